From an optimization exercise on the open Yosys and OpenROAD flow, aimed at small area; shortcuts taken in it are not production practice.
Function was checked by simulation only, so behaviour that the tests miss may differ from the original.
Order is by start time. A run may have started before the one above it ended, and the first run may already hold edits.
Some runs may be left out. An edit can pass the tests and still lose a function that they never use.
In runs 2 to 9 the design's own scripts or RTL, not TritonCTS, make the clock network.
The clock port is modelled as an ideal driver, which makes a skipped or thinned clock tree look cheaper than it is; a real chip needs a root buffer or a tree.
Power figures rest on the tool's default switching activity, not on a simulated workload.

--- run.sh ---
#!/bin/bash
# synth_recipe.tcl (not shown) runs the flow's synth.tcl, then flattens the netlist and writes it again
# the make line also repeats each setting of config.mk as NAME=value (left out here)
make -C /OpenROAD-flow-scripts/flow DESIGN_CONFIG=/design/flow/config.mk WORK_HOME=/design/flow/orfs CLKGATE_MAP_FILE= SYNTH_SCRIPT=/design/flow/synth_recipe.tcl finish
--- config.mk ---
export PLATFORM = sky130hd
export DESIGN_NAME = a_buf
export DESIGN_NICKNAME = a_buf
export VERILOG_FILES = /design/flow/design.v
export SDC_FILE = /design/flow/constraint.sdc
export NUM_CORES = 4
export LEC_CHECK = 0
export CAP_MARGIN = 20
export CORE_MARGIN = 2
export CORE_UTILIZATION = 30
export PLACE_DENSITY = 0.45
export SLEW_MARGIN = 20
--- constraint.sdc ---
create_clock -name core_clock -period 7.0 [get_ports {clk}]
set_input_delay 1.4000 -clock core_clock [delete_from_list [all_inputs] [get_ports {clk}]]
set_output_delay 1.4000 -clock core_clock [all_outputs]
set_load 0.01 [all_outputs]
--- design.v ---
module a_buf_shift_reg(
	input 								clk,
	input 								rst_n,
	input  [3-1:0]		shift_mode_i,
	input  [0:0]						right_input_data_valid_i,
	input  [31:0]  						right_input_data_i,
	output [0:0]  						left_output_data_valid_o,
	output [31:0] 						left_output_data_o,
	input  [0:0]   						down_input_data_valid_i,
	input  [31:0]  						down_input_data_i,
	output [0:0]  						up_output_data_valid_o,
	output [31:0] 						up_output_data_o
);
	reg [31:0] buf_data;
	wire shift_byte_mode;
	wire shift_2byte_mode;
	wire shift_4byte_mode;
	wire shift_out_mode;
	assign shift_byte_mode  = shift_mode_i[0]  & right_input_data_valid_i;
	assign shift_2byte_mode = shift_mode_i[1] & right_input_data_valid_i;
	assign shift_4byte_mode = shift_mode_i[2] & right_input_data_valid_i;
	assign shift_out_mode = down_input_data_valid_i;
	always @(posedge clk) begin
		if(shift_byte_mode) begin
			buf_data[7:0]   <= right_input_data_i[7:0];
			buf_data[15:8]  <= buf_data[7:0];
			buf_data[23:16] <= buf_data[15:8];
			buf_data[31:24] <= buf_data[23:16];
		end
		else if(shift_2byte_mode) begin
			buf_data[15:0]  <= right_input_data_i[15:0];
			buf_data[31:16] <= buf_data[15:0];
		end
		else if(shift_4byte_mode) begin
			buf_data[31:0] <= right_input_data_i[31:0];
		end
		else if(shift_out_mode) begin
			buf_data[31:0] <= down_input_data_i;
		end
	end
	assign left_output_data_valid_o = right_input_data_valid_i;
	assign left_output_data_o = {32{shift_byte_mode}} & {24'b0, buf_data[31:24]} |
								{32{shift_2byte_mode}} & {16'b0, buf_data[31:15]} |
								{32{shift_4byte_mode}} & buf_data[31:0];
	assign up_output_data_valid_o = shift_out_mode;
	assign up_output_data_o = buf_data[31:0];
endmodule
module a_buf(
	input  							clk,
	input  							rst_n,
	input  [0:0] 					wr_a_buf_valid_i,
	input  [0:0] 					wr_a_buf_id_i,
	input  [3-1:0] wr_a_buf_data_width_i,
	input  [128-1:0] wr_a_buf_data_i,
	input  [0:0] 					rd_a_buf_valid_i,
	input  [0:0] 					rd_a_buf_id_i,
	output [0:0] 					rd_a_buf_ret_valid_o,
	output [128-1:0] rd_a_buf_ret_data_o
);
	wire wr_1b;
	wire wr_2b;
	wire wr_4b;
	wire [31:0] wr_a_buf_data_rearrenged[4];
	reg [0:0] rd_a_buf_id_r;
	wire [2:0]		reg_i_shift_mode[2][4][4];
	wire [0:0]		reg_i_right_input_data_valid[2][4][4];
	wire [31:0]  	reg_i_right_input_data[2][4][4];
	wire [0:0]  	reg_o_left_output_data_valid[2][4][4];
	wire [31:0] 	reg_o_left_output_data[2][4][4];
	wire [0:0]   	reg_i_down_input_data_valid[2][4][4];
	wire [31:0]  	reg_i_down_input_data[2][4][4];
	wire [0:0]  	reg_o_up_output_data_valid[2][4][4];
	wire [31:0] 	reg_o_up_output_data[2][4][4];
	assign wr_1b = wr_a_buf_data_width_i[0];
	assign wr_2b = wr_a_buf_data_width_i[1];
	assign wr_4b = wr_a_buf_data_width_i[2];
genvar id;
genvar i;
genvar j;
generate
for(i=0; i<4; i=i+1) begin
	assign wr_a_buf_data_rearrenged[i] = wr_1b ? wr_a_buf_data_i[i*8+:8]   : 
										 wr_2b ? wr_a_buf_data_i[i*16+:16] :
												 wr_a_buf_data_i[i*32+:32];
end
endgenerate
generate
for(id=0; id<2; id=id+1) begin
for(i=0; i<4; i=i+1) begin
for(j=0; j<4; j=j+1) begin
	a_buf_shift_reg u_a_buf_shift_reg(
		.clk						(clk),
		.rst_n						(rst_n),
		.shift_mode_i				(reg_i_shift_mode[id][i][j]),
		.right_input_data_valid_i	(reg_i_right_input_data_valid[id][i][j]),
		.right_input_data_i			(reg_i_right_input_data[id][i][j]),
		.left_output_data_valid_o	(reg_o_left_output_data_valid[id][i][j]),
		.left_output_data_o			(reg_o_left_output_data[id][i][j]),
		.down_input_data_valid_i	(reg_i_down_input_data_valid[id][i][j]),
		.down_input_data_i			(reg_i_down_input_data[id][i][j]),
		.up_output_data_valid_o		(reg_o_up_output_data_valid[id][i][j]),
		.up_output_data_o			(reg_o_up_output_data[id][i][j])
	);
	assign reg_i_shift_mode[id][i][j] = wr_a_buf_data_width_i;
if(j==4-1) begin
	assign reg_i_right_input_data_valid[id][i][j] = wr_a_buf_valid_i && id==wr_a_buf_id_i;
	assign reg_i_right_input_data[id][i][j] = wr_a_buf_data_rearrenged[i];
end
else begin
	assign reg_i_right_input_data_valid[id][i][j] = reg_o_left_output_data_valid[id][i][j+1];
	assign reg_i_right_input_data[id][i][j] = reg_o_left_output_data[id][i][j+1];
end
if(i==4-1) begin
	assign reg_i_down_input_data_valid[id][i][j] = rd_a_buf_valid_i && id==rd_a_buf_id_i;
	assign reg_i_down_input_data[id][i][j] = 'b0;
end
else begin
	assign reg_i_down_input_data_valid[id][i][j] = reg_o_up_output_data_valid[id][i+1][j];
	assign reg_i_down_input_data[id][i][j] = reg_o_up_output_data[id][i+1][j];
end
end
end
end
endgenerate
always @(posedge clk or negedge rst_n) begin
	if(!rst_n) begin
		rd_a_buf_id_r <= 'b0;
	end
	else begin
		rd_a_buf_id_r <= rd_a_buf_id_i;
	end
end
generate
for(j=0; j<4; j=j+1) begin
	assign rd_a_buf_ret_data_o[j*32+:32] = reg_o_up_output_data[rd_a_buf_id_r][0][j];
end
endgenerate
	assign rd_a_buf_ret_valid_o = reg_o_up_output_data_valid[rd_a_buf_id_r][0][0];
endmodule
==> run summary, run 1 <==
Remaining antenna violation count after routing -> 0
IO buf count -> 265
Top cell type's share of synthesized area -> 50.5%
Seq pwr share -> 47.8%
Starting Density -> 30.2%
Mapped Cells -> 6211
Final Cycle Share -> 65.8%
Max Cap Viol -> 0
Post-CTS Resized -> 0
H-Tree Depth -> 4
Drt drc -> 0
Core area -> 202000 um^2
Initial antenna violation count -> 7
Switching Share -> 31.2%
I/O Pins -> 266
Grt ovf -> 0
Clock root buffer master -> clkbuf_16
Register Area -> 30800 um^2
Compound-Gate Fraction of Synth Area -> 26.8%
Netlist cell types -> 44
Finish-stage setup viols -> 0
Clock buffer count from CTS -> 134
WL final -> 287 mm
Final worst slack -> 2400 ps
Worst slew margin -> 24.6%
Die height -> 455 um
RePlAce Congestion -> 0.934
Peak VDD IR -> 0.274 mV
Vias in the first global route -> 50300
Largest net degree at the start of global routing -> 230
WP data required -> 5600 ps
Worst-skew pair later-pin latency -> 780 ps
Largest family of logic cells by synthesized area -> compound AO/OA/AOI/OAI gates
Iteration-0 DRC Markers -> 8293
Hold Vio Cnt, Final -> 0
Setup CP Type -> reg2out
Synth Area per Inst -> 9.80 um^2
Max Slew Vio Count -> 0
Clock transition at the registers of the reported paths -> 60 ps
Layout cell share with drive strength beyond 1 -> 6.77%
Syn. warnings -> 2
Nets -> 6154
DR pass1 iterations -> 7
Pre-CTS WS -> 2330 ps
Clk_skew -> 32.8 ps
Adder-cell area share of the yosys netlist -> 0%
Cts hold-fix bufs -> 0
Register area share after synthesis -> 50.5%
# fillers -> 20600
Layout area overhead -> 13.6%
First-pass GRT wire length -> 402 mm
Cell Pwr Density -> 261 nW/um^2
Min cycle time layout -> 4600 ps
P_leak -> 24.0 nW
Overall power -> 0.0181 W
Die width -> 455 um
WP data arrival -> 3200 ps
Internal power -> 0.0124 W
Synthesized area -> 60900 um^2
Peak Freq -> 217 MHz
Leading area contributor after synthesis -> edfxtp_1
DP Wirelength -> 191 mm
Mux contribution to synthesized area -> 3.53%
Min-Delay Path Class -> reg2reg
Clk pwr share -> 36.6%
Worst Tran Pin Value -> 1130 ps
Crit path max fanout -> 53
XOR/XNOR share of the synthesized area -> 0.0144%
Post-CTS Setup Inserts -> 0
CP Launch Type -> flip-flop
DR vias/cell -> 6.14
Post-Syn Nets -> 6348
Area of the multi-input gates -> 26900 um^2
Clk sinks -> 1025
#FFs+latches synth -> 1025
Simple logic cell fraction of the synthesized area -> 13.6%
Drt wl/cell -> 32.6 um
Global Route Usage Sum -> 26.8%
Clk buf depth -> 3
RSZ-0062 raised after global routing -> false
Combinational fraction of design power -> 15.6%
Sw power -> 0.00564 W
Die area -> 207000 um^2
Vias post-DR -> 54000
Critical Path Sink Type -> output pin
Area contributors post-synth -> edfxtp_1 50%, o21ai_0 5.5%, nand2_1 5.3%, a221o_1 4.2%, nor2_1 3.1%
Rows -> 165
TritonCTS clock tree -> built
Status -> complete, no violations
cell usage in the layout (no fill, tap or decap), drive strengths merged, types with 37 or more instances in the layout:
cell type      count
nor2             499
a22o              76
a311oi            51
buf               94
and3             184
mux2             127
nor2b             97
o21ai            781
mux2i             72
a2bb2oi           37
clkbuf           184
a221o            254
nand2            853
edfxtp          1024
inv               94
a221oi           189
clkdlybuf4s50    262
o31ai             50
nand2b           189
clkinv            42
o22ai            256
a222oi           144
a21oi            230
a22oi            198
worst max-delay path, stage by stage (launching register included):
cell,delay (ps)
dfrtp_4,750
buf_4,640
mux2_2,490
clkdlybuf4s50_1,500
worst paths after layout:
| path | startpoint | end | slack, ps | cells after the start |
|---|---|---|---|---|
| min | flip-flop | flip-flop | 550 | 2 |
| max in group asynchronous | rst_n | rd_a_buf_id_r | 6120 | 1 |
| min in group asynchronous | rst_n | rd_a_buf_id_r | 770 | 1 |
| min reg2reg | flip-flop | flip-flop | 550 | 2 |
| max | rd_a_buf_id_r | rd_a_buf_ret_data_o[67] | 2400 | 3 |
| max reg2reg | flip-flop | flip-flop | 5310 | 4 |
state kept, by name, summed over array words and instances (netlist names):
register,count
genblk2.genblk1.genblk1.u_a_buf_shift_reg.buf_data,1024
rd_a_buf_id_r,1
metal layers:
| metal | track usage (%) | part of all wire [%] |
|---|---|---|
| met5 | 0 | 0.0045 |
| met4 | 12.6 | 5.3 |
| met3 | 3.55 | 8.0 |
| met2 | 39.8 | 43 |
| met1 | 38.5 | 43 |
cell type report:
cell class                 count  area share, %
sequential                  1025           44.5
multi-input combinational   4413           38.9
timing repair buffer         356           5.50
clock buffer                 184           5.24
tap                         2672           4.83
clock inverter                53          0.561
inverter                      87          0.476
antenna                        8         0.0289
power groups by stage:
stage | sequential, W | combinational (W) | clock, W
after global placement | 0.00873 | 0.00276 | 0
after floorplan | 0.00812 | 0.00181 | 0
after detailed placement | 0.00873 | 0.00279 | 0
after CTS | 0.00860 | 0.00279 | 0.00670
after global routing | 0.00865 | 0.00304 | 0.00692
final | 0.00863 | 0.00282 | 0.00662
kinds of logic after synthesis:
kind of cell / after synthesis
and+or+nand+nor: 1869
buffers and inverters: 773
AOI/OAI and AO/OA: 2344
DFF: 1025
xor gates and xnor gates: 1
muxes: 199
stage by stage:
stage | util (%) | setup TNS (ps) | instances | hold WS (ps) | instance area [um^2]
floorplan | - | -1627530 | 6211 | 512 | 60900
global placement | 32.3 | 0 | 8552 | 523 | 65100
detailed placement | 32.3 | 0 | 8553 | 547 | 65200
CTS | 34.3 | 0 | 8790 | 560 | 69200
global route | 34.3 | 0 | 8791 | 568 | 69200
finish | 34.3 | 0 | 8798 | 552 | 69200
Yosys cell counts, drive strengths merged:
cell type and n:
nor3 19, a221o 254, a311oi 51, o31ai 50
nor2b 97, dfrtp 1, inv 87, nand3 8
buf 315, or2b 2, a21oi 230, a221oi 189
a2bb2oi 37, a31oi 23, nand2b 189, o22ai 256
o21ai 781, a22o 76, o221ai 21, mux2i 72
mux2 127, and2 6, a22oi 198, clkbuf 371
xor2 1, o211ai 1, and3 184, a32oi 32
nand2 853, edfxtp 1024, a211o 1, nor2 499
a222oi 144, nor4 12
==> inputs of run 2 (changes only) <==
==> design.v (replaced) <==
module a_buf_sop #(
	parameter N = 5
)(
	input  [N-1:0] s,
	input  [N-1:0] d,
	output         y
);
	assign y = |(s & d);
endmodule
module a_buf(
	input  							clk,
	input  							rst_n,
	input  [0:0] 					wr_a_buf_valid_i,
	input  [0:0] 					wr_a_buf_id_i,
	input  [3-1:0] wr_a_buf_data_width_i,
	input  [128-1:0] wr_a_buf_data_i,
	input  [0:0] 					rd_a_buf_valid_i,
	input  [0:0] 					rd_a_buf_id_i,
	output [0:0] 					rd_a_buf_ret_valid_o,
	output [128-1:0] rd_a_buf_ret_data_o
);
	localparam H  = 4;
	localparam NC = 2 * H * H;
	wire d_by = wr_a_buf_data_width_i[0];
	wire d_hf = wr_a_buf_data_width_i[1];
	wire d_wd = wr_a_buf_data_width_i[2];
	reg  [0:0]      rd_a_buf_id_r;
	reg  [32*NC-1:0] c;
	wire [31:0] din [0:H-1];
genvar b, i, j, k;
generate
for (i = 0; i < H; i = i + 1) begin : g_din
	assign din[i][7:0]   = d_by ? wr_a_buf_data_i[i*8+:8] :
	                       d_hf ? wr_a_buf_data_i[i*16+:8] : wr_a_buf_data_i[i*32+:8];
	assign din[i][15:8]  = d_hf ? wr_a_buf_data_i[i*16+8+:8] : wr_a_buf_data_i[i*32+8+:8];
	assign din[i][31:16] = wr_a_buf_data_i[i*32+16+:16];
end
for (b = 0; b < 2; b = b + 1) begin : g_b
	wire w      = wr_a_buf_valid_i & (wr_a_buf_id_i == b);
	wire by     = w & d_by;
	wire hf     = w & d_hf;
	wire wd     = w & d_wd;
	wire any    = by | hf | wd;
	wire rd     = rd_a_buf_valid_i & (rd_a_buf_id_i == b) & ~any;
	wire hd     = ~any & ~rd;
	wire hf_nb  = hf & ~by;
	wire wd_nb  = wd & ~by;
	wire hw_nb  = (hf | wd) & ~by;
	wire wd_nbh = wd & ~by & ~hf;
	for (i = 0; i < H; i = i + 1) begin : g_i
	for (j = 0; j < H; j = j + 1) begin : g_j
		wire [31:0] cur = c[32*((b*H+i)*H+j)+:32];
		wire [31:0] dn;
		wire [31:0] n;
		wire [31:0] nxt;
		if (i == H-1) begin : g_dn0
			assign dn = 32'b0;
		end else begin : g_dn
			assign dn = c[32*((b*H+i+1)*H+j)+:32];
		end
		if (j == H-1) begin : g_n0
			assign n = din[i];
		end else begin : g_n
			assign n = c[32*((b*H+i)*H+j+1)+:32];
		end
		for (k = 0; k < 32; k = k + 1) begin : g_k
			wire [2:0] ws;
			wire [2:0] wv;
			if (j == H-1) begin : g_e
				if (k < 8) begin : g_lo
					assign ws = {any, 1'b0, 1'b0};
					assign wv = {n[k], 1'b0, 1'b0};
				end else if (k < 16) begin : g_mid
					assign ws = {by, hw_nb, 1'b0};
					assign wv = {cur[k-8], n[k], 1'b0};
				end else begin : g_hi
					assign ws = {by, hf_nb, wd_nbh};
					assign wv = {cur[k-8], cur[k-16], n[k]};
				end
			end else begin : g_m
				if (k < 8) begin : g_lo
					assign ws = {by, hf, wd};
					assign wv = {n[24+k], n[15+k], n[k]};
				end else if (k < 16) begin : g_mid
					assign ws = {by, hf_nb, wd_nb};
					assign wv = {cur[k-8], n[15+k], n[k]};
				end else begin : g_hi
					assign ws = {by, hf_nb, wd_nbh};
					assign wv = {cur[k-8], cur[k-16], n[k]};
				end
			end
			localparam NW = (j == H-1) ? ((k < 8) ? 1 : (k < 16) ? 2 : 3) : 3;
			localparam NR = (i == H-1) ? 0 : 1;
			wire [NW+NR:0] s;
			wire [NW+NR:0] v;
			if (NR == 1) begin : g_r
				assign s = {ws[2:3-NW], rd, hd};
				assign v = {wv[2:3-NW], dn[k], cur[k]};
			end else begin : g_nr
				assign s = {ws[2:3-NW], hd};
				assign v = {wv[2:3-NW], cur[k]};
			end
			a_buf_sop #(.N(NW+NR+1)) u_sop (.s(s), .d(v), .y(nxt[k]));
		end
		always @(posedge clk)
			c[32*((b*H+i)*H+j)+:32] <= nxt;
	end
	end
end
for (j = 0; j < H; j = j + 1) begin : g_out
	for (k = 0; k < 32; k = k + 1) begin : g_k
		a_buf_sop #(.N(2)) u_sop (
			.s({rd_a_buf_id_r, ~rd_a_buf_id_r}),
			.d({c[32*(H*H+j)+k], c[32*j+k]}),
			.y(rd_a_buf_ret_data_o[j*32+k])
		);
	end
end
endgenerate
always @(posedge clk or negedge rst_n) begin
	if (!rst_n)
		rd_a_buf_id_r <= 1'b0;
	else
		rd_a_buf_id_r <= rd_a_buf_id_i;
end
	assign rd_a_buf_ret_valid_o = rd_a_buf_valid_i & (rd_a_buf_id_i == rd_a_buf_id_r);
endmodule
==> flow/run.sh (new file) <==
#!/bin/bash
# Layout flow: the standard ORFS flow (standard.sh) run on a private copy
# of the ORFS scripts that differs in two places:
#  - abc_area.script: ABC maps for area only (strash; dc2; dch; amap),
#  - cts.tcl: the clock tree is built by flow/clock_tree.tcl (small inverters
#    over compact groups of flip-flops) instead of TritonCTS.
# Ports get the smallest buffer. Each tool's output goes to the logs in orfs/logs;
# the make output of each part goes to synth.log and layout.log here.
set -euo pipefail
W=$(pwd)
rm -rf "$W/scripts"
cp -r "$FLOW_HOME/scripts" "$W/scripts"
cp "$W/flow/abc_area.script" "$W/scripts/abc_area.script"
grep -q 'log_cmd clock_tree_synthesis {\*}$cts_args' "$W/scripts/cts.tcl"
sed -i 's#log_cmd clock_tree_synthesis {\*}$cts_args#source $::env(MYCTS_TCL)#' "$W/scripts/cts.tcl"

export MYCTS_TCL="$W/flow/clock_tree.tcl"
export MYCTS_LEVELS="inv_4:10 inv_8:8 clkbuf_16:99"
export BUFFER_PORTS_ARGS="-buffer_cell sky130_fd_sc_hd__buf_1"

bash standard.sh SCRIPTS_DIR="$W/scripts" ABC_AREA=1 synth > "$W/synth.log" 2>&1
bash standard.sh SCRIPTS_DIR="$W/scripts" BUFFER_PORTS_ARGS="$BUFFER_PORTS_ARGS" finish > "$W/layout.log" 2>&1
==> flow/abc_area.script (new file) <==
strash
dc2
dch
amap
==> flow/clock_tree.tcl (new file) <==
# Clock tree built by recursive bisection of the sinks: each level groups the
# pins below it into compact groups of at most n, each driven by one cell at
# the group centroid; the clock port drives the top level.
set block [ord::get_db_block]
set db [ord::get_db]
set clk_port_net [$block findNet [expr {[info exists ::env(MYCTS_CLK)] ? $::env(MYCTS_CLK) : "clk"}]]
# MYCTS_LEVELS: from the flip-flops up, "cell:group_size ..."; the port drives the last level
set levels $::env(MYCTS_LEVELS)

# sinks: every instance pin on the clock net except the port
set sinks {}
foreach it [$clk_port_net getITerms] {
  set inst [$it getInst]
  set bb [$inst getBBox]
  set x [expr {([$bb xMin] + [$bb xMax]) / 2}]
  set y [expr {([$bb yMin] + [$bb yMax]) / 2}]
  lappend sinks [list $x $y $it]
}
puts "MYCTS sinks [llength $sinks]"

# split points into groups of at most n by recursive bisection along the wider side
proc bisect {pts n} {
  set cnt [llength $pts]
  set g [expr {($cnt + $n - 1) / $n}]
  set xs [lsort -integer [lmap p $pts {lindex $p 0}]]
  set ys [lsort -integer [lmap p $pts {lindex $p 1}]]
  set w [expr {[lindex $xs end] - [lindex $xs 0]}]
  set h [expr {[lindex $ys end] - [lindex $ys 0]}]
  # a group wider or taller than maxspan (dbu) is split even when small enough
  if {$g <= 1 && ($cnt <= 1 || max($w, $h) <= $::maxspan)} { return [list $pts] }
  if {$g <= 1} { set g 2 }
  set idx [expr {$w >= $h ? 0 : 1}]
  set sorted [lsort -integer -index $idx $pts]
  set g1 [expr {$g / 2}]
  set c1 [expr {($cnt * $g1 + $g / 2) / $g}]
  set a [lrange $sorted 0 [expr {$c1 - 1}]]
  set b [lrange $sorted $c1 end]
  return [concat [bisect $a $n] [bisect $b $n]]
}

proc centroid {pts} {
  set sx 0; set sy 0
  foreach p $pts { incr sx [lindex $p 0]; incr sy [lindex $p 1] }
  set c [llength $pts]
  return [list [expr {$sx / $c}] [expr {$sy / $c}]]
}

set core [$block getCoreArea]
proc place_at {inst xy} {
  global core
  set m [$inst getMaster]
  set x [expr {[lindex $xy 0] - [$m getWidth] / 2}]
  set y [expr {[lindex $xy 1] - [$m getHeight] / 2}]
  set x [expr {max([$core xMin], min($x, [$core xMax] - [$m getWidth]))}]
  set y [expr {max([$core yMin], min($y, [$core yMax] - [$m getHeight]))}]
  $inst setLocation $x $y
  $inst setPlacementStatus PLACED
}

set nb 0
proc new_buf {master name xy} {
  global block
  set inst [odb::dbInst_create $block $master $name]
  place_at $inst $xy
  set out [odb::dbNet_create $block "${name}_o"]
  $out setSigType CLOCK
  set o [$inst findITerm X]
  if {$o eq "NULL"} { set o [$inst findITerm Y] }
  $o connect $out
  return [list $inst $out]
}

set pins $sinks
set lv 0
foreach spec $levels {
  lassign [split $spec :] cell n span
  set ::maxspan [expr {$span eq "" ? 1e12 : int($span * 1000)}]
  set m [$db findMaster sky130_fd_sc_hd__$cell]
  set next {}
  set gi 0
  foreach grp [bisect $pins $n] {
    set xy [centroid $grp]
    lassign [new_buf $m "clktree_${lv}_$gi" $xy] inst out
    foreach p $grp {
      set it [lindex $p 2]
      if {[$it getNet] ne "NULL"} { $it disconnect }
      $it connect $out
    }
    lappend next [list {*}$xy [$inst findITerm A]]
    incr gi
  }
  puts "MYCTS level $lv $cell groups $gi"
  set pins $next
  incr lv
}
foreach p $pins { [lindex $p 2] connect $clk_port_net }
$clk_port_net setSigType CLOCK
set_propagated_clock [all_clocks]
==> standard.sh (new file) <==
#!/bin/bash
# synth_recipe.tcl (not shown) runs the flow's synth.tcl, then flattens the netlist and writes it again
# the make line also repeats each setting of config.mk as NAME=value (left out here)
make -C /OpenROAD-flow-scripts/flow DESIGN_CONFIG=/design/flow/config.mk WORK_HOME=/design/flow/orfs CLKGATE_MAP_FILE= SYNTH_SCRIPT=/design/flow/synth_recipe.tcl "${@:-finish}"
--- a/config.mk
+++ b/config.mk
@@ -7,6 +7,8 @@
 export LEC_CHECK = 0
 export CAP_MARGIN = 20
 export CORE_MARGIN = 2
-export CORE_UTILIZATION = 30
-export PLACE_DENSITY = 0.45
+export CORE_UTILIZATION = 50
+export PLACE_DENSITY = 0.6
 export SLEW_MARGIN = 20
+export SYNTH_HIERARCHICAL = 1
+export SYNTH_MINIMUM_KEEP_SIZE = 0
removed: run.sh
==> run summary, run 2 <==
I/O Pins -> 266
Die area -> 88000 um^2
Post-Syn Nets -> 4396
Overall power -> 0.0127 W
Synthesized area -> 42800 um^2
DR vias/cell -> 7.68
Finish-stage setup viols -> 0
Die width -> 297 um
Top cell type's share of synthesized area -> 47.9%
Crit path cell chain -> inv_6 -> buf_4 -> a22o_1 -> buf_1
Synth top cells by count -> 1240 x a22oi_1, 1024 x dfxtp_1, 948 x nand2_1
Clk_skew -> 34.0 ps
Final worst slack -> 2480 ps
Initial antenna violation count -> 2
RR Startpoint -> c[697]
Worst Tran Pin Value -> 1330 ps
Worst slew margin -> 11.2%
Top FF cell, synth -> dfxtp_1
Seq pwr share -> 63.0%
Combinational fraction of design power -> 15.2%
Vias post-DR -> 45100
Mapped Cells -> 4259
Final Cycle Share -> 64.6%
Worst r2r path cells -> 2
Register area share after synthesis -> 47.9%
Iteration-0 DRC Markers -> 9377
WP data required -> 5600 ps
Core area -> 85000 um^2
Reg2reg setup slack -> 5650 ps
R2R Path End -> c[650]
Leading area contributor after synthesis -> dfxtp_1
Min cycle time layout -> 4520 ps
CP Launch Type -> flip-flop
IO buf count -> 265
Post-CTS Resized -> 0
WL final -> 183 mm
Finished Core Util -> 55.5%
P_leak -> 18.8 nW
First-pass GRT wire length -> 271 mm
Worst-skew pair later-pin latency -> 700 ps
Clk pwr share -> 21.9%
EDFF count, synth -> 0
Hold Vio Cnt, Final -> 0
Most frequent cells in the layout -> 1240 x a22oi_1, 1024 x dfxtp_1, 947 x nand2_1, 736 x a222oi_1, 264 x buf_1
Synth Area per Inst -> 10.1 um^2
WP data arrival -> 3120 ps
Starting Density -> 50.4%
Rows -> 107
Pre-CTS WS -> 1940 ps
Nets -> 4864
Internal power -> 0.00771 W
Asr flop ratio synth -> 0.0976%
Netlist cell types -> 15
Min-Delay Path Class -> in2async
Post-CTS Setup Inserts -> 0
Reg with most FFs -> c
Layout cell share with drive strength beyond 1 -> 4.83%
Setup CP Type -> reg2out
RePlAce Congestion -> 0.890
Commonest non-fill, non-tap cell in the layout -> a22oi_1
#FFs+latches synth -> 1025
Largest net degree at the start of global routing -> 242
Cts hold-fix bufs -> 0
Max Slew Vio Count -> 0
Max Cap Viol -> 0
RSZ-0062 raised after global routing -> false
Peak Freq -> 221 MHz
DP Wirelength -> 116 mm
DR pass1 iterations -> 14
Peak VDD IR -> 0.362 mV
Clock transition at the registers of the reported paths -> 110 ps
Global Route Usage Sum -> 39.5%
Grt ovf -> 0
Setup TNS -> 0 ps
Drt drc -> 0
Status -> complete, no violations
Crit path max fanout -> 84
Area contributors post-synth -> dfxtp_1 48%, a22oi_1 22%, a222oi_1 17%, nand2_1 8.3%, a22o_1 2.9%
Layout area overhead -> 10.2%
Drt wl/cell -> 31.3 um
Most frequent cell after synthesis -> a22oi_1
Max incr delay on CP -> 610 ps
Critical Path Sink Type -> output pin
Remaining antenna violation count after routing -> 0
Cell Pwr Density -> 270 nW/um^2
Switching Share -> 39.5%
Number of flip-flops in the largest register -> 1024
CP max-delay cell -> dfrtp_4
Vias in the first global route -> 40900
Sw power -> 0.00503 W
Syn. warnings -> 7
Die height -> 297 um
Top flop regs -> c x1024, rd_a_buf_id_r x1
[run 2: cells by family (layout without fill, tap and decap cells)]
kind of cell	count (synthesis)	in the layout	share of synthesized area, %
flip-flops	1025	1025	47.9
other	0	1	0
AO/OA/AOI/OAI	2172	2172	42.7
buffers and inverters	71	537	0.623
AND/OR/NAND/NOR	991	991	8.71
[run 2: cell type report]
type,instances,area [um^2]
tap,1144,1430
fill,8064,37800
timing repair buffer,349,1920
antenna,1,2.50
inverter,187,1080
multi-input combinational,3163,22200
sequential,1025,20500
buffer,1,25.0
[run 2: through the flow]
step / hold WS (ps) / area [um^2] / instances
floorplan: 436 / 42900 / 4259
global placement: 452 / 46400 / 5752
detailed placement: 452 / 46400 / 5752
CTS: 431 / 47200 / 5869
global route: 444 / 47200 / 5869
finish: 447 / 47200 / 5870
[run 2: worst max path at each step]
| stage | start | endpoint | slack, ps | cells after the start |
|---|---|---|---|---|
| floorplan | wr_a_buf_id_i[0] | c[0] | -13990 | 7 |
| global placement | wr_a_buf_id_i[0] | c[158] | 1910 | 9 |
| detailed placement | wr_a_buf_id_i[0] | c[158] | 1940 | 9 |
| CTS | rd_a_buf_id_r | rd_a_buf_ret_data_o[37] | 2560 | 4 |
| global route | wr_a_buf_id_i[0] | c[158] | 2410 | 9 |
| finish | rd_a_buf_id_r | rd_a_buf_ret_data_o[37] | 2480 | 4 |
[run 2: per-layer routing]
layer | vias up | share of wire (%) | track usage, %
met3 | 375 | 12 | 6.13
li1 | 19700 | - | -
met1 | 21900 | 40 | 57.4
met5 | - | 0.0060 | 0
met4 | 2 | 4.0 | 15.3
met2 | 3106 | 44 | 58.6
[run 2: power by group through the flow]
stage	sequential (W)	clock (W)	combinational, W
3_3_place_gp	0.00808	0	0.00186
5_1_grt	0.00807	0.00300	0.00211
2_1_floorplan	0.00739	0	0.00140
4_1_cts	0.00795	0.00279	0.00189
3_5_place_dp	0.00809	0	0.00189
6_report	0.00802	0.00279	0.00193
[run 2: worst max-delay path: cells and delay by family, from the launching register on]
kind / cells / cell delay, ps
AOI/OAI and AO/OA: 1 / 270
buffers and inverters: 3 / 1380
DFF: 1 / 610
==> inputs of run 3 (changes only) <==
==> config.mk (replaced) <==
export PLATFORM = sky130hd
export DESIGN_NAME = a_buf
export DESIGN_NICKNAME = a_buf
export VERILOG_FILES = /design/flow/design.v
export SDC_FILE = /design/flow/constraint.sdc
export NUM_CORES = 4
export LEC_CHECK = 0
export CAP_MARGIN = 5
export CORE_MARGIN = 2
export CORE_UTILIZATION = 60
export PLACE_DENSITY = 0.7
export SLEW_MARGIN = 5
export SYNTH_HIERARCHICAL = 1
export SYNTH_MINIMUM_KEEP_SIZE = 0
==> run summary, run 3 <==
Register area share after synthesis -> 47.9%
Area contributors post-synth -> dfxtp_1 48%, a22oi_1 22%, a222oi_1 17%, nand2_1 8.3%, a22o_1 2.9%
Setup CP Type -> reg2out
R2R Path End -> c[34]
Status -> complete, no violations
WL final -> 172 mm
Drt wl/cell -> 30.4 um
Overall power -> 0.0126 W
Syn. warnings -> 7
Top FF cell, synth -> dfxtp_1
CP top delay family -> buffers and inverters
Final Cycle Share -> 67.6%
CP max-delay cell -> buf_4
Synthesized area -> 42800 um^2
Mapped Cells -> 4259
Top cell type's share of synthesized area -> 47.9%
Finish-stage setup viols -> 0
Post-Syn Nets -> 4396
RePlAce Congestion -> 0.942
Global Route Usage Sum -> 43.9%
# fillers -> 6152
RSZ-0062 raised after global routing -> false
Asr flop ratio synth -> 0.0976%
Initial antenna violation count -> 5
Peak VDD IR -> 0.216 mV
Hold Vio Cnt, Final -> 0
Clk_skew -> 27.6 ps
#FFs+latches synth -> 1025
Vias post-DR -> 45800
DR pass1 iterations -> 14
Cell Pwr Density -> 270 nW/um^2
Pre-CTS WS -> 2310 ps
I/O Pins -> 266
Leading area contributor after synthesis -> dfxtp_1
Min-Delay Path Class -> in2async
WP data required -> 5600 ps
Crit path max fanout -> 62
Die height -> 271 um
Min cycle time layout -> 4730 ps
Starting Density -> 60.8%
Final worst slack -> 2270 ps
Area of the multi-input gates -> 22200 um^2
First-pass GRT wire length -> 258 mm
Die width -> 271 um
Layout cell share with drive strength beyond 1 -> 4.50%
Max incr delay on CP -> 780 ps
DP Wirelength -> 108 mm
Netlist cell types -> 15
Vias in the first global route -> 41100
Critical Path Sink Type -> output pin
Post-CTS Resized -> 0
Max Slew Vio Count -> 0
Worst Tran Pin Value -> 1230 ps
WP data arrival -> 3330 ps
IO buf count -> 265
Iteration-0 DRC Markers -> 12000
Remaining antenna violation count after routing -> 0
Grt ovf -> 0
Critical path's most frequent cell -> buf_4
Rows -> 97
Cts hold-fix bufs -> 0
Crit path cell chain -> buf_4 -> buf_4 -> a22o_1 -> buf_1
Most frequent cell after synthesis -> a22oi_1
Peak Freq -> 211 MHz
Post-CTS Setup Inserts -> 0
Commonest non-fill, non-tap cell in the layout -> a22oi_1
Reg with most FFs -> c
Reg2reg setup slack -> 5540 ps
Die area -> 73500 um^2
Nets -> 4848
CP Buf/Inv Count -> 3
Max Cap Viol -> 0
Most frequent cells in the layout -> 1240 x a22oi_1, 1024 x dfxtp_1, 947 x nand2_1, 736 x a222oi_1, 264 x buf_1
Number of flip-flops in the largest register -> 1024
Worst-skew pair later-pin latency -> 690 ps
EDFF count, synth -> 0
Worst r2r path cells -> 2
Layout area overhead -> 9.29%
Drt drc -> 0
P_leak -> 18.7 nW
Top flop regs -> c x1024, rd_a_buf_id_r x1
Synth Area per Inst -> 10.1 um^2
CP Launch Type -> flip-flop
Worst slew margin -> 18.3%
Core area -> 70400 um^2
Largest net degree at the start of global routing -> 214
RR Startpoint -> c[81]
DR vias/cell -> 8.10
Register Area -> 20500 um^2
Synth top cells by count -> 1240 x a22oi_1, 1024 x dfxtp_1, 948 x nand2_1
Clock transition at the registers of the reported paths -> 100 ps
## run 3: how the worst max path moves through the flow
stage | slack, ps | from | endpoint | cells after the start
2_1_floorplan | -13990 | wr_a_buf_id_i[0] | c[0] | 7
3_3_place_gp | 2340 | wr_a_buf_data_width_i[0] | c[612] | 8
3_5_place_dp | 2310 | wr_a_buf_data_width_i[0] | c[612] | 8
4_1_cts | 2390 | rd_a_buf_id_r | rd_a_buf_ret_data_o[101] | 4
5_1_grt | 2270 | rd_a_buf_id_r | rd_a_buf_ret_data_o[101] | 4
6_report | 2270 | rd_a_buf_id_r | rd_a_buf_ret_data_o[101] | 4
## run 3: power by group
part           internal (W)  switching [W]  leakage, nW
combinational      0.000763        0.00115         9.76
sequential          0.00659        0.00139         8.37
clock              0.000340        0.00239        0.551
total               0.00769        0.00493         18.7
## run 3: area by class of cell
class                   instances  area share, %
multi-input cells            3163           47.4
flip-flops and latches       1025           43.9
repair buffers                333           3.81
well taps                     940           2.51
inverters                     187           2.31
plain buffers                   1         0.0535
diodes                          1        0.00535
## run 3: through the flow
step | instances | setup TNS [ps] | util (%) | hold slack [ps] | instance area (um^2)
after floorplan | 4259 | -8024590 | - | 436 | 42900
after global placement | 5532 | 0 | 65.3 | 452 | 46000
after detailed placement | 5532 | 0 | 65.3 | 454 | 46000
after CTS | 5649 | 0 | 66.5 | 443 | 46800
after global routing | 5649 | 0 | 66.5 | 447 | 46800
final | 5650 | 0 | 66.5 | 449 | 46800
## run 3: cells by family (layout without fill, tap and decap cells)
group                  count (synthesis)  after routing  synth area share (%)
AO/OA/AOI/OAI                       2172           2172                  42.7
flip-flops                          1025           1025                  47.9
buffers and inverters                 71            521                 0.623
other                                  0              1                     0
AND/OR/NAND/NOR                      991            991                  8.71
## run 3: layer usage
layer / wire [um] / up-vias / GRT usage, % / part of all wire (%)
li1: - / 19700 / - / -
met1: 63700 / 21700 / 62.2 / 37
met2: 73500 / 3881 / 63.8 / 43
met3: 26200 / 520 / 10.4 / 15
met4: 8550 / 8 / 19.0 / 5.0
met5: 69 / - / 0 / 0.040
==> inputs of run 4 (changes only) <==
--- a/flow/run.sh
+++ b/flow/run.sh
@@ -15,7 +15,7 @@
 sed -i 's#log_cmd clock_tree_synthesis {\*}$cts_args#source $::env(MYCTS_TCL)#' "$W/scripts/cts.tcl"
 
 export MYCTS_TCL="$W/flow/clock_tree.tcl"
-export MYCTS_LEVELS="inv_4:10 inv_8:8 clkbuf_16:99"
+export MYCTS_LEVELS="inv_4:10 inv_16:26"
 export BUFFER_PORTS_ARGS="-buffer_cell sky130_fd_sc_hd__buf_1"
 
 bash standard.sh SCRIPTS_DIR="$W/scripts" ABC_AREA=1 synth > "$W/synth.log" 2>&1
--- a/config.mk
+++ b/config.mk
@@ -5,10 +5,10 @@
 export SDC_FILE = /design/flow/constraint.sdc
 export NUM_CORES = 4
 export LEC_CHECK = 0
-export CAP_MARGIN = 5
+export CAP_MARGIN = 2
 export CORE_MARGIN = 2
 export CORE_UTILIZATION = 60
 export PLACE_DENSITY = 0.7
-export SLEW_MARGIN = 5
+export SLEW_MARGIN = 2
 export SYNTH_HIERARCHICAL = 1
 export SYNTH_MINIMUM_KEEP_SIZE = 0
==> run summary, run 4 <==
Syn. warnings -> 7
Worst setup path start -> wr_a_buf_data_width_i[0]
Core area -> 70400 um^2
Finished Core Util -> 66.3%
Worst slew margin -> 23.4%
Cts hold-fix bufs -> 0
Drt wl/cell -> 30.4 um
Area of the multi-input gates -> 22200 um^2
Post-Syn Nets -> 4396
Status -> complete, no violations
RR Startpoint -> c[81]
Worst-skew pair later-pin latency -> 260 ps
Final worst slack -> 2440 ps
Netlist cell types -> 15
Reg with most FFs -> c
# fillers -> 6158
Grt ovf -> 0
Largest net degree at the start of global routing -> 214
DP Wirelength -> 108 mm
Worst Tran Pin Value -> 1150 ps
Worst hold slack -> 481 ps
Rows -> 97
Drt drc -> 0
WP data arrival -> 4700 ps
Layout area overhead -> 9.08%
Min cycle time layout -> 4560 ps
IO buf count -> 265
RePlAce Congestion -> 0.942
First-pass GRT wire length -> 257 mm
Mapped Cells -> 4259
Nets -> 4838
Starting Density -> 60.8%
Die area -> 73500 um^2
Clk_skew -> 23.4 ps
Setup CP Type -> in2reg
Area contributors post-synth -> dfxtp_1 48%, a22oi_1 22%, a222oi_1 17%, nand2_1 8.3%, a22o_1 2.9%
WP data required -> 7140 ps
Hold Path Origin -> c[415]
Top flop regs -> c x1024, rd_a_buf_id_r x1
Vias post-DR -> 45600
Max Slew Vio Count -> 0
Asr flop ratio synth -> 0.0976%
I/O Pins -> 266
Number of stages on the worst hold path -> 2
Peak Freq -> 219 MHz
Crit path max fanout -> 57
Global Route Usage Sum -> 43.7%
Die width -> 271 um
P_leak -> 18.6 nW
WL final -> 171 mm
Synthesized area -> 42800 um^2
Register Area -> 20500 um^2
Critical Path Sink Type -> flip-flop
CP Launch Type -> input port
Min-Delay Path Class -> reg2reg
Cell Pwr Density -> 265 nW/um^2
Worst r2r path cells -> 2
Post-CTS Resized -> 0
Leading area contributor after synthesis -> dfxtp_1
Vias in the first global route -> 41100
RSZ-0062 raised after global routing -> false
Commonest non-fill, non-tap cell in the layout -> a22oi_1
Top cell type's share of synthesized area -> 47.9%
Register area share after synthesis -> 47.9%
Hold Crit Endpoint -> c[415]
Synth Area per Inst -> 10.1 um^2
R2R Path End -> c[34]
Peak VDD IR -> 0.314 mV
Remaining antenna violation count after routing -> 0
Initial antenna violation count -> 4
Max Cap Viol -> 0
Hold Vio Cnt, Final -> 0
#FFs+latches synth -> 1025
DR vias/cell -> 8.09
Most frequent cells in the layout -> 1240 x a22oi_1, 1024 x dfxtp_1, 947 x nand2_1, 736 x a222oi_1, 264 x buf_1
Top FF cell, synth -> dfxtp_1
Post-CTS Setup Inserts -> 0
Layout cell share with drive strength beyond 1 -> 4.30%
Die height -> 271 um
Synth top cells by count -> 1240 x a22oi_1, 1024 x dfxtp_1, 948 x nand2_1
Most frequent cell after synthesis -> a22oi_1
Number of flip-flops in the largest register -> 1024
Iteration-0 DRC Markers -> 12200
Finish-stage setup viols -> 0
Pre-CTS WS -> 2310 ps
EDFF count, synth -> 0
Final Cycle Share -> 65.1%
Clock transition at the registers of the reported paths -> 100 ps
DR pass1 iterations -> 15
Reg2reg setup slack -> 5560 ps
## run 4: cell counts after synthesis
Identical to the previous run, type by type.
## run 4: cells by family (layout without fill, tap and decap cells)
family | Yosys count | count (layout) | share of synthesized area [%]
simple gates | 991 | 991 | 8.71
flops | 1025 | 1025 | 47.9
compound gates | 2172 | 2172 | 42.7
other cells | 0 | 1 | 0
buf+inv | 71 | 511 | 0.623
## run 4: routing by layer
| metal | wire (um) | global-route usage, % | vias to the layer above |
|---|---|---|---|
| li1 | - | - | 19600 |
| met1 | 63400 | 62.0 | 21600 |
| met2 | 73200 | 63.9 | 3861 |
| met3 | 26300 | 9.98 | 519 |
| met4 | 8500 | 18.5 | 6 |
| met5 | 78 | 0 | - |
## run 4: how the worst max path moves through the flow
stage	end	slack, ps	cells after the start
after floorplan	c[0]	-13990	7
after global placement	c[612]	2340	8
after detailed placement	c[612]	2310	8
after CTS	c[612]	2590	8
after global routing	c[612]	2330	8
final	c[264]	2440	8
## run 4: layout make-up
cell class | count | share of cell area [%]
inverter | 178 | 2.17
tap | 940 | 2.52
timing repair buffer | 333 | 3.82
multi-input combinational | 3163 | 47.5
sequential | 1025 | 44.0
antenna | 1 | 0.00536
## run 4: worst max-delay path: stages
cell	delay (ps)
buf_1	400
clkinv_2	720
buf_4	520
nand2_1	240
inv_4	340
buf_4	480
a222oi_1	460
nand2_1	90
## run 4: power breakdown
part | switching, W | leakage, nW | total [W] | internal, W
sequential | 0.00139 | 8.37 | 0.00798 | 0.00659
combinational | 0.00115 | 9.76 | 0.00191 | 0.000763
clock | 0.00220 | 0.499 | 0.00250 | 0.000295
## run 4: through the flow
stage	cell area, um^2	power (W)	cells	setup TNS [ps]
6_report	46700	0.0124	5640	0
5_1_grt	46700	0.0128	5639	0
4_1_cts	46700	0.0122	5639	0
3_5_place_dp	46000	0.00987	5532	0
3_3_place_gp	46000	0.00982	5532	0
2_1_floorplan	42900	0.00879	4259	-8024590
==> inputs of run 5 (changes only) <==
--- a/design.v
+++ b/design.v
@@ -6,6 +6,13 @@
 	output         y
 );
 	assign y = |(s & d);
+endmodule
+module a_buf_pos4(
+	input  [3:0] sn,
+	input  [3:0] d,
+	output       y
+);
+	assign y = &(sn | d);
 endmodule
 module a_buf(
 	input  							clk,
@@ -47,6 +54,7 @@
 	wire wd_nb  = wd & ~by;
 	wire hw_nb  = (hf | wd) & ~by;
 	wire wd_nbh = wd & ~by & ~hf;
+	wire [3:0] sn_e = ~{by, hw_nb, rd, hd};
 	for (i = 0; i < H; i = i + 1) begin : g_i
 	for (j = 0; j < H; j = j + 1) begin : g_j
 		wire [31:0] cur = c[32*((b*H+i)*H+j)+:32];
@@ -100,7 +108,11 @@
 				assign s = {ws[2:3-NW], hd};
 				assign v = {wv[2:3-NW], cur[k]};
 			end
-			a_buf_sop #(.N(NW+NR+1)) u_sop (.s(s), .d(v), .y(nxt[k]));
+			if (j == H-1 && k >= 8 && k < 16 && NR == 1) begin : g_pos
+				a_buf_pos4 u_pos (.sn(sn_e), .d(v), .y(nxt[k]));
+			end else begin : g_sop
+				a_buf_sop #(.N(NW+NR+1)) u_sop (.s(s), .d(v), .y(nxt[k]));
+			end
 		end
 		always @(posedge clk)
 			c[32*((b*H+i)*H+j)+:32] <= nxt;
--- a/flow/run.sh
+++ b/flow/run.sh
@@ -1,7 +1,8 @@
 #!/bin/bash
 # Layout flow: the standard ORFS flow (standard.sh) run on a private copy
-# of the ORFS scripts that differs in two places:
+# of the ORFS scripts that differs in three places:
 #  - abc_area.script: ABC maps for area only (strash; dc2; dch; amap),
+#  - synth.tcl: module a_buf_pos4 is mapped by ABC with flow/abc_pos.script,
 #  - cts.tcl: the clock tree is built by flow/clock_tree.tcl (small inverters
 #    over compact groups of flip-flops) instead of TritonCTS.
 # Ports get the smallest buffer. Each tool's output goes to the logs in orfs/logs;
@@ -11,6 +12,9 @@
 rm -rf "$W/scripts"
 cp -r "$FLOW_HOME/scripts" "$W/scripts"
 cp "$W/flow/abc_area.script" "$W/scripts/abc_area.script"
+grep -q '  log_cmd abc {\*}$abc_args' "$W/scripts/synth.tcl"
+sed -i 's#^  log_cmd abc {\*}$abc_args#  log_cmd abc -script $::env(POS_ABC_SCRIPT) {*}[lrange $abc_args 2 end] a_buf_pos4\n&#' "$W/scripts/synth.tcl"
+export POS_ABC_SCRIPT="$W/flow/abc_pos.script"
 grep -q 'log_cmd clock_tree_synthesis {\*}$cts_args' "$W/scripts/cts.tcl"
 sed -i 's#log_cmd clock_tree_synthesis {\*}$cts_args#source $::env(MYCTS_TCL)#' "$W/scripts/cts.tcl"
 
==> flow/abc_pos.script (new file) <==
strash
dch
map -a
==> run summary, run 5 <==
Setup CP Type -> in2reg
Die area -> 73300 um^2
EDFF count, synth -> 0
Mapped Cells -> 4266
Critical Path Sink Type -> flip-flop
Compound-Gate Fraction of Synth Area -> 42.5%
XOR/XNOR share of the synthesized area -> 0%
# fillers -> 6133
Vias post-DR -> 46300
Setup TNS -> 0 ps
Register area share after synthesis -> 48.1%
Internal power -> 0.00780 W
Worst-skew pair later-pin latency -> 260 ps
Clk pwr share -> 19.7%
Global Route Usage Sum -> 45.2%
Synthesized area -> 42700 um^2
I/O Pins -> 266
Initial antenna violation count -> 4
Top cell type's share of synthesized area -> 48.0%
Layout cell share with drive strength beyond 1 -> 4.13%
Largest net degree at the start of global routing -> 233
Die height -> 271 um
Peak VDD IR -> 0.312 mV
DR vias/cell -> 8.21
Netlist cell types -> 14
Simple logic cell fraction of the synthesized area -> 8.72%
Area contributors post-synth -> dfxtp_1 48%, a22oi_1 20%, a222oi_1 17%, nand2_1 7.9%, a22o_1 3.0%
Post-CTS Setup Inserts -> 0
Peak Freq -> 204 MHz
Remaining antenna violation count after routing -> 0
Top FF cell, synth -> dfxtp_1
Sw power -> 0.00499 W
Reg with most FFs -> c
Hold Crit Endpoint -> c[410]
Final Cycle Share -> 70.1%
Overall power -> 0.0128 W
WL final -> 177 mm
Worst slew margin -> 11.8%
IO buf count -> 265
First-pass GRT wire length -> 263 mm
Commonest non-fill, non-tap cell in the layout -> a22oi_1
Largest family of logic cells by synthesized area -> compound AO/OA/AOI/OAI gates
Finished Core Util -> 66.2%
Synth Area per Inst -> 10.0 um^2
Status -> complete, no violations
Min cycle time layout -> 4910 ps
Drt wl/cell -> 31.4 um
Max Slew Vio Count -> 0
Synth top cells by count -> 1144 x a22oi_1, 1024 x dfxtp_1, 901 x nand2_1
DR pass1 iterations -> 22
Syn. warnings -> 7
Post-Syn Nets -> 4403
#FFs+latches synth -> 1025
Min-Delay Path Class -> reg2reg
Rows -> 97
Vias in the first global route -> 41600
WP data arrival -> 5100 ps
Most frequent cell after synthesis -> a22oi_1
Clock transition at the registers of the reported paths -> 100 ps
Grt ovf -> 0
RePlAce Congestion -> 0.924
Seq pwr share -> 64.3%
Max Cap Viol -> 0
Drt drc -> 0
Number of stages on the worst hold path -> 2
P_leak -> 18.4 nW
Most frequent cells in the layout -> 1144 x a22oi_1, 1024 x dfxtp_1, 898 x nand2_1, 736 x a222oi_1, 264 x buf_1
Leading area contributor after synthesis -> dfxtp_1
Hold Vio Cnt, Final -> 0
Finish-stage setup viols -> 0
RSZ-0062 raised after global routing -> false
Crit path max fanout -> 195
Mux contribution to synthesized area -> 0%
Nets -> 4837
Combinational fraction of design power -> 16.1%
Layout area overhead -> 8.86%
Cts hold-fix bufs -> 0
CP Launch Type -> input port
RR Startpoint -> c[698]
Starting Density -> 60.8%
Switching Share -> 39.0%
DP Wirelength -> 109 mm
Adder-cell area share of the yosys netlist -> 0%
Core area -> 70300 um^2
Top flop regs -> c x1024, rd_a_buf_id_r x1
Iteration-0 DRC Markers -> 12400
Worst Tran Pin Value -> 1320 ps
Cell Pwr Density -> 275 nW/um^2
Reg2reg setup slack -> 5700 ps
Post-CTS Resized -> 0
Worst r2r path cells -> 2
Hold Path Origin -> c[410]
WP data required -> 7190 ps
Asr flop ratio synth -> 0.0976%
Die width -> 271 um
R2R Path End -> c[651]
Clk_skew -> 17.1 ps
Number of flip-flops in the largest register -> 1024
[run 5: changes by cell type in the layout (fill, tap and decap cells not counted), moves of 2 or more]
cell	delta
buf_4	-3
nor3_4	+2
nor2_1	+49
a22oi_1	-96
buf_12	-5
nor2_4	-6
o22ai_1	+95
nor2_2	+2
diode_2	+2
o21ai_4	-2
clkinv_1	+9
nand2_1	-49
[run 5: power groups by stage]
stage / logic, W / registers, W / clock network [W]
after floorplan: 0.00147 / 0.00752 / 0
after global placement: 0.00195 / 0.00824 / 0
after detailed placement: 0.00199 / 0.00824 / 0
after CTS: 0.00200 / 0.00810 / 0.00248
after global routing: 0.00222 / 0.00826 / 0.00269
final: 0.00205 / 0.00822 / 0.00251
[run 5: per-module statistics from Yosys, one instance, submodules excluded, excerpt]
module      cells inside  area [um^2]  flops+latches
a_buf               1162        21300           1025
a_buf_pos4             3         16.3              0
[run 5: worst max-delay path: stages]
cell      delay (ps)
buf_2            110
inv_2            270
nor2_4            70
nor2_1           360
nand2_8          370
nor3_4           360
buf_12           760
buf_4            880
a222oi_1         190
nand2_1          110
[run 5: layer usage]
| layer | wire length [um] | track usage [%] | share of wire (%) | vias to the layer above |
|---|---|---|---|---|
| met2 | 75700 | 66.1 | 43 | 4228 |
| li1 | - | - | - | 19600 |
| met1 | 63600 | 63.0 | 36 | 21800 |
| met4 | 10400 | 22.9 | 5.9 | 4 |
| met5 | 29 | 0 | 0.016 | - |
| met3 | 27200 | 9.45 | 15 | 617 |
[run 5: cell type report]
class / count / area, um^2 / area share [%]
Antenna cell: 3 / 7.51 / 0.0161
Timing Repair Buffer: 325 / 1660 / 3.57
Multi-Input combinational cell: 3161 / 22100 / 47.5
Tap cell: 940 / 1180 / 2.53
Inverter: 187 / 1060 / 2.28
Sequential cell: 1025 / 20500 / 44.1
[run 5: how the worst max path moves through the flow]
stage	start	to	cells after the start
6_report	wr_a_buf_data_width_i[1]	c[526]	10
5_1_grt	wr_a_buf_data_width_i[1]	c[244]	10
4_1_cts	wr_a_buf_data_width_i[1]	c[131]	10
3_5_place_dp	wr_a_buf_data_width_i[1]	c[83]	10
3_3_place_gp	wr_a_buf_data_width_i[1]	c[60]	10
2_1_floorplan	wr_a_buf_id_i[0]	c[104]	8
[run 5: metrics by stage]
step	instance area, um^2	setup slack (ps)	std cells	hold slack, ps
final	46500	2090	5641	484
after CTS	46500	2180	5638	484
after global routing	46500	1910	5640	513
after detailed placement	45800	1940	5531	456
after floorplan	42900	-6310	4266	439
after global placement	45800	1980	5531	452
[run 5: kinds of logic after synthesis]
group	Yosys count
compound gates	2171
buf+inv	80
simple gates	990
flops	1025
==> inputs of run 6 (changes only) <==
--- a/flow/run.sh
+++ b/flow/run.sh
@@ -19,7 +19,7 @@
 sed -i 's#log_cmd clock_tree_synthesis {\*}$cts_args#source $::env(MYCTS_TCL)#' "$W/scripts/cts.tcl"
 
 export MYCTS_TCL="$W/flow/clock_tree.tcl"
-export MYCTS_LEVELS="inv_4:10 inv_16:26"
+export MYCTS_LEVELS="inv_8:20 inv_16:13"
 export BUFFER_PORTS_ARGS="-buffer_cell sky130_fd_sc_hd__buf_1"
 
 bash standard.sh SCRIPTS_DIR="$W/scripts" ABC_AREA=1 synth > "$W/synth.log" 2>&1
==> run summary, run 6 <==
Status -> complete, no violations
Netlist cell types -> 14
Rows -> 97
Top FF cell, synth -> dfxtp_1
IO buf count -> 265
CP max-delay cell -> buf_4
Post-CTS Resized -> 0
#FFs+latches synth -> 1025
Crit path max fanout -> 195
WL final -> 176 mm
Mapped Cells -> 4266
Post-Syn Nets -> 4403
Vias in the first global route -> 41200
Hold Vio Cnt, Final -> 0
Worst-skew pair later-pin latency -> 250 ps
Min cycle time layout -> 4920 ps
Pre-CTS WS -> 1940 ps
Number of flip-flops in the largest register -> 1024
WP data arrival -> 5110 ps
Global Route Usage Sum -> 45.0%
Min-Delay Path Class -> reg2reg
Syn. warnings -> 7
Synthesized area -> 42700 um^2
DP Wirelength -> 109 mm
CP Launch Type -> input port
Max Slew Vio Count -> 0
RePlAce Congestion -> 0.924
Leading area contributor after synthesis -> dfxtp_1
XOR/XNOR share of the synthesized area -> 0%
Largest net degree at the start of global routing -> 233
Largest family of logic cells by synthesized area -> compound AO/OA/AOI/OAI gates
DR vias/cell -> 8.24
CP Buf/Inv Count -> 4
Register Area -> 20500 um^2
Crit path cell chain -> buf_2 -> inv_2 -> nor2_4 -> nor2_1 -> nand2_8 -> nor3_4 -> buf_12 -> buf_4 -> a222oi_1 -> nand2_1
WP data required -> 7190 ps
Drt wl/cell -> 31.4 um
Final Cycle Share -> 70.3%
CP top delay family -> buffers and inverters
Area contributors post-synth -> dfxtp_1 48%, a22oi_1 20%, a222oi_1 17%, nand2_1 7.9%, a22o_1 3.0%
Peak VDD IR -> 0.273 mV
Worst Tran Pin Value -> 1310 ps
Die area -> 73300 um^2
Compound-Gate Fraction of Synth Area -> 42.5%
Layout area overhead -> 8.71%
Cts hold-fix bufs -> 0
Grt ovf -> 0
First-pass GRT wire length -> 262 mm
Cell Pwr Density -> 274 nW/um^2
Core area -> 70300 um^2
I/O Pins -> 266
Setup CP Type -> in2reg
RSZ-0062 raised after global routing -> false
Clk_skew -> 20.0 ps
Worst hold slack -> 481 ps
Simple logic cell fraction of the synthesized area -> 8.72%
EDFF count, synth -> 0
Reg with most FFs -> c
Max Cap Viol -> 0
Die width -> 271 um
Layout cell share with drive strength beyond 1 -> 3.08%
Drt drc -> 0
Starting Density -> 60.8%
Top cell type's share of synthesized area -> 48.0%
Register area share after synthesis -> 48.1%
DP Cell Count -> 5531
Die height -> 271 um
# fillers -> 6164
Clock transition at the registers of the reported paths -> 100 ps
Synth top cells by count -> 1144 x a22oi_1, 1024 x dfxtp_1, 901 x nand2_1
Vias post-DR -> 46000
Nets -> 4786
Final worst slack -> 2080 ps
Adder-cell area share of the yosys netlist -> 0%
Critical Path Sink Type -> flip-flop
Most frequent cell after synthesis -> a22oi_1
Area of the multi-input gates -> 22100 um^2
Overall power -> 0.0127 W
Initial antenna violation count -> 2
Most frequent cells in the layout -> 1144 x a22oi_1, 1024 x dfxtp_1, 898 x nand2_1, 736 x a222oi_1, 264 x buf_1
P_leak -> 18.3 nW
Mux contribution to synthesized area -> 0%
Post-CTS Setup Inserts -> 0
Iteration-0 DRC Markers -> 12600
Commonest non-fill, non-tap cell in the layout -> a22oi_1
Top flop regs -> c x1024, rd_a_buf_id_r x1
Finish-stage setup viols -> 0
Synth Area per Inst -> 10.0 um^2
Peak Freq -> 203 MHz
Worst slew margin -> 12.8%
Final std cells w/o fill -> 5588
Remaining antenna violation count after routing -> 0
DR pass1 iterations -> 15
Asr flop ratio synth -> 0.0976%
Max incr delay on CP -> 870 ps
[run 6: cell families (layout without fill, tap and decap cells)]
kind of cell / Yosys count / after routing
flip-flops: 1025 / 1025
AND/OR/NAND/NOR: 990 / 990
AO/OA/AOI/OAI: 2171 / 2171
buffers and inverters: 80 / 461
other: 0 / 1
[run 6: path summary, 6_finish.rpt]
kind                                  to                     start  slack, ps  depth (start not counted)
min in group asynchronous  rd_a_buf_id_r                     rst_n        890                          1
setup / recovery                  c[694]  wr_a_buf_data_width_i[1]       2080                         10
max in group asynchronous  rd_a_buf_id_r                     rst_n       6000                          1
hold / removal                    c[925]                    c[925]        480                          2
setup reg to reg                  c[651]                    c[698]       5740                          2
hold reg to reg                   c[925]                    c[925]        480                          2
[run 6: cell type report]
type | count | share of cell area (%)
well taps | 940 | 2.53
multi-input cells | 3161 | 47.5
inverters | 136 | 2.15
repair buffers | 325 | 3.57
flip-flops and latches | 1025 | 44.2
diodes | 1 | 0.00539
[run 6: through the flow]
| stage | util (%) | TNS, ps | area [um^2] |
|---|---|---|---|
| detailed placement | 65.1 | 0 | 45800 |
| global route | 66.1 | 0 | 46400 |
| global placement | 65.1 | 0 | 45800 |
| finish | 66.1 | 0 | 46400 |
| CTS | 66.1 | 0 | 46400 |
| floorplan | - | -5211150 | 42900 |
[run 6: modules after synthesis, one instance, submodules excluded, excerpt]
module | flip-flops and latches | times used | cell area [um^2]
a_buf | 1025 | 1 | 21300
a_buf_pos4 | 0 | 48 | 16.3
[run 6: worst register-to-register path, delay by kind of cell (launching register included)]
family	cells	cell delay (ps)
flip-flops	1	460
AO/OA/AOI/OAI	1	590
AND/OR/NAND/NOR	1	100
[run 6: layer usage]
metal	part of all wire, %	GRT usage [%]	vias up	routed length, um
li1	-	-	19500	-
met1	37	63.4	21900	64300
met2	43	65.7	4082	75100
met3	15	8.80	598	26000
met4	5.8	22.1	4	10200
met5	0.070	1.18	-	123
[run 6: power breakdown]
group / total, W / switching, W / leakage (nW) / internal, W
clock network: 0.00243 / 0.00213 / 0.354 / 0.000300
logic: 0.00205 / 0.00121 / 9.54 / 0.000839
registers: 0.00822 / 0.00156 / 8.40 / 0.00666
==> inputs of run 7 (changes only) <==
--- a/flow/run.sh
+++ b/flow/run.sh
@@ -19,7 +19,7 @@
 sed -i 's#log_cmd clock_tree_synthesis {\*}$cts_args#source $::env(MYCTS_TCL)#' "$W/scripts/cts.tcl"
 
 export MYCTS_TCL="$W/flow/clock_tree.tcl"
-export MYCTS_LEVELS="inv_8:20 inv_16:13"
+export MYCTS_LEVELS="inv_8:22 inv_16:12"
 export BUFFER_PORTS_ARGS="-buffer_cell sky130_fd_sc_hd__buf_1"
 
 bash standard.sh SCRIPTS_DIR="$W/scripts" ABC_AREA=1 synth > "$W/synth.log" 2>&1
==> run summary, run 7 <==
Clock transition at the registers of the reported paths -> 110 ps
Die width -> 271 um
Setup CP Type -> in2reg
Finish-stage setup viols -> 0
#FFs+latches synth -> 1025
Mapped Cells -> 4266
Clk_skew -> 17.1 ps
Vias post-DR -> 45900
Min cycle time layout -> 4980 ps
Synth Area per Inst -> 10.0 um^2
Register area share after synthesis -> 48.1%
Worst Tran Pin Value -> 1280 ps
Synth top cells by count -> 1144 x a22oi_1, 1024 x dfxtp_1, 901 x nand2_1
Syn. warnings -> 7
Setup TNS -> 0 ps
Grt ovf -> 0
DR pass1 iterations -> 17
Crit path cell chain -> buf_2 -> inv_2 -> nor2_4 -> nor2_1 -> nand2_8 -> a21oi_4 -> buf_12 -> buf_4 -> a22oi_1 -> nand2_1
Asr flop ratio synth -> 0.0976%
WL final -> 176 mm
DR vias/cell -> 8.22
Iteration-0 DRC Markers -> 12300
Rows -> 97
RePlAce Congestion -> 0.924
Die area -> 73300 um^2
Worst setup path start -> wr_a_buf_data_width_i[1]
Most frequent cell after synthesis -> a22oi_1
WP data required -> 7190 ps
Layout cell share with drive strength beyond 1 -> 2.97%
Status -> complete, no violations
Initial antenna violation count -> 3
Final Cycle Share -> 71.1%
DP Wirelength -> 109 mm
Cell Pwr Density -> 273 nW/um^2
Max Slew Vio Count -> 0
Worst slew margin -> 14.6%
Critical Path Sink Type -> flip-flop
EDFF count, synth -> 0
Global Route Usage Sum -> 45.0%
Drt wl/cell -> 31.5 um
Cts hold-fix bufs -> 0
Crit path max fanout -> 232
CP Buf/Inv Count -> 4
Hold Vio Cnt, Final -> 0
Post-DP Area -> 45800 um^2
Layout area overhead -> 8.59%
Finished Core Util -> 66.0%
Vias in the first global route -> 41100
P_leak -> 18.3 nW
# fillers -> 6145
Reg with most FFs -> c
CP max-delay cell -> buf_4
I/O Pins -> 266
Core area -> 70300 um^2
Post-Syn Nets -> 4403
Leading area contributor after synthesis -> dfxtp_1
Netlist cell types -> 14
Peak Freq -> 201 MHz
Reg2reg setup slack -> 5720 ps
Hold Path Origin -> c[410]
Most frequent cells in the layout -> 1144 x a22oi_1, 1024 x dfxtp_1, 898 x nand2_1, 736 x a222oi_1, 264 x buf_1
Remaining antenna violation count after routing -> 0
Post-CTS Resized -> 0
Synthesized area -> 42700 um^2
Area contributors post-synth -> dfxtp_1 48%, a22oi_1 20%, a222oi_1 17%, nand2_1 7.9%, a22o_1 3.0%
CP top delay family -> buffers and inverters
Max Cap Viol -> 0
Number of flip-flops in the largest register -> 1024
First-pass GRT wire length -> 262 mm
Commonest non-fill, non-tap cell in the layout -> a22oi_1
Register Area -> 20500 um^2
RSZ-0062 raised after global routing -> false
Die height -> 271 um
CP Launch Type -> input port
IO buf count -> 265
Worst-skew pair later-pin latency -> 250 ps
Post-CTS Setup Inserts -> 0
Nets -> 4781
Peak VDD IR -> 0.266 mV
Top FF cell, synth -> dfxtp_1
WP data arrival -> 5160 ps
Largest net degree at the start of global routing -> 233
Min-Delay Path Class -> reg2reg
Max incr delay on CP -> 970 ps
Top flop regs -> c x1024, rd_a_buf_id_r x1
Drt drc -> 0
RR Startpoint -> c[302]
Post-route cell area -> 46400 um^2
Area of the multi-input gates -> 22100 um^2
Top cell type's share of synthesized area -> 48.0%
Starting Density -> 60.8%
==> run 7: cell types whose count changed in the layout (fill, tap and decap cells not counted) <==
| cell | change |
|---|---|
| diode_2 | +1 |
| inv_8 | -5 |
==> run 7: path summary, 6_finish.rpt <==
| path | cells after the start | endpoint |
|---|---|---|
| max | 10 | c[83] |
| min | 2 | c[410] |
| max reg2reg | 2 | c[270] |
| min reg2reg | 2 | c[410] |
| max in group asynchronous | 1 | rd_a_buf_id_r |
| min in group asynchronous | 1 | rd_a_buf_id_r |
==> run 7: modules after synthesis, one instance, submodules excluded, a selection <==
module	cell area (um^2)	flip-flops and latches
a_buf_pos4	16.3	0
a_buf	21300	1025
==> run 7: cells by family after synthesis <==
family | share of synthesized area (%)
AND/OR/NAND/NOR | 8.72
AO/OA/AOI/OAI | 42.5
buffers and inverters | 0.703
flip-flops | 48.1
==> run 7: cell type report <==
type	instances	share of cell area (%)
inverters	131	2.03
diodes	2	0.0108
well taps	940	2.54
repair buffers	325	3.58
multi-input cells	3161	47.6
flip-flops and latches	1025	44.3
==> run 7: worst reg2reg max path: cells and delay by family, from the launching register on <==
kind / cells / cell delay, ps
AO/OA/AOI/OAI: 1 / 590
flip-flops: 1 / 430
AND/OR/NAND/NOR: 1 / 120
==> run 7: routing by layer <==
layer  GRT usage (%)  routed length [um]
met4            22.4               10200
met5            1.18                 127
met3            8.86               26100
met1            63.1               64000
met2            65.9               75600
==> run 7: metrics by stage <==
| stage | hold slack (ps) | setup WS, ps | cells | power [W] |
|---|---|---|---|---|
| 2_1_floorplan | 439 | -6310 | 4266 | 0.00899 |
| 3_5_place_dp | 456 | 1940 | 5531 | 0.0102 |
| 4_1_cts | 487 | 2180 | 5582 | 0.0125 |
| 5_1_grt | 517 | 1880 | 5584 | 0.0130 |
| 6_report | 490 | 2020 | 5584 | 0.0127 |
| 3_3_place_gp | 452 | 1980 | 5531 | 0.0102 |
==> run 7: power breakdown <==
part           internal [W]  switching [W]
Clock              0.000280        0.00210
Combinational      0.000839        0.00121
Sequential          0.00666        0.00156
Total               0.00778        0.00487
==> inputs of run 8 (changes only) <==
--- a/config.mk
+++ b/config.mk
@@ -5,10 +5,10 @@
 export SDC_FILE = /design/flow/constraint.sdc
 export NUM_CORES = 4
 export LEC_CHECK = 0
-export CAP_MARGIN = 2
+export CAP_MARGIN = 0
 export CORE_MARGIN = 2
 export CORE_UTILIZATION = 60
 export PLACE_DENSITY = 0.7
-export SLEW_MARGIN = 2
+export SLEW_MARGIN = 0
 export SYNTH_HIERARCHICAL = 1
 export SYNTH_MINIMUM_KEEP_SIZE = 0
==> run summary, run 8 <==
Status -> complete, no violations
Top FF cell, synth -> dfxtp_1
WL final -> 176 mm
P_leak -> 18.3 nW
R2R Path End -> c[270]
Rows -> 97
Leading area contributor after synthesis -> dfxtp_1
Number of flip-flops in the largest register -> 1024
Switching Share -> 38.5%
Simple logic cell fraction of the synthesized area -> 8.72%
Largest family of logic cells by synthesized area -> compound AO/OA/AOI/OAI gates
Finish-stage setup viols -> 0
Max incr delay on CP -> 970 ps
Layout area overhead -> 8.59%
Register Area -> 20500 um^2
IO buf count -> 265
Worst Tran Pin Value -> 1280 ps
Post-route cell area -> 46400 um^2
Synth top cells by count -> 1144 x a22oi_1, 1024 x dfxtp_1, 901 x nand2_1
DR pass1 iterations -> 17
Die height -> 271 um
Register area share after synthesis -> 48.1%
#FFs+latches synth -> 1025
Top flop regs -> c x1024, rd_a_buf_id_r x1
Sw power -> 0.00487 W
Post-DP Area -> 45800 um^2
Combinational fraction of design power -> 16.2%
Most frequent cells in the layout -> 1144 x a22oi_1, 1024 x dfxtp_1, 898 x nand2_1, 736 x a222oi_1, 264 x buf_1
Setup TNS -> 0 ps
Cts hold-fix bufs -> 0
Nets -> 4781
Final Cycle Share -> 71.1%
Reg2reg setup slack -> 5720 ps
Finished Core Util -> 66.0%
# fillers -> 6145
Most frequent cell after synthesis -> a22oi_1
Top cell type's share of synthesized area -> 48.0%
Synthesized area -> 42700 um^2
Setup CP Type -> in2reg
Peak Freq -> 201 MHz
Clock transition at the registers of the reported paths -> 110 ps
Number of stages on the worst hold path -> 2
Area contributors post-synth -> dfxtp_1 48%, a22oi_1 20%, a222oi_1 17%, nand2_1 7.9%, a22o_1 3.0%
DP Wirelength -> 109 mm
XOR/XNOR share of the synthesized area -> 0%
Min-Delay Path Class -> reg2reg
Hold Path Origin -> c[410]
Global Route Usage Sum -> 45.0%
CP Launch Type -> input port
Crit path cell chain -> buf_2 -> inv_2 -> nor2_4 -> nor2_1 -> nand2_8 -> a21oi_4 -> buf_12 -> buf_4 -> a22oi_1 -> nand2_1
Vias in the first global route -> 41100
Layout cell share with drive strength beyond 1 -> 2.97%
Netlist cell types -> 14
Largest net degree at the start of global routing -> 233
Clk_skew -> 17.1 ps
RR Startpoint -> c[302]
Hold Crit Endpoint -> c[410]
Mux contribution to synthesized area -> 0%
Initial antenna violation count -> 3
Drt drc -> 0
Post-Syn Nets -> 4403
Core area -> 70300 um^2
Adder-cell area share of the yosys netlist -> 0%
WP data arrival -> 5160 ps
RePlAce Congestion -> 0.924
Remaining antenna violation count after routing -> 0
Max Cap Viol -> 0
Crit path max fanout -> 232
Worst slew margin -> 14.6%
Cell Pwr Density -> 273 nW/um^2
Die width -> 271 um
Drt wl/cell -> 31.5 um
Post-CTS Resized -> 0
Worst r2r path cells -> 2
Asr flop ratio synth -> 0.0976%
CP Buf/Inv Count -> 4
CP top delay family -> buffers and inverters
Commonest non-fill, non-tap cell in the layout -> a22oi_1
Grt ovf -> 0
Syn. warnings -> 7
WP data required -> 7190 ps
First-pass GRT wire length -> 262 mm
Area of the multi-input gates -> 22100 um^2
Reg with most FFs -> c
Max Slew Vio Count -> 0
Seq pwr share -> 65.0%
Vias post-DR -> 45900
Worst hold slack -> 490 ps
Worst-skew pair later-pin latency -> 250 ps
I/O Pins -> 266
Min cycle time layout -> 4980 ps
Iteration-0 DRC Markers -> 12300
Clk pwr share -> 18.8%
Hold Vio Cnt, Final -> 0
CP max-delay cell -> buf_4
Die area -> 73300 um^2
Synth Area per Inst -> 10.0 um^2
Critical Path Sink Type -> flip-flop
DR vias/cell -> 8.22
Post-CTS Setup Inserts -> 0
Mapped Cells -> 4266
Compound-Gate Fraction of Synth Area -> 42.5%
Peak VDD IR -> 0.266 mV
EDFF count, synth -> 0
Starting Density -> 60.8%
Internal power -> 0.00778 W
RSZ-0062 raised after global routing -> false
## run 8: cell counts in the layout (fill, tap and decap cells not counted)
No cell type changed its count.
## run 8: area by class of cell
cell class,instances,share of cell area [%]
inverters,131,2.03
well taps,940,2.54
repair buffers,325,3.58
multi-input cells,3161,47.6
flip-flops and latches,1025,44.3
diodes,2,0.0108
## run 8: modules after synthesis (local to each module, per instance), excerpt
module | flops+latches | cells inside
a_buf | 1025 | 1162
a_buf_pos4 | 0 | 3
## run 8: power groups by stage
stage | Sequential (W) | Combinational [W] | Clock (W)
2_1_floorplan | 0.00752 | 0.00147 | 0
3_3_place_gp | 0.00824 | 0.00195 | 0
3_5_place_dp | 0.00824 | 0.00199 | 0
4_1_cts | 0.00810 | 0.00200 | 0.00235
5_1_grt | 0.00826 | 0.00222 | 0.00256
6_report | 0.00822 | 0.00205 | 0.00238
## run 8: how the worst max path moves through the flow
stage,cells after the start,end,from
after floorplan,8,c[104],wr_a_buf_id_i[0]
after detailed placement,10,c[83],wr_a_buf_data_width_i[1]
after CTS,10,c[83],wr_a_buf_data_width_i[1]
after global routing,10,c[156],wr_a_buf_data_width_i[1]
after global placement,10,c[60],wr_a_buf_data_width_i[1]
final,10,c[83],wr_a_buf_data_width_i[1]
## run 8: logic make-up (layout without fill, tap and decap cells)
logic type	after synthesis	after routing
compound gates	2171	2171
flops	1025	1025
simple gates	990	990
buf+inv	80	456
other cells	0	2
## run 8: through the flow
step	std cells	worst slack (ps)	total power (W)
floorplan	4266	-6310	0.00899
global placement	5531	1980	0.0102
detailed placement	5531	1940	0.0102
CTS	5582	2180	0.0125
global route	5584	1880	0.0130
finish	5584	2020	0.0127
## run 8: worst register-to-register path, stage by stage (launching register included)
cell	delay [ps]
dfxtp_1	430
a222oi_1	590
nand2_1	120
## run 8: metal layers
layer / vias up / routed length [um] / track usage (%)
met5: - / 127 / 1.18
met4: 4 / 10200 / 22.4
met3: 580 / 26100 / 8.86
met2: 4100 / 75600 / 65.9
met1: 21800 / 64000 / 63.1
li1: 19500 / - / -
==> inputs of run 9 (changes only) <==
--- a/flow/run.sh
+++ b/flow/run.sh
@@ -19,7 +19,7 @@
 sed -i 's#log_cmd clock_tree_synthesis {\*}$cts_args#source $::env(MYCTS_TCL)#' "$W/scripts/cts.tcl"
 
 export MYCTS_TCL="$W/flow/clock_tree.tcl"
-export MYCTS_LEVELS="inv_8:22 inv_16:12"
+export MYCTS_LEVELS="inv_8:20 inv_16:13"
 export BUFFER_PORTS_ARGS="-buffer_cell sky130_fd_sc_hd__buf_1"
 
 bash standard.sh SCRIPTS_DIR="$W/scripts" ABC_AREA=1 synth > "$W/synth.log" 2>&1
==> run summary, run 9 <==
Min-Delay Path Class -> reg2reg
Iteration-0 DRC Markers -> 12600
Reg2reg setup slack -> 5740 ps
Clk_skew -> 20.0 ps
Post-Syn Nets -> 4403
Die width -> 271 um
Asr flop ratio synth -> 0.0976%
Hold Crit Endpoint -> c[925]
Synth top cells by count -> 1144 x a22oi_1, 1024 x dfxtp_1, 901 x nand2_1
Nets -> 4786
Netlist cell types -> 14
DR vias/cell -> 8.24
Cts hold-fix bufs -> 0
Finish-stage setup viols -> 0
Starting Density -> 60.8%
Clock transition at the registers of the reported paths -> 100 ps
Layout area overhead -> 8.71%
Register area share after synthesis -> 48.1%
Leading area contributor after synthesis -> dfxtp_1
Area contributors post-synth -> dfxtp_1 48%, a22oi_1 20%, a222oi_1 17%, nand2_1 7.9%, a22o_1 3.0%
Status -> complete, no violations
Peak VDD IR -> 0.273 mV
Switching Share -> 38.6%
Drt wl/cell -> 31.4 um
R2R Path End -> c[651]
RR Startpoint -> c[698]
Worst setup path start -> wr_a_buf_data_width_i[1]
Cell Pwr Density -> 274 nW/um^2
Largest net degree at the start of global routing -> 233
Worst Tran Pin Value -> 1310 ps
RePlAce Congestion -> 0.924
Synth Area per Inst -> 10.0 um^2
Top cell type's share of synthesized area -> 48.0%
Vias in the first global route -> 41200
CP max-delay cell -> buf_4
Initial antenna violation count -> 2
Vias post-DR -> 46000
EDFF count, synth -> 0
Max incr delay on CP -> 870 ps
Max Cap Viol -> 0
Most frequent cell after synthesis -> a22oi_1
Peak Freq -> 203 MHz
Critical Path Sink Type -> flip-flop
DR pass1 iterations -> 15
Remaining antenna violation count after routing -> 0
Crit path max fanout -> 195
Most frequent cells in the layout -> 1144 x a22oi_1, 1024 x dfxtp_1, 898 x nand2_1, 736 x a222oi_1, 264 x buf_1
Top FF cell, synth -> dfxtp_1
CP Launch Type -> input port
Crit path cell chain -> buf_2 -> inv_2 -> nor2_4 -> nor2_1 -> nand2_8 -> nor3_4 -> buf_12 -> buf_4 -> a222oi_1 -> nand2_1
Layout cell share with drive strength beyond 1 -> 3.08%
#FFs+latches synth -> 1025
Reg with most FFs -> c
Number of flip-flops in the largest register -> 1024
Final Cycle Share -> 70.3%
WP data arrival -> 5110 ps
Min cycle time layout -> 4920 ps
Worst slew margin -> 12.8%
Post-DP Area -> 45800 um^2
Global Route Usage Sum -> 45.0%
Die area -> 73300 um^2
Hold Vio Cnt, Final -> 0
Max Slew Vio Count -> 0
WP data required -> 7190 ps
Drt drc -> 0
WL final -> 176 mm
RSZ-0062 raised after global routing -> false
IO buf count -> 265
DP Wirelength -> 109 mm
I/O Pins -> 266
DP Cell Count -> 5531
Clk pwr share -> 19.1%
Hold Path Origin -> c[925]
Core area -> 70300 um^2
Final std cells w/o fill -> 5588
Setup CP Type -> in2reg
Post-route cell area -> 46400 um^2
Worst-skew pair later-pin latency -> 250 ps
Internal power -> 0.00780 W
Die height -> 271 um
Post-CTS Setup Inserts -> 0
Number of stages on the worst hold path -> 2
Mapped Cells -> 4266
Overall power -> 0.0127 W
Worst r2r path cells -> 2
P_leak -> 18.3 nW
Grt ovf -> 0
Setup TNS -> 0 ps
Seq pwr share -> 64.7%
Commonest non-fill, non-tap cell in the layout -> a22oi_1
First-pass GRT wire length -> 262 mm
Sw power -> 0.00490 W
Syn. warnings -> 7
Combinational fraction of design power -> 16.2%
Top flop regs -> c x1024, rd_a_buf_id_r x1
Post-CTS Resized -> 0
Synthesized area -> 42700 um^2
Rows -> 97
run 9: cell families (layout without fill, tap and decap cells):
group | after synthesis | after routing | share of synthesized area, %
compound gates | 2171 | 2171 | 42.5
flops | 1025 | 1025 | 48.1
simple gates | 990 | 990 | 8.72
buf+inv | 80 | 461 | 0.703
other cells | 0 | 1 | 0
run 9: Yosys stat by module (local to each module, per instance), excerpt:
module | times used | flip-flops and latches
a_buf_pos4 | 48 | 0
a_buf | 1 | 1025
run 9: worst max-delay path by stage:
stage                  end  cells after the start  slack (ps)
finish              c[694]                     10        2080
global route        c[156]                     10        1890
CTS                  c[83]                     10        2190
detailed placement   c[83]                     10        1940
global placement     c[60]                     10        1980
floorplan           c[104]                      8       -6310
run 9: area by class of cell:
cell class,instances,area (um^2)
Fill cell,6164,23800
Multi-Input combinational cell,3161,22100
Sequential cell,1025,20500
Timing Repair Buffer,325,1660
Tap cell,940,1180
Inverter,136,1000
Antenna cell,1,2.50
run 9: metal layers:
| metal | up-vias | GRT usage [%] | routed length, um |
|---|---|---|---|
| met5 | - | 1.18 | 123 |
| met4 | 4 | 22.1 | 10200 |
| met3 | 598 | 8.80 | 26000 |
| met2 | 4082 | 65.7 | 75100 |
| met1 | 21900 | 63.4 | 64300 |
| li1 | 19500 | - | - |
run 9: metrics by stage:
step	hold WS, ps	utilization (%)	worst slack [ps]
2_1_floorplan	439	-	-6310
3_3_place_gp	452	65.1	1980
3_5_place_dp	456	65.1	1940
4_1_cts	484	66.1	2190
5_1_grt	515	66.1	1890
6_report	481	66.1	2080
run 9: power groups by stage:
| stage | clock network [W] | logic (W) | registers, W |
|---|---|---|---|
| global route | 0.00262 | 0.00222 | 0.00826 |
| CTS | 0.00241 | 0.00200 | 0.00810 |
| finish | 0.00243 | 0.00205 | 0.00822 |
| detailed placement | 0 | 0.00199 | 0.00824 |
| floorplan | 0 | 0.00147 | 0.00752 |
| global placement | 0 | 0.00195 | 0.00824 |
run 9: critical path, delay by kind of cell:
family,cells,cell delay [ps]
AOI/OAI and AO/OA,1,180
buffers and inverters,4,1970
and+or+nand+nor,5,1280

## what the ideal ports hide
How much do the figures lean on ideal ports? The routed layouts below were timed once more, with nothing changed but the port constraints.
Step 1 (the two cells are an assumption about what drives the block):
set clk [get_ports {clk}]
set_driving_cell -lib_cell sky130_fd_sc_hd__clkbuf_16 $clk
set_driving_cell -lib_cell sky130_fd_sc_hd__buf_2 [delete_from_list [all_inputs] $clk]
Step 2, shift: input delay + t, output delay - t, t = (earliest + latest rising clock arrival at the registers) / 2. This alone moves slack from input paths to output paths.
Slacks: ideal ports / drivers / drivers and shift; pairs: ideal ports / drivers.
run	t (ns)	setup slack, ns	worst setup path after step 2
run 1	0.847	2.396 / 2.316 / 2.276	input to register
run 2	0.757	2.480 / 2.405 / 1.834	input to register
run 3	0.750	2.265 / 2.191 / 2.181	input to register
run 4	0.516	2.440 / 2.398 / 2.172	input to register
run 5	0.524	2.090 / 2.299 / 1.817	input to register
run 6	0.502	2.078 / 2.292 / 1.816	input to register
run 7	0.498	2.024 / 2.262 / 1.764	input to register
run 8	0.498	2.024 / 2.262 / 1.764	input to register
run 9	0.502	2.078 / 2.292 / 1.816	input to register
After both steps setup and hold are still met in every run listed. The setup slack of run 2, which loses most, moves by -0.075 ns with the drivers and by -0.646 ns with both steps.
